This design comes from an exercise in tuning for small area on the open sky130 flow, not from production work.
Where RTL was checked, it was by simulation tests only, not by an equivalence proof against the original.
Runs are listed by start time; runs that overlapped did not see each other's results, and the first one shown may already differ from the original design.
Some runs may be left out. An edit can pass the tests and still lose a function that they never use.
The RTL of runs 2 and 3 was laid out without a check of its function.
The flow treats the clock pin as an ideal source, which a real chip does not have.
Power figures rest on the tool's default switching activity, not on a simulated workload.

==> flow/design.v <==
`default_nettype none
`timescale 1ns/1ns
module generator #(
    parameter   [31:0]  BASE_ADDRESS    = 32'h3000_0000,         
    parameter   [15:0]  PERIOD          = 16'd8,                  
    parameter   [7:0]   RAM_END_ADDR  = 8'd0                   
)(
    input wire          caravel_wb_clk_i,        
    input wire          caravel_wb_rst_i,        
    input wire          caravel_wb_stb_i,        
    input wire          caravel_wb_cyc_i,        
    input wire          caravel_wb_we_i,         
    input wire  [3:0]   caravel_wb_sel_i,        
    input wire  [31:0]  caravel_wb_dat_i,        
    input wire  [31:0]  caravel_wb_adr_i,        
    output reg          caravel_wb_ack_o,        
    output reg  [31:0]  caravel_wb_dat_o,        
    output wire         rambus_wb_rst_o,         
    output reg          rambus_wb_stb_o,         
    output reg          rambus_wb_cyc_o,         
    output reg          rambus_wb_we_o,          
    output reg  [3:0]   rambus_wb_sel_o,         
    output reg  [31:0]  rambus_wb_dat_o,         
    output reg  [7:0]   rambus_wb_adr_o,         
    input wire          rambus_wb_ack_i,         
    input wire  [31:0]  rambus_wb_dat_i,         
    output reg [7:0]    dac,
    output wire         dbg_ram_addr_zero,
    output wire         dbg_state_run,
    output wire         dbg_dac_start,
    output wire         dbg_ram_wb_stb,
    output wire         dbg_caravel_wb_stb
);
    wire clk = caravel_wb_clk_i;
    wire reset = caravel_wb_rst_i;
    assign dbg_ram_addr_zero = ram_address == 0;
    assign dbg_state_run = run;
    assign dbg_dac_start = dbg_dac_start_q;
    assign dbg_ram_wb_stb = rambus_wb_stb_o;
    assign dbg_caravel_wb_stb = caravel_wb_stb_i;
    reg dbg_dac_start_q;
    always @(posedge clk)
        dbg_dac_start_q <= dac_state == DAC_STATE_UPDATE;
    reg [15:0] period;
    reg [7:0] ram_end_addr;
    reg run;
    always @(posedge clk) begin
        if(reset) begin
            period          <= PERIOD;
            ram_end_addr    <= RAM_END_ADDR;
            run             <= 1'b0;
        end
        else if(caravel_wb_stb_i && caravel_wb_cyc_i && caravel_wb_we_i && caravel_wb_adr_i == BASE_ADDRESS) begin
            period          <= caravel_wb_dat_i[15:0];
            ram_end_addr    <= caravel_wb_dat_i[23:16];
            run             <= caravel_wb_dat_i[24];
        end
    end
    always @(posedge clk) begin
        if(reset)
            caravel_wb_dat_o <= 0;
        else if(caravel_wb_stb_i && caravel_wb_cyc_i && !caravel_wb_we_i && caravel_wb_adr_i == BASE_ADDRESS) begin
            caravel_wb_dat_o <= { 7'b0, run, ram_end_addr, period };
        end
    end
    always @(posedge clk) begin
        if(reset)
            caravel_wb_ack_o <= 0;
        else
            caravel_wb_ack_o <= (caravel_wb_stb_i && caravel_wb_adr_i == BASE_ADDRESS);
    end
    localparam DAC_STATE_STOP           = 0;
    localparam DAC_STATE_UPDATE         = 1;
    localparam DAC_STATE_WAIT           = 2;
    localparam RAM_STATE_INIT           = 0;
    localparam RAM_STATE_WAIT           = 1;
    localparam RAM_STATE_ACK            = 2;
    reg [2:0]   dac_state;
    reg [31:0]  dac_data;
    reg [31:0]  dac_data_buf;
    reg [15:0]  wait_period;
    reg [2:0]   ram_state;
    reg [7:0]   ram_address;
    reg         fetch_next;
    reg         fetch_first;
    reg [1:0]   byte_count;
    always @(posedge clk) begin
        if(reset) begin
            dac                 <= 0;
            dac_state           <= DAC_STATE_STOP;
            dac_data            <= 0;
            dac_data_buf        <= 0;
            wait_period         <= period;
            fetch_next          <= 0;
            fetch_first         <= 1;
            byte_count          <= 0;
            ram_address         <= 0;
            ram_state           <= RAM_STATE_INIT;
            rambus_wb_adr_o     <= 0;
            rambus_wb_stb_o     <= 0;
            rambus_wb_cyc_o     <= 0;
            rambus_wb_dat_o     <= 0;
            rambus_wb_sel_o     <= 4'b1111;
            rambus_wb_we_o      <= 0;
        end else begin
            case(dac_state)
                DAC_STATE_STOP: begin
                    if(run)
                        dac_state       <= DAC_STATE_UPDATE;
                    end
                DAC_STATE_UPDATE: begin
                    dac             <= dac_data_buf[7:0];
                    byte_count      <= byte_count + 1;
                    dac_data_buf    <= (dac_data_buf >> 8);
                    dac_state       <= DAC_STATE_WAIT;
                    wait_period     <= period - 1;
                    if(byte_count == 1)  
                        fetch_next  <= 1;
                    end
                DAC_STATE_WAIT: begin
                    wait_period     <= wait_period - 1'b1;
                    fetch_next      <= 0;
                    if(wait_period == 1)
                        dac_state   <= DAC_STATE_UPDATE;
                    end
                default:
                    dac_state <= DAC_STATE_STOP;
            endcase
            case(ram_state)
		RAM_STATE_INIT: begin
		    if (ram_address & 8'h08) begin
		    	    ram_address <= 0;
		    	    ram_state <= RAM_STATE_WAIT;
		    	end else begin
		    	    ram_address <= ram_address + 1;
			end
		    end
                RAM_STATE_WAIT: begin
                    if(fetch_next || fetch_first) begin
                        ram_state           <= RAM_STATE_ACK;
                        rambus_wb_adr_o     <= ram_address;
                        ram_address         <= ram_address + 1;
                        rambus_wb_cyc_o     <= 1;
                        rambus_wb_stb_o     <= 1;
                        if(ram_address == ram_end_addr - 1)
                            ram_address     <= 0;
                        end
                        fetch_first <= 0;
                    end
                RAM_STATE_ACK: begin
                    if(rambus_wb_ack_i) begin
                        rambus_wb_cyc_o     <= 0;
                        rambus_wb_stb_o     <= 0;
                        dac_data            <= rambus_wb_dat_i;
                        dac_data_buf        <= dac_data;
                        ram_state           <= RAM_STATE_WAIT;
                        end
                    end
                default:
                    ram_state <= RAM_STATE_WAIT;
            endcase
        end
    end
    assign rambus_wb_rst_o = reset || (ram_state == RAM_STATE_INIT);
endmodule
==> flow/run.sh <==
#!/bin/bash
# synth_recipe.tcl (not shown) runs the flow's synth.tcl, then flattens the netlist and writes it again
# the make line also repeats each setting of config.mk as NAME=value (left out here)
make -C /OpenROAD-flow-scripts/flow DESIGN_CONFIG=/design/flow/config.mk WORK_HOME=/design/flow/orfs CLKGATE_MAP_FILE= SYNTH_SCRIPT=/design/flow/synth_recipe.tcl finish
==> flow/config.mk <==
export PLATFORM = sky130hd
export DESIGN_NAME = generator
export DESIGN_NICKNAME = generator
export VERILOG_FILES = /design/flow/design.v
export SDC_FILE = /design/flow/constraint.sdc
export NUM_CORES = 4
export LEC_CHECK = 0
export CAP_MARGIN = 20
export CORE_MARGIN = 2
export CORE_UTILIZATION = 40
export SLEW_MARGIN = 20
==> flow/constraint.sdc <==
create_clock -name core_clock -period 10.0 [get_ports {caravel_wb_clk_i}]
set_input_delay 2.0000 -clock core_clock [delete_from_list [all_inputs] [get_ports {caravel_wb_clk_i}]]
set_output_delay 2.0000 -clock core_clock [all_outputs]
set_load 0.01 [all_outputs]
==> flow_summary.json, run 1 <==
{
  "wirelength_um": 18600,
  "dpl_worst_slack_ns": 4.86,
  "fin_worst_skew_ns": 0.0129,
  "holdWs_ns": 0.445,
  "synth.distinct_cells": 56,
  "syn-cell-area_sq_um": 7620,
  "cp_data_arrival_time_ns": 3.14,
  "synth.largest_area_cell": "dfxtp_1",
  "rows": 50,
  "synth_top_family_by_area": "simple AND/OR/NAND/NOR gates",
  "status": "complete, no violations",
  "antenna_left": 0,
  "cts_buffer_depth": 2,
  "cts.clk_slew.worst_paths_ns": 0.07,
  "crit_fanout": 46,
  "gp_congestion": 0.801,
  "grt_max_degree": 90,
  "synth_top_area_frac": 0.391,
  "power.density_nw_per_um2": 155,
  "synthTopCellsByArea": "dfxtp_1 39%, nand2_1 13%, a21oi_1 8.7%, edfxtp_1 6.3%, buf_4 4.9%",
  "ys_async_sr_fraction": 0,
  "grt-ovfl-total": 0,
  "setup_slack_ns": 4.86,
  "post_cts_buffers": 0,
  "drt_iter0_drc": 413,
  "hold_viol": 0,
  "layout_commonest_cell": "nand2_1",
  "synth_compound_area_frac": 0.167,
  "grtUsageTotal": 0.186,
  "rsz0062_at_grt": "false",
  "syn_area_per_cell_sq_um": 7.85,
  "die_y_um": 142,
  "final_nets": 1184,
  "post_drt_via_cell_ratio": 5.06,
  "insertion_delay_ns": 0.43,
  "finalCritPeriodShare": 0.514,
  "core_area_sq_um": 18700,
  "drive_gt1_frac": 0.0452,
  "yosys_warnings": 1,
  "required_ns": 8.00,
  "hold_buffers": 0,
  "via_count": 6668,
  "start_kind": "input port",
  "hold_path.class": "flip-flop to flip-flop",
  "cts-resized-gates": 0,
  "cp-end-kind": "output port",
  "final-setup-viol-count": 0,
  "layout_common_cells": "268 x nand2_1, 149 x dfxtp_1, 143 x clkdlybuf4s50_1",
  "synthesis.instances": 971,
  "stdcell_area_sq_um": 9560,
  "fill_cells": 1872,
  "placed_cell_area_sq_um": 8940,
  "cts_num_sinks": 165,
  "grt_antenna_before_repair": 0,
  "root_buffer": "clkbuf_16",
  "synth_xor_area_frac": 0.0274,
  "synth-simple-area-share": 0.245,
  "fin_setup_tns_ns": 0,
  "p_leak_nw": 3.37,
  "ys_seq_area_frac": 0.454,
  "synthFlopType": "dfxtp_1",
  "period_needed_ns": 5.14,
  "fmax_mhz": 195,
  "ir_drop_mv": 0.124,
  "synth-edff-count": 16,
  "first_pass_iters": 4,
  "wl_per_cell_um": 14.1,
  "port_buffers": 144,
  "synthMuxAreaShare": 0,
  "fp.dieW_um": 142,
  "diodes": 0,
  "crit_type": "input port to output port",
  "initial_core_util": 0.408,
  "grt_first_pass_wirelength_um": 30200,
  "area.growth.synth_to_final_pct": 25.3,
  "cts_buffers": 17,
  "grt_pass1_vias": 6006,
  "maxSlewHeadroom": 0.344,
  "dieArea_sq_um": 20200,
  "io_pins": 200,
  "dp.cells": 1285,
  "drc": 0,
  "cts_tree": "done",
  "h-tree-depth": 4,
  "hpwl_um": 12400,
  "ys_ff_latch": 165,
  "finalNonFillerCells": 1317,
  "synth_fa_ha_area_frac": 0.0131,
  "worstMarginPinSlew_ns": 0.984,
  "maxCapViolations": 0,
  "drv_slew": 0
}
[report_power, final]
group | internal [W] | switching (W)
Clock | 0.000362 | 0.000312
Sequential | 0.000679 | 0.0000154
Combinational | 0.0000581 | 0.0000521
Total | 0.00110 | 0.000379
[cells by family (layout without fill, tap and decap cells)]
| kind of cell | Yosys count | after routing |
|---|---|---|
| xor+xnor | 23 | 23 |
| fa+ha+maj | 8 | 8 |
| buf+inv | 132 | 202 |
| other cells | 2 | 44 |
| simple gates | 430 | 430 |
| flops | 165 | 165 |
| compound gates | 211 | 211 |
[Yosys cell counts, types with 16 or more instances]
cell / count
a21oi_1: 132
nand2_1: 268
dfxtp_1: 149
clkbuf_1: 55
inv_1: 18
edfxtp_1: 16
nand3_1: 17
buf_4: 50
a311oi_1: 24
nor3_1: 18
nor2_1: 67
[per-layer routing]
layer | wire, um | share of wire | vias up | track usage
met5 | 0 | 0 | - | 0
met4 | 210 | 0.011 | 0 | 0.0553
met3 | 712 | 0.038 | 16 | 0.0370
met2 | 8800 | 0.47 | 127 | 0.302
met1 | 8890 | 0.48 | 3101 | 0.252
li1 | - | - | 3424 | -
[state kept, by name (all words and copies together), names as in the netlist, 2 cells and up]
signal and count:
dac_data 32, dac_data_buf 32, caravel_wb_dat_o 25, period 16, wait_period 16, dac 8, ram_address 8, ram_end_addr 8
rambus_wb_adr_o 8, byte_count 2, dac_state 2, ram_state 2
[cell type report]
cell class / count / area [sq um] / area share
Sequential cell: 165 / 3460 / 0.362
Tap cell: 234 / 293 / 0.0306
Clock buffer: 18 / 429 / 0.0449
Timing Repair Buffer: 152 / 1500 / 0.157
Inverter: 18 / 67.6 / 0.00707
Clock inverter: 14 / 183 / 0.0191
Multi-Input combinational cell: 716 / 3620 / 0.379
[worst max-delay path, cell delays in order]
cell and delay, ns:
buf_4 0.39, o21bai_1 0.18, clkdlybuf4s50_1 0.56
[path summary, 6_finish.rpt]
kind | start | slack (ns) | to | cells after the start
worst max register to register | ram_end_addr[0] | 7.34 | ram_address[6] | 8
worst min register to register | dac_data_buf[2] | 0.45 | dac[2] | 2
worst max-delay path | caravel_wb_rst_i | 4.86 | rambus_wb_rst_o | 3
worst min-delay path | dac_data_buf[2] | 0.45 | dac[2] | 2
[stage by stage]
| stage | utilization | total power, W |
|---|---|---|
| floorplan | - | 0.000777 |
| global placement | 0.478 | 0.000819 |
| detailed placement | 0.478 | 0.000820 |
| CTS | 0.511 | 0.00149 |
| global route | 0.511 | 0.00154 |
| finish | 0.511 | 0.00148 |
==> run 2: changes to the inputs <==
==> flow/design.v (replaced) <==
`default_nettype none
`timescale 1ns/1ns
module generator #(
    parameter   [31:0]  BASE_ADDRESS    = 32'h3000_0000,
    parameter   [15:0]  PERIOD          = 16'd8,
    parameter   [7:0]   RAM_END_ADDR    = 8'd0
)(
    input wire          caravel_wb_clk_i,        
    input wire          caravel_wb_rst_i,        
    input wire          caravel_wb_stb_i,        
    input wire          caravel_wb_cyc_i,        
    input wire          caravel_wb_we_i,         
    input wire  [3:0]   caravel_wb_sel_i,        
    input wire  [31:0]  caravel_wb_dat_i,        
    input wire  [31:0]  caravel_wb_adr_i,        
    output reg          caravel_wb_ack_o,        
    output wire [31:0]  caravel_wb_dat_o,        
    output wire         rambus_wb_rst_o,         
    output wire         rambus_wb_stb_o,         
    output wire         rambus_wb_cyc_o,         
    output wire         rambus_wb_we_o,          
    output wire [3:0]   rambus_wb_sel_o,         
    output wire [31:0]  rambus_wb_dat_o,         
    output reg  [7:0]   rambus_wb_adr_o,         
    input wire          rambus_wb_ack_i,         
    input wire  [31:0]  rambus_wb_dat_i,         
    output reg  [7:0]   dac,
    output wire         dbg_ram_addr_zero,
    output wire         dbg_state_run,
    output wire         dbg_dac_start,
    output wire         dbg_ram_wb_stb,
    output wire         dbg_caravel_wb_stb
);
    wire clk   = caravel_wb_clk_i;
    wire reset = caravel_wb_rst_i;
    wire adr_match = caravel_wb_adr_i == BASE_ADDRESS;
    wire bus_wr    = caravel_wb_stb_i & caravel_wb_cyc_i &  caravel_wb_we_i & adr_match;
    wire bus_rd    = caravel_wb_stb_i & caravel_wb_cyc_i & ~caravel_wb_we_i & adr_match;
    reg [15:0] period;
    reg [7:0]  ram_end_addr;
    reg        run;
    always @(posedge clk) begin
        if (reset) begin
            period       <= PERIOD;
            ram_end_addr <= RAM_END_ADDR;
            run          <= 1'b0;
        end else if (bus_wr) begin
            period       <= caravel_wb_dat_i[15:0];
            ram_end_addr <= caravel_wb_dat_i[23:16];
            run          <= caravel_wb_dat_i[24];
        end
    end
    reg [24:0] rd_data;
    always @(posedge clk) begin
        if (reset)
            rd_data <= 25'd0;
        else if (bus_rd)
            rd_data <= {run, ram_end_addr, period};
    end
    assign caravel_wb_dat_o = {7'd0, rd_data};
    always @(posedge clk)
        caravel_wb_ack_o <= ~reset & caravel_wb_stb_i & adr_match;
    reg        running;
    reg        upd;
    reg        dac_start_q;
    reg [1:0]  byte_count;
    reg [15:0] wait_cnt;             
    always @(posedge clk) begin
        dac_start_q <= upd;
        wait_cnt    <= upd ? period : wait_cnt - 16'd1;
        if (reset) begin
            running    <= 1'b0;
            upd        <= 1'b0;
            byte_count <= 2'd0;
        end else begin
            running <= running | run;
            upd     <= running ? (~upd & (wait_cnt == 16'd2)) : run;
            if (upd)
                byte_count <= byte_count + 2'd1;
        end
    end
    wire fetch_next = dac_start_q & (byte_count == 2'd2);
    reg        init;
    reg        req;
    reg [7:0]  ram_address;
    wire s_init  = init & ~req;
    wire s_first = init &  req;
    wire s_wait  = ~init & ~req;
    wire s_ack   = ~init &  req;
    wire fetch   = s_first | (s_wait & fetch_next);
    wire got     = s_ack & rambus_wb_ack_i;
    wire [7:0] ra_inc = ram_address + 8'd1;
    always @(posedge clk) begin
        if (reset) begin
            init            <= 1'b1;
            req             <= 1'b0;
            ram_address     <= 8'd0;
            rambus_wb_adr_o <= 8'd0;
        end else begin
            init <= s_init;
            if (s_init) begin
                req         <= ram_address[3];
                ram_address <= ram_address[3] ? 8'd0 : ra_inc;
            end else if (fetch) begin
                req             <= 1'b1;
                rambus_wb_adr_o <= ram_address;
                ram_address     <= (ra_inc == ram_end_addr) ? 8'd0 : ra_inc;
            end else if (got) begin
                req <= 1'b0;
            end
        end
    end
    reg [31:0] dac_data;
    reg [31:0] dac_data_buf;
    always @(posedge clk) begin
        if (reset) begin
            dac          <= 8'd0;
            dac_data     <= 32'd0;
            dac_data_buf <= 32'd0;
        end else begin
            if (upd)
                dac <= dac_data_buf[7:0];
            if (got) begin
                dac_data     <= rambus_wb_dat_i;
                dac_data_buf <= dac_data;
            end else if (upd)
                dac_data_buf <= dac_data_buf >> 8;
        end
    end
    assign rambus_wb_stb_o    = s_ack;
    assign rambus_wb_cyc_o    = s_ack;
    assign rambus_wb_rst_o    = reset | s_init;
    assign rambus_wb_we_o     = 1'b0;
    assign rambus_wb_sel_o    = 4'b1111;
    assign rambus_wb_dat_o    = 32'd0;
    assign dbg_ram_addr_zero  = ram_address == 8'd0;
    assign dbg_state_run      = run;
    assign dbg_dac_start      = dac_start_q;
    assign dbg_ram_wb_stb     = s_ack;
    assign dbg_caravel_wb_stb = caravel_wb_stb_i;
endmodule
==> flow/flow/run.sh (new file) <==
#!/bin/bash
# Own layout flow: the standard flow (standard synthesis unchanged), with
# minimum-size port buffers and a clock tree built from small buffers.
set -euo pipefail
export BUFFER_PORTS_ARGS="-buffer_cell sky130_fd_sc_hd__buf_1"
export CTS_ARGS="-sink_clustering_enable -repair_clock_nets -dont_use_dummy_load -buf_list sky130_fd_sc_hd__clkbuf_4 -root_buf sky130_fd_sc_hd__clkbuf_4"
bash standard.sh > standard.log 2>&1
==> flow/standard.sh (new file) <==
#!/bin/bash
# synth_recipe.tcl (not shown) runs the flow's synth.tcl, then flattens the netlist and writes it again
# the make line also repeats each setting of config.mk as NAME=value (left out here)
make -C /OpenROAD-flow-scripts/flow DESIGN_CONFIG=/design/flow/config.mk WORK_HOME=/design/flow/orfs CLKGATE_MAP_FILE= SYNTH_SCRIPT=/design/flow/synth_recipe.tcl "${@:-finish}"
--- a/flow/config.mk
+++ b/flow/config.mk
@@ -8,4 +8,4 @@
 export CAP_MARGIN = 20
 export CORE_MARGIN = 2
-export CORE_UTILIZATION = 40
+export CORE_UTILIZATION = 60
 export SLEW_MARGIN = 20
removed: flow/run.sh
==> flow_summary.json, run 2 <==
{
  "grt_pass1_vias": 5422,
  "hold_buffers": 0,
  "synth.distinct_cells": 54,
  "drt_iter0_drc": 310,
  "hpwl_um": 10300,
  "maxSlewHeadroom": 0.292,
  "wirelength_um": 14700,
  "cts-resized-gates": 0,
  "syn_area_per_cell_sq_um": 8.31,
  "layout_common_cells": "201 x nand2_1, 161 x dfxtp_1, 143 x buf_1",
  "ys_seq_area_frac": 0.464,
  "yosysMostFrequentCell": "nand2_1",
  "biggestRegsByFlops": "dac_data (32), dac_data_buf (32), rd_data (25)",
  "grtUsageTotal": 0.241,
  "dpl_worst_slack_ns": 5.18,
  "cp_cell_sequence": "clkbuf_4 > or2_2 > buf_1",
  "synth-edff-count": 0,
  "maxCapViolations": 0,
  "p_leak_nw": 2.57,
  "insertion_delay_ns": 0.54,
  "synth.largest_area_cell": "dfxtp_1",
  "finish.utilization": 0.656,
  "synthTopCellsByArea": "dfxtp_1 46%, nand2_1 11%, a21oi_1 7.1%, mux2i_1 5.9%, buf_4 5.1%",
  "cp-end-kind": "output port",
  "ys_ff_latch": 162,
  "die_y_um": 112,
  "post_drt_via_cell_ratio": 5.34,
  "drv_slew": 0,
  "dieArea_sq_um": 12500,
  "post_cts_buffers": 0,
  "core_area_sq_um": 11400,
  "power.density_nw_per_um2": 145,
  "cts_num_sinks": 162,
  "hold_viol": 0,
  "synth_top_area_frac": 0.464,
  "slowest_delay_ns": 0.37,
  "fin_setup_tns_ns": 0,
  "final-setup-viol-count": 0,
  "area.growth.synth_to_final_pct": 6.79,
  "setup_slack_ns": 5.19,
  "cts_buffers": 17,
  "required_ns": 8.00,
  "crit_fanout": 38,
  "via_count": 5807,
  "final_nets": 1059,
  "cts_buffer_depth": 2,
  "rsz0062_at_grt": "false",
  "wl_per_cell_um": 13.5,
  "diodes": 0,
  "syn-cell-area_sq_um": 6990,
  "fin_worst_skew_ns": 0.0285,
  "io_pins": 200,
  "finalCritPeriodShare": 0.481,
  "fmax_mhz": 208,
  "grt-ovfl-total": 0,
  "r2r_slack_ns": 7.61,
  "period_needed_ns": 4.81,
  "start_kind": "input port",
  "drc": 0,
  "layout_commonest_cell": "nand2_1",
  "synthesis.instances": 841,
  "worstMarginPinSlew_ns": 1.06,
  "fp.dieW_um": 112,
  "ys_async_sr_fraction": 0,
  "synthFlopType": "dfxtp_1",
  "grt_antenna_before_repair": 0,
  "initial_core_util": 0.614,
  "hold_path.class": "flip-flop to flip-flop",
  "first_pass_iters": 8,
  "ir_drop_mv": 0.0976,
  "cp_data_arrival_time_ns": 2.81,
  "port_buffers": 144,
  "gp_congestion": 0.851,
  "crit_type": "input port to output port",
  "h-tree-depth": 4,
  "cts_tree": "done",
  "status": "complete, no violations",
  "cts.clk_slew.worst_paths_ns": 0.11,
  "drive_gt1_frac": 0.0381,
  "rows": 39,
  "yosys_warnings": 1,
  "antenna_left": 0,
  "yosys-top-cells-count": "202 x nand2_1, 162 x dfxtp_1, 99 x a21oi_1",
  "root_buffer": "clkbuf_4",
  "worst_path_max_delay_cell": "or2_2",
  "grt_first_pass_wirelength_um": 24700,
  "grt_max_degree": 109
}
run 2: changes by cell type in the layout (fill, tap and decap cells not counted), sizes merged, moves of 12 or more:
cell / previous run / this run
a21oi: 132 / 100
mux2i: 0 / 41
clkdlybuf4s50: 143 / 0
a311oi: 24 / 0
nand2: 268 / 202
buf: 9 / 147
a211oi: 3 / 26
dfxtp: 149 / 162
nor2: 67 / 53
edfxtp: 16 / 0
inv: 26 / 11
nand3: 17 / 5
run 2: stage by stage:
| stage | hold slack, ns | std cells | power (W) | cell area (sq um) |
|---|---|---|---|---|
| after floorplan | 0.347 | 883 | 0.000813 | 7140 |
| after global placement | 0.422 | 1071 | 0.000829 | 7330 |
| after detailed placement | 0.427 | 1071 | 0.000835 | 7330 |
| after CTS | 0.439 | 1088 | 0.00110 | 7460 |
| after global routing | 0.471 | 1088 | 0.00114 | 7460 |
| final | 0.439 | 1088 | 0.00109 | 7460 |
run 2: power by group:
group / internal, W / switching, W / leakage [nW] / total (W)
Clock: 0.0000778 / 0.000186 / 0.0782 / 0.000264
Sequential: 0.000677 / 0.0000313 / 1.31 / 0.000708
Combinational: 0.0000529 / 0.0000604 / 1.18 / 0.000113
Total: 0.000807 / 0.000278 / 2.57 / 0.00109
run 2: cells by family after synthesis:
logic type / after synthesis / share of synthesized area
flops: 162 / 0.464
other cells: 2 / 0.00108
mux: 42 / 0.0604
buf+inv: 114 / 0.0881
xor+xnor: 20 / 0.0262
compound gates: 157 / 0.134
simple gates: 338 / 0.215
fa+ha+maj: 6 / 0.0107
run 2: critical path, delay by kind of cell:
family	cells	cell delay [ns]
buffers and inverters	2	0.42
AND/OR/NAND/NOR	1	0.37
run 2: final timing paths:
check	startpoint	end	cells past startpoint
worst max-delay path	caravel_wb_rst_i	rambus_wb_rst_o	3
worst min-delay path	dac_data[26]	dac_data_buf[26]	2
worst max register to register	ram_address[2]	ram_address[4]	8
worst min register to register	dac_data[26]	dac_data_buf[26]	2
run 2: area by class of cell:
type                       instances  area, sq um
fill                            1044         3910
multi-input combinational        607         3290
sequential                       162         3240
timing repair buffer             148          574
tap                              143          179
clock buffer                      17          128
inverter                          11         41.3
run 2: metal layers:
layer | GRT usage | vias to the layer above | wire length (um)
met3 | 0.0506 | 20 | 746
met4 | 0.0922 | 0 | 267
met5 | 0 | - | 0
met1 | 0.301 | 2670 | 6330
li1 | - | 2948 | -
met2 | 0.409 | 169 | 7390
==> run 3: changes to the inputs <==
==> flow/flow/run.sh (replaced) <==
#!/bin/bash
# Own layout flow: the standard flow (standard synthesis unchanged), with
# minimum-size port buffers and a clock tree built from small buffers.
set -euo pipefail
export BUFFER_PORTS_ARGS="-buffer_cell sky130_fd_sc_hd__buf_1"
export CTS_ARGS="-sink_clustering_enable -repair_clock_nets -dont_use_dummy_load -buf_list sky130_fd_sc_hd__clkbuf_4 -root_buf sky130_fd_sc_hd__clkbuf_8"
bash standard.sh > standard.log 2>&1
==> flow_summary.json, run 3 <==
{
  "status": "complete, no violations",
  "fin_setup_tns_ns": 0,
  "hold_path.class": "flip-flop to flip-flop",
  "hpwl_um": 10300,
  "ir_drop_mv": 0.0975,
  "cts-resized-gates": 0,
  "cts.clk_slew.worst_paths_ns": 0.11,
  "post_drt_via_cell_ratio": 5.35,
  "fin_worst_skew_ns": 0.0290,
  "worst_path_max_delay_cell": "or2_2",
  "yosysMostFrequentCell": "nand2_1",
  "power.internal_w": 0.000813,
  "synth.largest_area_cell": "dfxtp_1",
  "drv_slew": 0,
  "area.growth.synth_to_final_pct": 6.88,
  "setup_slack_ns": 5.18,
  "fp.dieW_um": 112,
  "yosys-top-cells-count": "202 x nand2_1, 162 x dfxtp_1, 99 x a21oi_1",
  "fill_cells": 1045,
  "syn-cell-area_sq_um": 6990,
  "grt-ovfl-total": 0,
  "cp_cell_sequence": "clkbuf_4 > or2_2 > buf_1",
  "maxSlewHeadroom": 0.290,
  "drive_gt1_frac": 0.0381,
  "start_kind": "input port",
  "port_buffers": 144,
  "p_leak_nw": 2.57,
  "worstMarginPinSlew_ns": 1.07,
  "drt_iter0_drc": 297,
  "via_count": 5821,
  "hold_buffers": 0,
  "pwr-share-seq": 0.650,
  "grt_pass1_vias": 5419,
  "synthFlopType": "dfxtp_1",
  "core_area_sq_um": 11400,
  "grt_first_pass_wirelength_um": 24700,
  "synth_top_area_frac": 0.464,
  "power.density_nw_per_um2": 146,
  "antenna_left": 0,
  "post_cts_buffers": 0,
  "synth.distinct_cells": 54,
  "crit_type": "input port to output port",
  "crit_fanout": 38,
  "grt_max_degree": 109,
  "maxCapViolations": 0,
  "io_pins": 200,
  "diodes": 0,
  "initial_core_util": 0.614,
  "syn_area_per_cell_sq_um": 8.31,
  "cts_num_sinks": 162,
  "insertion_delay_ns": 0.43,
  "wl_per_cell_um": 13.5,
  "combPwrFrac": 0.104,
  "multiInputGateArea_sq_um": 3290,
  "ff_latch_area_sq_um": 3240,
  "slowest_delay_ns": 0.37,
  "dpl_worst_slack_ns": 5.18,
  "cts_buffers": 17,
  "final-setup-viol-count": 0,
  "p_clk_frac": 0.247,
  "grtUsageTotal": 0.241,
  "cp-end-kind": "output port",
  "grt_antenna_before_repair": 0,
  "finalCritPeriodShare": 0.482,
  "synth-edff-count": 0,
  "root_buffer": "clkbuf_8",
  "h-tree-depth": 4,
  "cts_tree": "done",
  "finalPower_w": 0.00109,
  "first_pass_iters": 5,
  "fmax_mhz": 208,
  "synthesis.instances": 841,
  "cts_buffer_depth": 2,
  "layout_common_cells": "201 x nand2_1, 161 x dfxtp_1, 143 x buf_1",
  "hold_viol": 0,
  "rows": 39,
  "required_ns": 8.00,
  "ys_ff_latch": 162,
  "cp_data_arrival_time_ns": 2.82,
  "gp_congestion": 0.851,
  "rsz0062_at_grt": "false",
  "period_needed_ns": 4.82,
  "ys_async_sr_fraction": 0,
  "die_y_um": 112,
  "dieArea_sq_um": 12500,
  "synthTopCellsByArea": "dfxtp_1 46%, nand2_1 11%, a21oi_1 7.1%, mux2i_1 5.9%, buf_4 5.1%",
  "yosys_warnings": 1,
  "switching_share": 0.254,
  "layout_commonest_cell": "nand2_1",
  "p_switching_w": 0.000277,
  "wirelength_um": 14700,
  "drc": 0,
  "ys_seq_area_frac": 0.464,
  "biggestRegsByFlops": "dac_data (32), dac_data_buf (32), rd_data (25)",
  "final_nets": 1059
}
## run 3: cell counts after synthesis
Identical to the previous run, type by type.
## run 3: power groups by stage
stage / registers [W] / logic (W) / clock network [W]
6_report: 0.000708 / 0.000113 / 0.000269
5_1_grt: 0.000713 / 0.000130 / 0.000304
2_1_floorplan: 0.000715 / 0.0000978 / 0
3_5_place_dp: 0.000722 / 0.000113 / 0
4_1_cts: 0.000708 / 0.000114 / 0.000282
3_3_place_gp: 0.000719 / 0.000109 / 0
## run 3: cell type report
| type | count | area share |
|---|---|---|
| Inverter | 11 | 0.00553 |
| Sequential cell | 162 | 0.435 |
| Multi-Input combinational cell | 607 | 0.441 |
| Timing Repair Buffer | 148 | 0.0769 |
| Clock buffer | 17 | 0.0179 |
| Tap cell | 143 | 0.0240 |
## run 3: cells by family after synthesis
family / Yosys count / synth area share
fa+ha+maj: 6 / 0.0107
other cells: 2 / 0.00108
flops: 162 / 0.464
mux: 42 / 0.0604
buf+inv: 114 / 0.0881
compound gates: 157 / 0.134
xor+xnor: 20 / 0.0262
simple gates: 338 / 0.215
## run 3: worst paths after layout
check | startpoint | cells after the start | slack (ns) | end
worst max register to register | ram_address[2] | 8 | 7.61 | ram_address[4]
worst min-delay path | dac_data[26] | 2 | 0.44 | dac_data_buf[26]
worst max-delay path | caravel_wb_rst_i | 3 | 5.18 | rambus_wb_rst_o
worst min register to register | dac_data[26] | 2 | 0.44 | dac_data_buf[26]
## run 3: critical path, delay by kind of cell
kind / cells / cell delay [ns]
buffers and inverters: 2 / 0.42
and+or+nand+nor: 1 / 0.37
## run 3: stage by stage
step / cells / hold WS (ns) / area [sq um] / utilization
floorplan: 883 / 0.347 / 7140 / -
global placement: 1071 / 0.422 / 7330 / 0.645
detailed placement: 1071 / 0.427 / 7330 / 0.645
CTS: 1088 / 0.439 / 7460 / 0.656
global route: 1088 / 0.471 / 7470 / 0.657
finish: 1088 / 0.440 / 7470 / 0.657
## run 3: metal layers
layer	vias up	global-route usage	part of all wire
li1	2952	-	-
met1	2679	0.301	0.43
met5	-	0	0
met2	172	0.409	0.51
met4	0	0.0922	0.015
met3	18	0.0506	0.047
==> run 4: changes to the inputs <==
==> flow/design.v (replaced) <==
`default_nettype none
`timescale 1ns/1ns
module generator #(
    parameter   [31:0]  BASE_ADDRESS    = 32'h3000_0000,
    parameter   [15:0]  PERIOD          = 16'd8,
    parameter   [7:0]   RAM_END_ADDR    = 8'd0
)(
    input wire          caravel_wb_clk_i,        
    input wire          caravel_wb_rst_i,        
    input wire          caravel_wb_stb_i,        
    input wire          caravel_wb_cyc_i,        
    input wire          caravel_wb_we_i,         
    input wire  [3:0]   caravel_wb_sel_i,        
    input wire  [31:0]  caravel_wb_dat_i,        
    input wire  [31:0]  caravel_wb_adr_i,        
    output reg          caravel_wb_ack_o,        
    output wire [31:0]  caravel_wb_dat_o,        
    output wire         rambus_wb_rst_o,         
    output wire         rambus_wb_stb_o,         
    output wire         rambus_wb_cyc_o,         
    output wire         rambus_wb_we_o,          
    output wire [3:0]   rambus_wb_sel_o,         
    output wire [31:0]  rambus_wb_dat_o,         
    output reg  [7:0]   rambus_wb_adr_o,         
    input wire          rambus_wb_ack_i,         
    input wire  [31:0]  rambus_wb_dat_i,         
    output reg  [7:0]   dac,
    output wire         dbg_ram_addr_zero,
    output wire         dbg_state_run,
    output wire         dbg_dac_start,
    output wire         dbg_ram_wb_stb,
    output wire         dbg_caravel_wb_stb
);
    wire clk   = caravel_wb_clk_i;
    wire reset = caravel_wb_rst_i;
    wire nrst  = ~reset;
    wire adr_match = caravel_wb_adr_i == BASE_ADDRESS;
    wire bus_acc   = caravel_wb_stb_i & caravel_wb_cyc_i & adr_match;
    wire bus_wr    = bus_acc &  caravel_wb_we_i;
    wire bus_rd    = bus_acc & ~caravel_wb_we_i;
    reg [15:0] period;
    reg [7:0]  ram_end_addr;
    reg        run;
    wire [24:0] cfg     = {run, ram_end_addr, period};
    wire        wr_ld   = nrst & bus_wr;
    wire        wr_hd   = nrst & ~bus_wr;
    wire [24:0] cfg_ao;
    gen_ao22 #(25) u_cfg (.a(caravel_wb_dat_i[24:0]), .sa(wr_ld), .b(cfg), .sb(wr_hd), .y(cfg_ao));
    always @(posedge clk)
        {run, ram_end_addr, period} <= {cfg_ao[24:4], cfg_ao[3] | reset, cfg_ao[2:0]};
    reg [24:0] rd_data;
    wire rd_ld = nrst & bus_rd;
    wire rd_hd = nrst & ~bus_rd;
    wire [24:0] rd_nx;
    gen_ao22 #(25) u_rd (.a(cfg), .sa(rd_ld), .b(rd_data), .sb(rd_hd), .y(rd_nx));
    always @(posedge clk)
        rd_data <= rd_nx;
    assign caravel_wb_dat_o = {7'd0, rd_data};
    always @(posedge clk)
        caravel_wb_ack_o <= nrst & caravel_wb_stb_i & adr_match;
    reg        running;
    reg        upd;
    reg        dac_start_q;
    reg [1:0]  byte_count;
    reg [15:0] wait_cnt;             
    wire [15:0] wait_dec = wait_cnt - 16'd1;
    wire [15:0] wait_nx;
    gen_ao22 #(16) u_wait (.a(period), .sa(upd), .b(wait_dec), .sb(~upd), .y(wait_nx));
    always @(posedge clk) begin
        dac_start_q <= upd;
        wait_cnt    <= wait_nx;
        running     <= nrst & (running | run);
        upd         <= nrst & (running ? (~upd & (wait_cnt == 16'd2)) : run);
        byte_count  <= {2{nrst}} & (byte_count + {1'b0, upd});
    end
    wire fetch_next = dac_start_q & byte_count[1] & ~byte_count[0];
    reg        init;
    reg        req;
    reg [7:0]  ram_address;
    wire s_init  = init & ~req;
    wire s_first = init &  req;
    wire s_wait  = ~init & ~req;
    wire s_ack   = ~init &  req;
    wire fetch   = s_first | (s_wait & fetch_next);
    wire got     = s_ack & rambus_wb_ack_i;
    wire [7:0] ra_inc  = ram_address + 8'd1;
    wire       ra_wrap = ra_inc == ram_end_addr;
    wire       ra_ld   = nrst & ((s_init & ~ram_address[3]) | (fetch & ~ra_wrap));
    wire       ra_hd   = nrst & ~s_init & ~fetch;
    wire       ad_ld   = nrst & fetch;
    wire       ad_hd   = nrst & ~fetch;
    wire [7:0] ra_nx, ad_nx;
    gen_ao22 #(8) u_ra (.a(ra_inc), .sa(ra_ld), .b(ram_address), .sb(ra_hd), .y(ra_nx));
    gen_ao22 #(8) u_ad (.a(ram_address), .sa(ad_ld), .b(rambus_wb_adr_o), .sb(ad_hd), .y(ad_nx));
    always @(posedge clk) begin
        init            <= reset | s_init;
        req             <= nrst & ((s_init & ram_address[3]) | fetch | (s_ack & ~rambus_wb_ack_i));
        ram_address     <= ra_nx;
        rambus_wb_adr_o <= ad_nx;
    end
    reg [31:0] dac_data;
    reg [31:0] dac_data_buf;
    wire g_ld = nrst & got;                  
    wire g_hd = nrst & ~got;
    wire b_sh = nrst & ~got & upd;           
    wire b_hd = nrst & ~got & ~upd;
    wire d_ld = nrst & upd;
    wire d_hd = nrst & ~upd;
    wire [31:0] dd_nx, buf_nx;
    wire [7:0]  dac_nx;
    gen_ao22  #(32) u_dd   (.a(rambus_wb_dat_i), .sa(g_ld), .b(dac_data), .sb(g_hd), .y(dd_nx));
    gen_ao22  #(8)  u_bufh (.a(dac_data[31:24]), .sa(g_ld), .b(dac_data_buf[31:24]), .sb(b_hd),
                            .y(buf_nx[31:24]));
    gen_ao222 #(24) u_bufl (.a(dac_data[23:0]), .sa(g_ld), .b(dac_data_buf[31:8]), .sb(b_sh),
                            .c(dac_data_buf[23:0]), .sc(b_hd), .y(buf_nx[23:0]));
    gen_ao22  #(8)  u_dac  (.a(dac_data_buf[7:0]), .sa(d_ld), .b(dac), .sb(d_hd), .y(dac_nx));
    always @(posedge clk) begin
        dac_data     <= dd_nx;
        dac_data_buf <= buf_nx;
        dac          <= dac_nx;
    end
    assign rambus_wb_stb_o    = s_ack;
    assign rambus_wb_cyc_o    = s_ack;
    assign rambus_wb_rst_o    = reset | s_init;
    assign rambus_wb_we_o     = 1'b0;
    assign rambus_wb_sel_o    = 4'b1111;
    assign rambus_wb_dat_o    = 32'd0;
    assign dbg_ram_addr_zero  = ram_address == 8'd0;
    assign dbg_state_run      = run;
    assign dbg_dac_start      = dac_start_q;
    assign dbg_ram_wb_stb     = s_ack;
    assign dbg_caravel_wb_stb = caravel_wb_stb_i;
endmodule
module gen_ao22 #(
    parameter W = 1
)(
    input  wire [W-1:0] a,
    input  wire         sa,
    input  wire [W-1:0] b,
    input  wire         sb,
    output wire [W-1:0] y
);
    assign y = ({W{sa}} & a) | ({W{sb}} & b);
endmodule
module gen_ao222 #(
    parameter W = 1
)(
    input  wire [W-1:0] a,
    input  wire         sa,
    input  wire [W-1:0] b,
    input  wire         sb,
    input  wire [W-1:0] c,
    input  wire         sc,
    output wire [W-1:0] y
);
    assign y = ({W{sa}} & a) | ({W{sb}} & b) | ({W{sc}} & c);
endmodule
==> flow/flow/run.sh (replaced) <==
#!/bin/bash
# Own layout flow: the standard flow (standard synthesis unchanged), with
# minimum-size port buffers, one shared tie cell, combinational cells at their
# smallest size after floorplan, and a clock tree of small buffers.
set -euo pipefail
here=$(pwd)
export BUFFER_PORTS_ARGS="-buffer_cell sky130_fd_sc_hd__buf_1"
export CTS_ARGS="-sink_clustering_enable -repair_clock_nets -dont_use_dummy_load -buf_list sky130_fd_sc_hd__clkbuf_8 -root_buf sky130_fd_sc_hd__clkbuf_8 -sink_clustering_size 24"
export POST_FLOORPLAN_TCL=$here/flow/post_floorplan.tcl
bash standard.sh > standard.log 2>&1
==> flow/flow/post_floorplan.tcl (new file) <==
# Runs at the end of ORFS floorplan (POST_FLOORPLAN_TCL).
# 1. Drive every constant output from one tie cell (LO and HI pins of one conb_1).
# 2. Swap each combinational cell for the smallest-area cell of the same function.

set block [ord::get_db_block]

set ties {}
foreach inst [$block getInsts] {
  if {[[$inst getMaster] getName] eq "sky130_fd_sc_hd__conb_1"} {
    lappend ties $inst
  }
}
puts "bench-flow: [llength $ties] tie cells before merging"
if {[llength $ties] > 1} {
  set keep [lindex $ties 0]
  foreach pin {LO HI} {
    set kit [$keep findITerm $pin]
    set knet [$kit getNet]
    foreach tie [lrange $ties 1 end] {
      set it [$tie findITerm $pin]
      set net [$it getNet]
      if {$net eq "NULL" || $net eq ""} { continue }
      if {$knet eq "NULL" || $knet eq ""} {
        set knet [odb::dbNet_create $block "tie_${pin}_shared"]
        $kit connect $knet
      }
      foreach other [$net getITerms] {
        if {$other ne $it} {
          $other disconnect
          $other connect $knet
        }
      }
      foreach bt [$net getBTerms] {
        $bt disconnect
        $bt connect $knet
      }
      $it disconnect
    }
  }
  foreach tie [lrange $ties 1 end] {
    foreach pin {LO HI} {
      set net [[$tie findITerm $pin] getNet]
      if {$net ne "NULL" && $net ne ""} { [$tie findITerm $pin] disconnect }
    }
    odb::dbInst_destroy $tie
  }
  # drop nets left without pins
  foreach net [$block getNets] {
    if {[llength [$net getITerms]] == 0 && [llength [$net getBTerms]] == 0} {
      odb::dbNet_destroy $net
    }
  }
}

set area_of {}
foreach lc [get_lib_cells sky130_fd_sc_hd__*] {
  dict set area_of [get_name $lc] [get_property $lc area]
}
set dont_use $::env(DONT_USE_CELLS)
set swapped 0
foreach inst [$block getInsts] {
  set m [[$inst getMaster] getName]
  if {![regexp {^sky130_fd_sc_hd__(.+)_([0-9]+)$} $m -> base sz]} { continue }
  if {[regexp {^(df|edf|sdf|sedf|dl|conb|tap|fill|decap|clk|lpflow|diode|probe)} $base]} { continue }
  set best $m
  set best_area [dict get $area_of $m]
  dict for {name a} $area_of {
    if {[regexp "^sky130_fd_sc_hd__${base}_\[0-9\]+\$" $name] && [lsearch -exact $dont_use $name] < 0} {
      if {$a < $best_area} { set best $name; set best_area $a }
    }
  }
  if {$best ne $m} {
    replace_cell [get_cells [$inst getName]] [get_lib_cells $best]
    incr swapped
  }
}
puts "bench-flow: $swapped cells swapped for smaller ones"
--- a/flow/config.mk
+++ b/flow/config.mk
@@ -10,2 +10,4 @@
 export CORE_UTILIZATION = 60
 export SLEW_MARGIN = 20
+export SYNTH_HIERARCHICAL = 1
+export SYNTH_MINIMUM_KEEP_SIZE = 0
==> flow_summary.json, run 4 <==
{
  "synthFlopType": "dfxtp_1",
  "cp_data_arrival_time_ns": 2.68,
  "grt_first_pass_wirelength_um": 20900,
  "initial_core_util": 0.620,
  "insertion_delay_ns": 0.43,
  "period_needed_ns": 4.68,
  "diodes": 0,
  "placed_cell_area_sq_um": 6420,
  "h-tree-depth": 4,
  "layout_commonest_cell": "dfxtp_1",
  "switching_share": 0.241,
  "p_switching_w": 0.000281,
  "met3_usage": 0.0496,
  "synth-edff-count": 0,
  "area.growth.synth_to_final_pct": 3.62,
  "start_kind": "input port",
  "top_usage_layer": "met2",
  "fin_worst_skew_ns": 0.0293,
  "yosysMostFrequentCell": "dfxtp_1",
  "cts_buffer_depth": 2,
  "required_ns": 8.00,
  "grt_max_degree": 65,
  "fmax_mhz": 214,
  "wirelength_um": 13000,
  "syn_area_per_cell_sq_um": 11.2,
  "post_drt_via_cell_ratio": 5.73,
  "grt_antenna_before_repair": 0,
  "dieArea_sq_um": 11600,
  "synthesis.instances": 576,
  "synth_top_area_frac": 0.505,
  "hold_path.class": "flip-flop to flip-flop",
  "cts-resized-gates": 0,
  "via_count": 4528,
  "rsz0062_at_grt": "false",
  "hpwl_um": 9040,
  "holdPathStages": 1,
  "core_area_sq_um": 10400,
  "syn-cell-area_sq_um": 6430,
  "port_buffers": 144,
  "maxSlewHeadroom": 0.298,
  "power.internal_w": 0.000883,
  "rows": 37,
  "fin_setup_tns_ns": 0,
  "grt-ovfl-total": 0,
  "crit_type": "input port to output port",
  "status": "complete, no violations",
  "worstMarginPinSlew_ns": 1.05,
  "yosys_warnings": 7,
  "drive_gt1_frac": 0.0535,
  "power.density_nw_per_um2": 175,
  "final_nets": 768,
  "post_cts_buffers": 0,
  "biggestRegsByFlops": "dac_data (32), dac_data_buf (32), rd_data (25)",
  "first_pass_iters": 5,
  "grt_pass1_vias": 4334,
  "p_clk_frac": 0.293,
  "ys_seq_area_frac": 0.505,
  "setup_slack_ns": 5.32,
  "pwr-share-seq": 0.604,
  "finalCritPeriodShare": 0.468,
  "antenna_left": 0,
  "met1_usage": 0.307,
  "drt_iter0_drc": 234,
  "final-setup-viol-count": 0,
  "cts_buffers": 17,
  "wl_per_cell_um": 16.5,
  "combPwrFrac": 0.103,
  "drv_slew": 0,
  "cp-end-kind": "output port",
  "ys_async_sr_fraction": 0,
  "crit_fanout": 18,
  "synth.largest_area_cell": "dfxtp_1",
  "die_y_um": 107,
  "worstRegToRegCells": 8,
  "root_buffer": "clkbuf_8",
  "ir_drop_mv": 0.102,
  "layout_common_cells": "162 x dfxtp_1, 144 x buf_1, 130 x a22o_1",
  "io_pins": 200,
  "drc": 0,
  "maxCapViolations": 0,
  "hold_buffers": 0,
  "yosys-top-cells-count": "162 x dfxtp_1, 112 x a22o_1, 47 x buf_4",
  "fp.dieW_um": 107,
  "cts_num_sinks": 162,
  "hold_viol": 0,
  "ys_ff_latch": 162,
  "cts.clk_slew.worst_paths_ns": 0.07,
  "grtUsageMet2": 0.361,
  "synth.distinct_cells": 50,
  "dpl_worst_slack_ns": 5.30,
  "p_leak_nw": 2.70,
  "cts_tree": "done",
  "stdcell_area_sq_um": 6660,
  "grtUsageTotal": 0.229,
  "gp_congestion": 0.844,
  "synthTopCellsByArea": "dfxtp_1 50%, a22o_1 15%, buf_4 5.5%, buf_6 5.1%, a222oi_1 3.7%"
}
## run 4: path summary, 6_finish.rpt
check | start | slack [ns] | endpoint
max reg2reg | ram_address[0] | 7.41 | ram_address[6]
min | running | 0.45 | upd
max | caravel_wb_rst_i | 5.32 | rambus_wb_rst_o
min reg2reg | running | 0.45 | upd
## run 4: through the flow
step	total power, W	utilization	hold slack [ns]	instances
6_report	0.00116	0.642	0.453	790
5_1_grt	0.00122	0.642	0.486	790
4_1_cts	0.00117	0.641	0.454	790
3_5_place_dp	0.000837	0.619	0.442	773
3_3_place_gp	0.000831	0.619	0.436	773
2_1_floorplan	0.000821	-	0.410	618
## run 4: layout make-up
type | count | area, sq um
clock buffers | 17 | 234
fillers | 907 | 3710
inverters | 35 | 131
multi-input cells | 289 | 2290
flip-flops and latches | 162 | 3240
well taps | 136 | 170
repair buffers | 151 | 593
## run 4: kinds of logic (layout without fill, tap and decap cells)
logic type      after synthesis  after routing  synth area share
flops                       162            162             0.505
other cells                   2              1           0.00117
buf+inv                     124            203             0.137
fa+ha+maj                     5              5           0.00974
xor+xnor                     26             26            0.0354
simple gates                 79             79            0.0685
compound gates              178            178             0.243
## run 4: per-layer routing
layer  routed length, um  up-vias
met5                   0        -
met4                 151        0
met3                 820       13
met2                6050      163
met1                5990     2114
li1                    -     2238
## run 4: worst max-delay path: stages
cell and delay [ns]:
buf_1 0.08, buf_4 0.27, a21o_1 0.16, buf_1 0.17
## run 4: power by group through the flow
stage | clock network [W] | registers (W) | logic, W
after detailed placement | 0 | 0.000716 | 0.000121
after global placement | 0 | 0.000714 | 0.000116
after global routing | 0.000381 | 0.000707 | 0.000136
final | 0.000341 | 0.000703 | 0.000120
after floorplan | 0 | 0.000710 | 0.000111
after CTS | 0.000351 | 0.000702 | 0.000120
==> run 5: changes to the inputs <==
==> flow/flow/run.sh (replaced) <==
#!/bin/bash
# Own layout flow: the standard flow (standard synthesis unchanged), with
# minimum-size port buffers, one shared tie cell, combinational cells at their
# smallest size after floorplan, and a clock tree of small buffers, upsized
# where their slew is high.
set -euo pipefail
here=$(pwd)
export BUFFER_PORTS_ARGS="-buffer_cell sky130_fd_sc_hd__buf_1"
export CTS_ARGS="-sink_clustering_enable -repair_clock_nets -dont_use_dummy_load -buf_list sky130_fd_sc_hd__clkbuf_4 -root_buf sky130_fd_sc_hd__clkbuf_8"
export POST_FLOORPLAN_TCL=$here/flow/post_floorplan.tcl
export POST_CTS_TCL=$here/flow/post_cts.tcl
bash standard.sh > standard.log 2>&1
==> flow/flow/post_cts.tcl (new file) <==
# Runs at the end of ORFS CTS (POST_CTS_TCL): the tree is built from clkbuf_4;
# upsize to clkbuf_8 each clock buffer whose estimated output slew is above
# the target, then legalise the placement again.
set target 0.105
set_propagated_clock [all_clocks]
estimate_parasitics -placement
set changed 0
foreach inst [get_cells *] {
  if {[get_property $inst ref_name] eq "sky130_fd_sc_hd__clkbuf_4"} {
    if {[get_property [get_pins [get_name $inst]/X] slew_max] > $target} {
      replace_cell $inst [get_lib_cells sky130_fd_sc_hd__clkbuf_8]
      incr changed
    }
  }
}
puts "bench-flow: $changed clock buffers upsized"
if {$changed > 0} {
  detailed_placement
  check_placement -verbose
  estimate_parasitics -placement
}
--- a/flow/config.mk
+++ b/flow/config.mk
@@ -6,8 +6,8 @@
 export NUM_CORES = 4
 export LEC_CHECK = 0
-export CAP_MARGIN = 20
+export CAP_MARGIN = 0
 export CORE_MARGIN = 2
 export CORE_UTILIZATION = 60
-export SLEW_MARGIN = 20
+export SLEW_MARGIN = 0
 export SYNTH_HIERARCHICAL = 1
 export SYNTH_MINIMUM_KEEP_SIZE = 0
==> flow_summary.json, run 5 <==
{
  "status": "complete, no violations",
  "initial_core_util": 0.620,
  "finalPower_w": 0.00112,
  "grtUsageTotal": 0.226,
  "finalCritPeriodShare": 0.467,
  "ys_async_sr_fraction": 0,
  "synthTopCellsByArea": "dfxtp_1 50%, a22o_1 15%, buf_4 5.5%, buf_6 5.1%, a222oi_1 3.7%",
  "finish.utilization": 0.635,
  "rows": 37,
  "via_count": 4542,
  "cts_num_sinks": 162,
  "post_drt_via_cell_ratio": 5.75,
  "reg2reg_to": "ram_address[4]",
  "fin_worst_skew_ns": 0.0338,
  "first_pass_iters": 5,
  "p_switching_w": 0.000275,
  "yosysMostFrequentCell": "dfxtp_1",
  "required_ns": 8.00,
  "synthesis.instances": 576,
  "diodes": 0,
  "r2r_slack_ns": 7.45,
  "die_y_um": 107,
  "cts_tree": "done",
  "r2r-start": "ram_address[0]",
  "ys_ff_latch": 162,
  "ir_drop_mv": 0.101,
  "p_leak_nw": 2.67,
  "p_clk_frac": 0.263,
  "switching_share": 0.246,
  "fill_cells": 919,
  "core_area_sq_um": 10400,
  "min_from": "running",
  "syn-cell-area_sq_um": 6430,
  "drv_slew": 0,
  "worstRegToRegCells": 8,
  "period_needed_ns": 4.67,
  "maxCapViolations": 0,
  "pwr-share-seq": 0.629,
  "hold_path.class": "flip-flop to flip-flop",
  "hpwl_um": 9040,
  "grt-ovfl-total": 0,
  "ys_seq_area_frac": 0.505,
  "synth_top_area_frac": 0.505,
  "wirelength_um": 12900,
  "dieArea_sq_um": 11600,
  "insertion_delay_ns": 0.42,
  "crit_type": "input port to output port",
  "drive_gt1_frac": 0.0535,
  "power.internal_w": 0.000841,
  "final-setup-viol-count": 0,
  "synth.distinct_cells": 50,
  "cts.clk_slew.worst_paths_ns": 0.07,
  "worstMarginPinSlew_ns": 1.16,
  "port_buffers": 144,
  "biggestRegsByFlops": "dac_data (32), dac_data_buf (32), rd_data (25)",
  "synth-edff-count": 0,
  "wl_per_cell_um": 16.4,
  "final_nets": 768,
  "power.density_nw_per_um2": 169,
  "worstSetupEndpoint": "rambus_wb_rst_o",
  "maxSlewHeadroom": 0.227,
  "cp_data_arrival_time_ns": 2.67,
  "grt_antenna_before_repair": 0,
  "rsz0062_at_grt": "false",
  "yosys-top-cells-count": "162 x dfxtp_1, 112 x a22o_1, 47 x buf_4",
  "combPwrFrac": 0.108,
  "io_pins": 200,
  "grt_pass1_vias": 4303,
  "fin_setup_tns_ns": 0,
  "antenna_left": 0,
  "crit_fanout": 18,
  "start_kind": "input port",
  "area.growth.synth_to_final_pct": 2.53,
  "synthFlopType": "dfxtp_1",
  "gp_congestion": 0.844,
  "yosys_warnings": 7,
  "drc": 0,
  "grt_max_degree": 65,
  "startpoint": "caravel_wb_rst_i",
  "grt_first_pass_wirelength_um": 20800,
  "cp-end-kind": "output port",
  "syn_area_per_cell_sq_um": 11.2,
  "layout_common_cells": "162 x dfxtp_1, 144 x buf_1, 130 x a22o_1",
  "fmax_mhz": 214,
  "layout_commonest_cell": "dfxtp_1",
  "drt_iter0_drc": 265,
  "fp.dieW_um": 107,
  "hold_viol": 0,
  "synth.largest_area_cell": "dfxtp_1"
}
## run 5: cell count changes in the layout (fill, tap and decap cells not counted)
cell,delta
clkbuf_8,-10
a21oi_4,-1
clkbuf_4,+10
a21oi_2,+1
## run 5: worst min path at each step
stage / end / slack, ns / cells after the start
floorplan: dac_start_q / 0.41 / 0
global placement: upd / 0.44 / 1
detailed placement: upd / 0.44 / 1
global route: dac_data_buf[15] / 0.48 / 2
finish: upd / 0.45 / 1
## run 5: final cells by class
cell class | count | area (sq um) | area share
multi-input combinational | 289 | 2280 | 0.346
clock buffer | 17 | 171 | 0.0260
sequential | 162 | 3240 | 0.492
tap | 136 | 170 | 0.0258
timing repair buffer | 151 | 593 | 0.0900
inverter | 35 | 131 | 0.0199
## run 5: kinds of logic after synthesis
family | share of synthesized area
compound gates | 0.243
flops | 0.505
buf+inv | 0.137
simple gates | 0.0685
xor+xnor | 0.0354
fa+ha+maj | 0.00974
other cells | 0.00117
## run 5: metrics by stage
| step | hold WS (ns) | cells | area (sq um) | worst slack, ns |
|---|---|---|---|---|
| final | 0.452 | 790 | 6590 | 5.33 |
| after global routing | 0.484 | 790 | 6590 | 5.26 |
| after detailed placement | 0.442 | 773 | 6420 | 5.30 |
| after global placement | 0.436 | 773 | 6420 | 5.32 |
| after floorplan | 0.410 | 618 | 6580 | 5.67 |
## run 5: routing by layer
layer / track usage / wire length [um] / part of all wire
met3: 0.0502 / 827 / 0.064
met4: 0.0751 / 178 / 0.014
met1: 0.307 / 5990 / 0.46
met5: 0 / 0 / 0
met2: 0.358 / 5930 / 0.46
## run 5: critical path, cell delays in order
cell	delay, ns
buf_1	0.08
buf_4	0.26
a21o_1	0.16
buf_1	0.17
## run 5: power groups by stage
stage	Clock, W	Sequential, W	Combinational, W
3_3_place_gp	0	0.000714	0.000116
5_1_grt	0.000333	0.000707	0.000135
3_5_place_dp	0	0.000716	0.000121
6_report	0.000294	0.000702	0.000120
2_1_floorplan	0	0.000710	0.000111
==> run 6: changes to the inputs <==
--- a/flow/config.mk
+++ b/flow/config.mk
@@ -6,8 +6,8 @@
 export NUM_CORES = 4
 export LEC_CHECK = 0
-export CAP_MARGIN = 0
+export CAP_MARGIN = 20
 export CORE_MARGIN = 2
 export CORE_UTILIZATION = 60
-export SLEW_MARGIN = 0
+export SLEW_MARGIN = 20
 export SYNTH_HIERARCHICAL = 1
 export SYNTH_MINIMUM_KEEP_SIZE = 0
==> flow_summary.json, run 6 <==
{
  "yosys-top-cells-count": "162 x dfxtp_1, 112 x a22o_1, 47 x buf_4",
  "dieArea_sq_um": 11600,
  "synth_compound_area_frac": 0.243,
  "biggestRegsByFlops": "dac_data (32), dac_data_buf (32), rd_data (25)",
  "status": "complete, no violations",
  "synth_xor_area_frac": 0.0354,
  "fin_worst_skew_ns": 0.0325,
  "ys_seq_area_frac": 0.505,
  "grtUsageTotal": 0.226,
  "yosysMostFrequentCell": "dfxtp_1",
  "die_y_um": 107,
  "crit_type": "input port to output port",
  "synth.largest_area_cell": "dfxtp_1",
  "wl_per_cell_um": 16.4,
  "finalCritPeriodShare": 0.468,
  "multiInputGateArea_sq_um": 2290,
  "gp_congestion": 0.844,
  "yosys_warnings": 7,
  "first_pass_iters": 5,
  "period_needed_ns": 4.68,
  "layout_common_cells": "162 x dfxtp_1, 144 x buf_1, 130 x a22o_1",
  "syn_area_per_cell_sq_um": 11.2,
  "synthMuxAreaShare": 0,
  "stdcell_area_sq_um": 6600,
  "synthesis.instances": 576,
  "grt-ovfl-total": 0,
  "maxSlewHeadroom": 0.297,
  "wirelength_um": 13000,
  "diodes": 0,
  "drv_slew": 0,
  "via_count": 4529,
  "fin_setup_tns_ns": 0,
  "insertion_delay_ns": 0.42,
  "ys_async_sr_fraction": 0,
  "maxCapViolations": 0,
  "grt_antenna_before_repair": 0,
  "ir_drop_mv": 0.101,
  "synth_fa_ha_area_frac": 0.00974,
  "layout_commonest_cell": "dfxtp_1",
  "hold_viol": 0,
  "synth-simple-area-share": 0.0685,
  "fp.dieW_um": 107,
  "cp-end-kind": "output port",
  "fmax_mhz": 214,
  "synth_top_area_frac": 0.505,
  "p_leak_nw": 2.67,
  "placed_cell_area_sq_um": 6420,
  "final-setup-viol-count": 0,
  "final_nets": 768,
  "fill_cells": 918,
  "cts_num_sinks": 162,
  "synthFlopType": "dfxtp_1",
  "synthTopCellsByArea": "dfxtp_1 50%, a22o_1 15%, buf_4 5.5%, buf_6 5.1%, a222oi_1 3.7%",
  "worstRegToRegCells": 8,
  "power.density_nw_per_um2": 169,
  "drc": 0,
  "crit_fanout": 18,
  "hpwl_um": 9040,
  "grt_max_degree": 65,
  "top_usage_layer": "met2",
  "rows": 37,
  "met1_usage": 0.307,
  "holdWs_ns": 0.453,
  "cp_data_arrival_time_ns": 2.68,
  "holdPathStages": 1,
  "ff_latch_area_sq_um": 3240,
  "syn-cell-area_sq_um": 6430,
  "grtUsageMet2": 0.358,
  "post_drt_via_cell_ratio": 5.73,
  "cts.clk_slew.worst_paths_ns": 0.07,
  "drt_iter0_drc": 278,
  "ys_ff_latch": 162,
  "required_ns": 8.00,
  "synth.distinct_cells": 50,
  "rsz0062_at_grt": "false",
  "antenna_left": 0,
  "met3_usage": 0.0502,
  "area.growth.synth_to_final_pct": 2.65,
  "worstMarginPinSlew_ns": 1.05,
  "io_pins": 200,
  "grt_first_pass_wirelength_um": 20800,
  "synth-edff-count": 0,
  "initial_core_util": 0.620,
  "grt_pass1_vias": 4303,
  "start_kind": "input port",
  "core_area_sq_um": 10400,
  "cts_tree": "done",
  "synth_top_family_by_area": "compound AO/OA/AOI/OAI gates",
  "hold_path.class": "flip-flop to flip-flop",
  "port_buffers": 144,
  "drive_gt1_frac": 0.0535
}
==> run 6: worst paths after layout <==
path	from	end	slack [ns]
worst max-delay path	caravel_wb_rst_i	rambus_wb_rst_o	5.32
worst min-delay path	running	upd	0.45
worst max register to register	ram_address[0]	ram_address[4]	7.45
worst min register to register	running	upd	0.45
==> run 6: logic make-up after synthesis <==
group           after synthesis
compound gates              178
flops                       162
buf+inv                     124
other cells                   2
simple gates                 79
xor+xnor                     26
fa+ha+maj                     5
==> run 6: routing by layer <==
layer,share of wire,wire length [um],up-vias
met2,0.46,5970,149
met1,0.47,6070,2130
met4,0.014,178,0
met5,0,0,-
met3,0.058,746,13
li1,-,-,2237
==> run 6: layout make-up <==
cell class,count,area share
sequential,162,0.492
timing repair buffer,151,0.0899
multi-input combinational,289,0.347
tap,136,0.0258
inverter,35,0.0199
clock buffer,17,0.0260
==> run 6: power breakdown <==
part	switching [W]	total [W]	internal, W
sequential	0.0000297	0.000702	0.000672
combinational	0.0000605	0.000120	0.0000598
clock	0.000185	0.000294	0.000109
total	0.000276	0.00112	0.000841
==> run 6: stage by stage <==
step                utilization  power, W  setup slack (ns)  cells
floorplan                     -  0.000821              5.67    618
global placement          0.619  0.000831              5.32    773
detailed placement        0.619  0.000837              5.30    773
global route              0.636   0.00118              5.24    790
finish                    0.636   0.00112              5.32    790
==> run 6: critical path: stages <==
cell,delay [ns]
buf_1,0.08
buf_4,0.27
a21o_1,0.16
buf_1,0.17
==> run 7: changes to the inputs <==
--- a/flow/config.mk
+++ b/flow/config.mk
@@ -6,8 +6,8 @@
 export NUM_CORES = 4
 export LEC_CHECK = 0
-export CAP_MARGIN = 20
+export CAP_MARGIN = 0
 export CORE_MARGIN = 2
-export CORE_UTILIZATION = 60
-export SLEW_MARGIN = 20
+export CORE_UTILIZATION = 75
+export SLEW_MARGIN = 0
 export SYNTH_HIERARCHICAL = 1
 export SYNTH_MINIMUM_KEEP_SIZE = 0
==> flow_summary.json, run 7 <==
{
  "status": "complete, no violations",
  "cts_num_sinks": 162,
  "start_kind": "input port",
  "syn_area_per_cell_sq_um": 11.2,
  "worst_path_max_delay_cell": "buf_1",
  "synthFlopType": "dfxtp_1",
  "biggestRegsByFlops": "dac_data (32), dac_data_buf (32), rd_data (25)",
  "required_ns": 8.00,
  "critPathBufInv": 2,
  "diodes": 0,
  "cp-end-kind": "output port",
  "dieArea_sq_um": 9320,
  "drt_iter0_drc": 215,
  "hpwl_um": 8930,
  "core_area_sq_um": 8260,
  "initial_core_util": 0.778,
  "gp_congestion": 0.875,
  "ys_seq_area_frac": 0.505,
  "synth-edff-count": 0,
  "synthesis.instances": 576,
  "wirelength_um": 12900,
  "slowest_delay_ns": 0.73,
  "synth_top_area_frac": 0.505,
  "synthTopCellsByArea": "dfxtp_1 50%, a22o_1 15%, buf_4 5.5%, buf_6 5.1%, a222oi_1 3.7%",
  "placed_cell_area_sq_um": 6360,
  "yosys_warnings": 7,
  "cpLargestDelayFamily": "buffers and inverters",
  "grt_first_pass_wirelength_um": 20600,
  "post_drt_via_cell_ratio": 6.08,
  "grt_max_degree": 65,
  "period_needed_ns": 5.09,
  "io_pins": 200,
  "grtUsageTotal": 0.284,
  "syn-cell-area_sq_um": 6430,
  "fill_cells": 575,
  "fin_setup_tns_ns": 0,
  "crit_type": "input port to output port",
  "rsz0062_at_grt": "false",
  "wl_per_cell_um": 17.0,
  "cp_cell_sequence": "buf_1 > a21o_1 > buf_1",
  "drive_gt1_frac": 0.0492,
  "maxCapViolations": 0,
  "worstMarginPinSlew_ns": 1.18,
  "crit_fanout": 18,
  "cts_tree": "done",
  "insertion_delay_ns": 0.41,
  "ys_async_sr_fraction": 0,
  "yosysMostFrequentCell": "dfxtp_1",
  "port_buffers": 144,
  "rows": 33,
  "area.growth.synth_to_final_pct": 1.48,
  "maxSlewHeadroom": 0.213,
  "grt_antenna_before_repair": 0,
  "layout_common_cells": "162 x dfxtp_1, 144 x buf_1, 130 x a22o_1",
  "via_count": 4597,
  "antenna_left": 0,
  "drc": 0,
  "fin_worst_skew_ns": 0.0260,
  "synth.distinct_cells": 50,
  "final-setup-viol-count": 0,
  "cp_data_arrival_time_ns": 3.09,
  "fp.dieW_um": 96.6,
  "finalPower_w": 0.00111,
  "hold_viol": 0,
  "cts.clk_slew.worst_paths_ns": 0.08,
  "p_leak_nw": 2.65,
  "synth.largest_area_cell": "dfxtp_1",
  "cpMostUsedCell": "buf_1",
  "hold_path.class": "flip-flop to flip-flop",
  "stdcell_area_sq_um": 6520,
  "ys_ff_latch": 162,
  "fmax_mhz": 197,
  "ir_drop_mv": 0.0951,
  "layout_commonest_cell": "dfxtp_1",
  "finalCritPeriodShare": 0.509,
  "grt_pass1_vias": 4319,
  "grt-ovfl-total": 0,
  "die_y_um": 96.6,
  "power.density_nw_per_um2": 170,
  "drv_slew": 0,
  "yosys-top-cells-count": "162 x dfxtp_1, 112 x a22o_1, 47 x buf_4",
  "first_pass_iters": 6,
  "final_nets": 765
}
-- run 7: cell counts after synthesis --
Identical to the previous run, type by type.
-- run 7: cells by family (layout without fill, tap and decap cells) --
kind of cell	Yosys count	after routing	share of synthesized area
AOI/OAI and AO/OA	178	178	0.243
buffers and inverters	124	200	0.137
adders and majority gates	5	5	0.00974
DFF	162	162	0.505
and+or+nand+nor	79	79	0.0685
xor gates and xnor gates	26	26	0.0354
other	2	1	0.00117
-- run 7: report_power, final --
part / total, W / switching [W] / leakage [nW] / internal, W
Clock: 0.000287 / 0.000182 / 0.0937 / 0.000105
Combinational: 0.000121 / 0.0000620 / 1.25 / 0.0000590
Sequential: 0.000702 / 0.0000292 / 1.31 / 0.000672
-- run 7: worst paths after layout --
check / end / startpoint / depth (start not counted) / slack (ns)
max: rambus_wb_rst_o / caravel_wb_rst_i / 3 / 4.91
min: upd / running / 1 / 0.47
max reg2reg: ram_address[3] / ram_address[0] / 8 / 7.34
min reg2reg: upd / running / 1 / 0.47
-- run 7: per-stage QoR --
step | std cells | utilization | setup WS [ns] | hold WS (ns)
finish | 756 | 0.790 | 4.91 | 0.469
global route | 756 | 0.790 | 4.82 | 0.491
detailed placement | 739 | 0.770 | 4.91 | 0.432
global placement | 739 | 0.770 | 4.93 | 0.429
floorplan | 618 | - | 5.67 | 0.410
-- run 7: area by class of cell --
class / instances / area (sq um) / share of cell area
clock buffer: 17 / 165 / 0.0253
inverter: 35 / 131 / 0.0201
multi-input combinational: 289 / 2280 / 0.350
sequential: 162 / 3240 / 0.497
tap: 105 / 131 / 0.0201
timing repair buffer: 148 / 571 / 0.0875
-- run 7: per-layer routing --
layer,vias up,share of wire,wire (um),GRT usage
met5,-,0,0,0
met3,12,0.066,844,0.0667
li1,2235,-,-,-
met4,0,0.0071,91,0.0669
met2,173,0.49,6260,0.470
met1,2177,0.44,5660,0.379
==> run 8: changes to the inputs <==
--- a/flow/design.v
+++ b/flow/design.v
@@ -64,7 +64,12 @@
     reg [1:0]  byte_count;
     reg [15:0] wait_cnt;             
-    wire [15:0] wait_dec = wait_cnt - 16'd1;
+    wire [16:0] wait_z;
+    assign wait_z[0] = 1'b1;
+    genvar gi;
+    generate for (gi = 0; gi < 16; gi = gi + 1) begin : g_dec
+        assign wait_z[gi+1] = wait_z[gi] & ~wait_cnt[gi];
+    end endgenerate
     wire [15:0] wait_nx;
-    gen_ao22 #(16) u_wait (.a(period), .sa(upd), .b(wait_dec), .sb(~upd), .y(wait_nx));
+    gen_ldx #(16) u_wait (.a(period), .sa(upd), .b(wait_cnt), .t(wait_z[15:0]), .y(wait_nx));
     always @(posedge clk) begin
         dac_start_q <= upd;
@@ -72,5 +77,5 @@
         running     <= nrst & (running | run);
         upd         <= nrst & (running ? (~upd & (wait_cnt == 16'd2)) : run);
-        byte_count  <= {2{nrst}} & (byte_count + {1'b0, upd});
+        byte_count  <= {2{nrst}} & {byte_count[1] ^ (byte_count[0] & upd), byte_count[0] ^ upd};
     end
     wire fetch_next = dac_start_q & byte_count[1] & ~byte_count[0];
@@ -84,5 +89,10 @@
     wire fetch   = s_first | (s_wait & fetch_next);
     wire got     = s_ack & rambus_wb_ack_i;
-    wire [7:0] ra_inc  = ram_address + 8'd1;
+    wire [8:0] ra_c;
+    assign ra_c[0] = 1'b1;
+    generate for (gi = 0; gi < 8; gi = gi + 1) begin : g_inc
+        assign ra_c[gi+1] = ra_c[gi] & ram_address[gi];
+    end endgenerate
+    wire [7:0] ra_inc  = ram_address ^ ra_c[7:0];
     wire       ra_wrap = ra_inc == ram_end_addr;
     wire       ra_ld   = nrst & ((s_init & ~ram_address[3]) | (fetch & ~ra_wrap));
@@ -156,2 +166,13 @@
     assign y = ({W{sa}} & a) | ({W{sb}} & b) | ({W{sc}} & c);
 endmodule
+module gen_ldx #(
+    parameter W = 1
+)(
+    input  wire [W-1:0] a,
+    input  wire         sa,
+    input  wire [W-1:0] b,
+    input  wire [W-1:0] t,
+    output wire [W-1:0] y
+);
+    assign y = sa ? a : (b ^ t);
+endmodule
--- a/flow/config.mk
+++ b/flow/config.mk
@@ -8,5 +8,5 @@
 export CAP_MARGIN = 0
 export CORE_MARGIN = 2
-export CORE_UTILIZATION = 75
+export CORE_UTILIZATION = 60
 export SLEW_MARGIN = 0
 export SYNTH_HIERARCHICAL = 1
==> flow_summary.json, run 8 <==
{
  "status": "complete, no violations",
  "hold_path.class": "flip-flop to flip-flop",
  "core_area_sq_um": 10200,
  "final-setup-viol-count": 0,
  "crit_type": "input port to output port",
  "cts_tree": "done",
  "cp-end-kind": "output port",
  "synth-edff-count": 0,
  "period_needed_ns": 4.67,
  "fin_setup_tns_ns": 0,
  "synthesis.instances": 554,
  "ir_drop_mv": 0.146,
  "initial_core_util": 0.611,
  "slowest_delay_ns": 0.25,
  "layout_common_cells": "162 x dfxtp_1, 144 x buf_1, 114 x a22o_1",
  "maxSlewHeadroom": 0.195,
  "p_leak_nw": 2.58,
  "grt_pass1_vias": 4171,
  "whs_endpoint": "dac_start_q",
  "area.growth.synth_to_final_pct": 3.64,
  "required_ns": 8.00,
  "r2r-start": "init",
  "maxCapViolations": 0,
  "cts_num_sinks": 162,
  "post_drt_via_cell_ratio": 5.63,
  "insertion_delay_ns": 0.43,
  "yosys-top-cells-count": "162 x dfxtp_1, 102 x a22o_1, 47 x buf_4",
  "met1_usage": 0.289,
  "min_from": "upd",
  "cts.clk_slew.worst_paths_ns": 0.10,
  "rows": 37,
  "wl_per_cell_um": 16.1,
  "antenna_left": 0,
  "drt_iter0_drc": 266,
  "grt-ovfl-total": 0,
  "yosys_warnings": 7,
  "via_count": 4355,
  "grt_max_degree": 65,
  "ys_ff_latch": 162,
  "port_buffers": 144,
  "syn-cell-area_sq_um": 6250,
  "placed_cell_area_sq_um": 6310,
  "wirelength_um": 12500,
  "biggestRegsByFlops": "dac_data (32), dac_data_buf (32), rd_data (25)",
  "grtUsageMet2": 0.372,
  "diodes": 0,
  "cp_cell_sequence": "buf_1 > buf_4 > nand2b_1 > buf_1",
  "cp_data_arrival_time_ns": 2.67,
  "fill_cells": 889,
  "grtUsageTotal": 0.227,
  "io_pins": 200,
  "reg2reg_to": "dac_data_buf[19]",
  "finalCritPeriodShare": 0.467,
  "stdcell_area_sq_um": 6480,
  "ys_seq_area_frac": 0.519,
  "top_usage_layer": "met2",
  "hold_viol": 0,
  "holdPathStages": 0,
  "grt_antenna_before_repair": 0,
  "fp.dieW_um": 106,
  "worstRegToRegCells": 7,
  "ys_async_sr_fraction": 0,
  "drv_slew": 0,
  "synthFlopType": "dfxtp_1",
  "synthTopCellsByArea": "dfxtp_1 52%, a22o_1 14%, buf_4 5.6%, buf_6 5.2%, a222oi_1 3.8%",
  "layout_commonest_cell": "dfxtp_1",
  "fmax_mhz": 214,
  "yosysMostFrequentCell": "dfxtp_1",
  "worst_path_max_delay_cell": "buf_4",
  "fin_worst_skew_ns": 0.0327,
  "grt_first_pass_wirelength_um": 20200,
  "dieArea_sq_um": 11300,
  "synth_top_area_frac": 0.519,
  "first_pass_iters": 9,
  "synth.largest_area_cell": "dfxtp_1",
  "synth.distinct_cells": 39,
  "critPathBufInv": 3,
  "rsz0062_at_grt": "false",
  "cpMostUsedCell": "buf_1",
  "drive_gt1_frac": 0.0517,
  "cpLargestDelayFamily": "buffers and inverters",
  "gp_congestion": 0.758,
  "syn_area_per_cell_sq_um": 11.3,
  "met3_usage": 0.0619,
  "die_y_um": 106,
  "final_nets": 755,
  "drc": 0,
  "crit_fanout": 19,
  "hpwl_um": 8620,
  "r2r_slack_ns": 7.12,
  "worstMarginPinSlew_ns": 1.21,
  "start_kind": "input port",
  "power.density_nw_per_um2": 172
}
[run 8: cell types whose count changed in the layout (fill, tap and decap cells not counted), sizes merged, moves of 4 or more]
| cell | before | now |
|---|---|---|
| a22o | 130 | 114 |
| o21ai | 2 | 16 |
| xnor2 | 11 | 23 |
| xor2 | 15 | 3 |
| nand2 | 9 | 19 |
| nor2 | 22 | 13 |
| a21oi | 8 | 2 |
| nor3 | 11 | 6 |
| buf | 148 | 152 |
[run 8: power breakdown]
group / internal (W) / total [W] / switching [W] / leakage [nW]
logic: 0.0000533 / 0.000109 / 0.0000560 / 1.17
registers: 0.000679 / 0.000715 / 0.0000356 / 1.31
clock network: 0.000109 / 0.000293 / 0.000184 / 0.0963
total: 0.000841 / 0.00112 / 0.000276 / 2.58
[run 8: area by class of cell]
cell class,instances,area (sq um),share of cell area
clock buffers,17,171,0.0264
inverters,32,120,0.0185
multi-input cells,275,2180,0.336
flip-flops and latches,162,3240,0.500
well taps,136,170,0.0262
repair buffers,152,601,0.0926
[run 8: per-stage QoR]
stage / setup slack, ns / total power, W / utilization / hold slack, ns / std cells
floorplan: 5.59 / 0.000826 / - / 0.407 / 597
global placement: 5.33 / 0.000832 / 0.617 / 0.419 / 757
detailed placement: 5.31 / 0.000838 / 0.617 / 0.418 / 757
global route: 5.26 / 0.00117 / 0.634 / 0.430 / 774
finish: 5.33 / 0.00112 / 0.634 / 0.411 / 774
[run 8: worst reg2reg max path, delay by kind of cell (launching register included)]
family	cells	cell delay [ns]
buffers and inverters	2	0.90
flip-flops	1	0.44
AND/OR/NAND/NOR	4	1.26
AO/OA/AOI/OAI	1	0.21
[run 8: routing by layer]
layer / wire [um] / vias to the layer above
li1: - / 2160
met1: 5590 / 2044
met2: 6030 / 140
met3: 721 / 11
met4: 124 / 0
met5: 0 / -
[run 8: cell families after synthesis]
| group | after synthesis | synth area share |
|---|---|---|
| AOI/OAI and AO/OA | 163 | 0.226 |
| xor gates and xnor gates | 26 | 0.0364 |
| adders and majority gates | 8 | 0.0160 |
| buffers and inverters | 116 | 0.134 |
| DFF | 162 | 0.519 |
| other | 2 | 0.00120 |
| and+or+nand+nor | 77 | 0.0680 |
[run 8: worst max path at each step]
stage	start	endpoint	slack [ns]	cells past startpoint
3_5_place_dp	caravel_wb_rst_i	rambus_wb_rst_o	5.31	4
5_1_grt	caravel_wb_rst_i	rambus_wb_rst_o	5.26	4
6_report	caravel_wb_rst_i	rambus_wb_rst_o	5.33	4
3_3_place_gp	caravel_wb_rst_i	rambus_wb_rst_o	5.33	4
2_1_floorplan	caravel_wb_rst_i	rambus_wb_rst_o	5.59	2
==> run 9: changes to the inputs <==
--- a/flow/config.mk
+++ b/flow/config.mk
@@ -8,5 +8,5 @@
 export CAP_MARGIN = 0
 export CORE_MARGIN = 2
-export CORE_UTILIZATION = 60
+export CORE_UTILIZATION = 75
 export SLEW_MARGIN = 0
 export SYNTH_HIERARCHICAL = 1
==> flow_summary.json, run 9 <==
{
  "wl_per_cell_um": 15.9,
  "fmax_mhz": 215,
  "cts.clk_slew.worst_paths_ns": 0.09,
  "power.internal_w": 0.000841,
  "worst_path_max_delay_cell": "buf_4",
  "wirelength_um": 11800,
  "drt_iter0_drc": 246,
  "cp_data_arrival_time_ns": 2.65,
  "maxSlewHeadroom": 0.222,
  "holdWs_ns": 0.437,
  "finalCritPeriodShare": 0.465,
  "placed_cell_area_sq_um": 6260,
  "insertion_delay_ns": 0.42,
  "grt-ovfl-total": 0,
  "fin_worst_skew_ns": 0.0329,
  "synth_top_area_frac": 0.519,
  "cp_cell_sequence": "buf_1 > buf_4 > nand2b_1 > buf_1",
  "synth.largest_area_cell": "dfxtp_1",
  "drv_slew": 0,
  "hold_path.class": "flip-flop to flip-flop",
  "grt_max_degree": 65,
  "rows": 33,
  "cp-end-kind": "output port",
  "ys_async_sr_fraction": 0,
  "drive_gt1_frac": 0.0487,
  "ir_drop_mv": 0.101,
  "maxCapViolations": 0,
  "crit_type": "input port to output port",
  "start_kind": "input port",
  "drc": 0,
  "area.growth.synth_to_final_pct": 2.78,
  "status": "complete, no violations",
  "yosys_warnings": 7,
  "dpl_worst_slack_ns": 5.35,
  "grt_antenna_before_repair": 0,
  "p_switching_w": 0.000272,
  "final-setup-viol-count": 0,
  "synthTopCellsByArea": "dfxtp_1 52%, a22o_1 14%, buf_4 5.6%, buf_6 5.2%, a222oi_1 3.8%",
  "final_nets": 753,
  "cts_num_sinks": 162,
  "critPathBufInv": 3,
  "port_buffers": 144,
  "rsz0062_at_grt": "false",
  "p_leak_nw": 2.57,
  "dieArea_sq_um": 9090,
  "ys_seq_area_frac": 0.519,
  "pwr-share-seq": 0.641,
  "initial_core_util": 0.769,
  "period_needed_ns": 4.65,
  "cts_tree": "done",
  "power.density_nw_per_um2": 173,
  "io_pins": 200,
  "synthesis.instances": 554,
  "core_area_sq_um": 8130,
  "grt_pass1_vias": 4127,
  "stdcell_area_sq_um": 6430,
  "switching_share": 0.244,
  "diodes": 0,
  "first_pass_iters": 9,
  "post_drt_via_cell_ratio": 5.94,
  "layout_common_cells": "162 x dfxtp_1, 144 x buf_1, 114 x a22o_1",
  "syn-cell-area_sq_um": 6250,
  "setup_slack_ns": 5.35,
  "combPwrFrac": 0.099,
  "synth.distinct_cells": 39,
  "worstMarginPinSlew_ns": 1.17,
  "finalPower_w": 0.00111,
  "biggestRegsByFlops": "dac_data (32), dac_data_buf (32), rd_data (25)",
  "syn_area_per_cell_sq_um": 11.3,
  "cpLargestDelayFamily": "buffers and inverters",
  "required_ns": 8.00,
  "hold_viol": 0,
  "via_count": 4398,
  "gp_congestion": 0.838,
  "antenna_left": 0,
  "crit_fanout": 19,
  "yosys-top-cells-count": "162 x dfxtp_1, 102 x a22o_1, 47 x buf_4",
  "yosysMostFrequentCell": "dfxtp_1",
  "die_y_um": 95.3,
  "grtUsageTotal": 0.267,
  "hpwl_um": 8350,
  "slowest_delay_ns": 0.26,
  "ys_ff_latch": 162,
  "synth-edff-count": 0,
  "fp.dieW_um": 95.3,
  "layout_commonest_cell": "dfxtp_1",
  "synthFlopType": "dfxtp_1",
  "fin_setup_tns_ns": 0,
  "p_clk_frac": 0.260,
  "cpMostUsedCell": "buf_1",
  "grt_first_pass_wirelength_um": 18700
}
run 9: changes by cell type in the layout (fill, tap and decap cells not counted), sizes merged:
cell,before,now
buf,152,150
run 9: area by class of cell:
| type | count | area, sq um |
|---|---|---|
| multi-input cells | 275 | 2180 |
| clock buffers | 17 | 171 |
| well taps | 105 | 131 |
| repair buffers | 150 | 586 |
| inverters | 32 | 120 |
| flip-flops and latches | 162 | 3240 |
| fillers | 552 | 1710 |
run 9: cell families after synthesis:
family	Yosys count	share of synthesized area
AOI/OAI and AO/OA	163	0.226
xor gates and xnor gates	26	0.0364
adders and majority gates	8	0.0160
buffers and inverters	116	0.134
DFF	162	0.519
other	2	0.00120
and+or+nand+nor	77	0.0680
run 9: worst register-to-register path: cells and delay by family (launching register included):
family / cells / cell delay [ns]
simple gates: 4 / 1.34
flops: 1 / 0.43
buf+inv: 2 / 0.53
compound gates: 1 / 0.44
run 9: layer usage:
metal | global-route usage | up-vias | share of wire
met2 | 0.436 | 142 | 0.49
met4 | 0.112 | 0 | 0.015
met1 | 0.334 | 2090 | 0.43
met3 | 0.0743 | 15 | 0.061
met5 | 0 | - | 0
li1 | - | 2151 | -
run 9: power by group through the flow:
stage | sequential [W] | combinational [W] | clock, W
after global placement | 0.000726 | 0.000105 | 0
after detailed placement | 0.000728 | 0.000110 | 0
after floorplan | 0.000722 | 0.000104 | 0
final | 0.000713 | 0.000110 | 0.000289
after global routing | 0.000719 | 0.000124 | 0.000321
run 9: worst paths after layout:
| kind | from | end | slack, ns | depth (start not counted) |
|---|---|---|---|---|
| worst min register to register | running | upd | 0.44 | 1 |
| worst max register to register | req | dac_data_buf[17] | 7.15 | 7 |
| worst max-delay path | caravel_wb_rst_i | rambus_wb_rst_o | 5.35 | 4 |
| worst min-delay path | running | upd | 0.44 | 1 |
run 9: through the flow:
step / util / cells
after detailed placement: 0.769 / 724
after floorplan: - / 597
after global routing: 0.790 / 741
after global placement: 0.769 / 724
final: 0.790 / 741
==> run 10: changes to the inputs <==
--- a/flow/config.mk
+++ b/flow/config.mk
@@ -8,5 +8,6 @@
 export CAP_MARGIN = 0
 export CORE_MARGIN = 2
-export CORE_UTILIZATION = 75
+export CORE_UTILIZATION = 85
+export PLACE_DENSITY = 0.9
 export SLEW_MARGIN = 0
 export SYNTH_HIERARCHICAL = 1
==> flow_summary.json, run 10 <==
{
  "port_buffers": 144,
  "cpMostUsedCell": "buf_1",
  "fp.dieW_um": 89.8,
  "p_leak_nw": 2.55,
  "start_kind": "input port",
  "met3_usage": 0.0763,
  "synth.largest_area_cell": "dfxtp_1",
  "synth-edff-count": 0,
  "cts.clk_slew.worst_paths_ns": 0.07,
  "diodes": 0,
  "status": "complete, no violations",
  "rsz0062_at_grt": "false",
  "worst_path_max_delay_cell": "buf_4",
  "synthTopCellsByArea": "dfxtp_1 52%, a22o_1 14%, buf_4 5.6%, buf_6 5.2%, a222oi_1 3.8%",
  "ir_drop_mv": 0.154,
  "syn_area_per_cell_sq_um": 11.3,
  "critPathBufInv": 3,
  "hold_path.class": "flip-flop to flip-flop",
  "setup_slack_ns": 5.33,
  "synth_top_area_frac": 0.519,
  "ys_async_sr_fraction": 0,
  "drv_slew": 0,
  "dp.cells": 716,
  "drive_gt1_frac": 0.0457,
  "grt_max_degree": 65,
  "required_ns": 8.00,
  "finalNonFillerCells": 733,
  "cpLargestDelayFamily": "buffers and inverters",
  "via_count": 4501,
  "insertion_delay_ns": 0.42,
  "initial_core_util": 0.872,
  "dpl_worst_slack_ns": 5.34,
  "yosysMostFrequentCell": "dfxtp_1",
  "cp_cell_sequence": "buf_1 > buf_4 > nand2b_1 > buf_1",
  "rows": 31,
  "final_nets": 751,
  "finalCritPeriodShare": 0.467,
  "drc": 0,
  "yosys_warnings": 7,
  "grt_first_pass_wirelength_um": 20600,
  "worstMarginPinSlew_ns": 1.28,
  "synthMuxAreaShare": 0,
  "synth_fa_ha_area_frac": 0.0160,
  "grtUsageMet2": 0.556,
  "gp_congestion": 0.862,
  "period_needed_ns": 4.67,
  "crit_fanout": 19,
  "layout_common_cells": "162 x dfxtp_1, 144 x buf_1, 114 x a22o_1",
  "fin_worst_skew_ns": 0.0348,
  "maxSlewHeadroom": 0.143,
  "cp_data_arrival_time_ns": 2.67,
  "cts_tree": "done",
  "yosys-top-cells-count": "162 x dfxtp_1, 102 x a22o_1, 47 x buf_4",
  "synthFlopType": "dfxtp_1",
  "top_usage_layer": "met2",
  "finalPower_w": 0.00112,
  "grt_antenna_before_repair": 0,
  "wirelength_um": 12700,
  "cp-end-kind": "output port",
  "crit_type": "input port to output port",
  "area.growth.synth_to_final_pct": 2.32,
  "synthesis.instances": 554,
  "grt-ovfl-total": 0,
  "grtUsageTotal": 0.317,
  "holdWs_ns": 0.446,
  "biggestRegsByFlops": "dac_data (32), dac_data_buf (32), rd_data (25)",
  "maxCapViolations": 0,
  "hold_viol": 0,
  "met1_usage": 0.383,
  "fin_setup_tns_ns": 0,
  "core_area_sq_um": 7180,
  "synth_top_family_by_area": "compound AO/OA/AOI/OAI gates",
  "grt_pass1_vias": 4384,
  "drt_iter0_drc": 456,
  "synth-simple-area-share": 0.0680,
  "dieArea_sq_um": 8060,
  "synth_compound_area_frac": 0.226,
  "fmax_mhz": 214,
  "final-setup-viol-count": 0,
  "io_pins": 200,
  "power.density_nw_per_um2": 174,
  "ys_seq_area_frac": 0.519,
  "wl_per_cell_um": 17.3,
  "first_pass_iters": 7,
  "syn-cell-area_sq_um": 6250,
  "synth_xor_area_frac": 0.0364,
  "ys_ff_latch": 162,
  "layout_commonest_cell": "dfxtp_1",
  "post_drt_via_cell_ratio": 6.14,
  "antenna_left": 0,
  "slowest_delay_ns": 0.26,
  "synth.distinct_cells": 39,
  "die_y_um": 89.8,
  "hpwl_um": 8590,
  "cts_num_sinks": 162
}
## run 10: cells by family after synthesis
| group | Yosys count |
|---|---|
| other | 2 |
| buffers and inverters | 116 |
| XOR/XNOR | 26 |
| flip-flops | 162 |
| AND/OR/NAND/NOR | 77 |
| AO/OA/AOI/OAI | 163 |
| adder cells (fa/ha/maj) | 8 |
## run 10: stage by stage
stage / cell area [sq um] / utilization
final: 6400 / 0.892
after global routing: 6400 / 0.892
after detailed placement: 6230 / 0.869
after global placement: 6230 / 0.869
after floorplan: 6420 / -
## run 10: layout make-up
| type | instances | area, sq um |
|---|---|---|
| sequential | 162 | 3240 |
| multi-input combinational | 275 | 2180 |
| fill | 366 | 776 |
| timing repair buffer | 148 | 571 |
| clock buffer | 17 | 165 |
| tap | 99 | 124 |
| inverter | 32 | 120 |
## run 10: path summary, 6_finish.rpt
check                                      start          endpoint  slack, ns  depth (start not counted)
worst max-delay path            caravel_wb_rst_i   rambus_wb_rst_o       5.33                          4
worst min-delay path                     running               upd       0.45                          1
worst max register to register              init  dac_data_buf[19]       7.10                          7
worst min register to register           running               upd       0.45                          1
## run 10: power by group
part	switching (W)	internal, W	leakage (nW)
logic	0.0000581	0.0000530	1.15
registers	0.0000366	0.000679	1.31
clock network	0.000185	0.000105	0.0937
total	0.000279	0.000837	2.55
## run 10: metal layers
layer / routed length (um) / share of wire
met2: 6400 / 0.51
met1: 5200 / 0.41
met5: 0 / 0
met3: 792 / 0.063
met4: 261 / 0.021
==> run 11: changes to the inputs <==
--- a/flow/design.v
+++ b/flow/design.v
@@ -71,5 +71,7 @@
     end endgenerate
     wire [15:0] wait_nx;
-    gen_ldx #(16) u_wait (.a(period), .sa(upd), .b(wait_cnt), .t(wait_z[15:0]), .y(wait_nx));
+    gen_ldx #(15) u_wait (.a(period[15:1]), .sa(upd), .b(wait_cnt[15:1]), .t(wait_z[15:1]),
+                          .y(wait_nx[15:1]));
+    assign wait_nx[0] = upd ? period[0] : ~wait_cnt[0];
     always @(posedge clk) begin
         dac_start_q <= upd;
==> flow_summary.json, run 11 <==
{
  "die_y_um": 89.5,
  "cp_data_arrival_time_ns": 2.73,
  "cp-end-kind": "output port",
  "grt_first_pass_wirelength_um": 20000,
  "grt_antenna_before_repair": 0,
  "finalCritPeriodShare": 0.473,
  "grtUsageTotal": 0.329,
  "switching_share": 0.259,
  "period_needed_ns": 4.73,
  "antenna_left": 0,
  "cts_tree": "done",
  "fin_setup_tns_ns": 0,
  "fp.dieW_um": 89.5,
  "layout_commonest_cell": "dfxtp_1",
  "insertion_delay_ns": 0.43,
  "drc": 0,
  "worstMarginPinSlew_ns": 1.19,
  "pwr-share-seq": 0.627,
  "drv_slew": 0,
  "area.growth.synth_to_final_pct": 3.28,
  "grt_max_degree": 65,
  "ys_ff_latch": 162,
  "post_drt_via_cell_ratio": 6.31,
  "hpwl_um": 9040,
  "hold_viol": 0,
  "via_count": 4638,
  "diodes": 0,
  "wl_per_cell_um": 18.4,
  "required_ns": 8.00,
  "io_pins": 200,
  "gp_congestion": 0.814,
  "status": "complete, no violations",
  "syn_area_per_cell_sq_um": 11.2,
  "dieArea_sq_um": 8020,
  "p_clk_frac": 0.253,
  "grt_pass1_vias": 4237,
  "wirelength_um": 13500,
  "ir_drop_mv": 0.144,
  "port_buffers": 144,
  "final_nets": 753,
  "power.internal_w": 0.000857,
  "holdWs_ns": 0.458,
  "power.density_nw_per_um2": 180,
  "maxCapViolations": 0,
  "fmax_mhz": 212,
  "initial_core_util": 0.867,
  "crit_fanout": 20,
  "synth.largest_area_cell": "dfxtp_1",
  "ys_async_sr_fraction": 0,
  "synthesis.instances": 554,
  "syn-cell-area_sq_um": 6220,
  "cts.clk_slew.worst_paths_ns": 0.09,
  "synth_top_area_frac": 0.521,
  "cts_num_sinks": 162,
  "finish.utilization": 0.895,
  "final-setup-viol-count": 0,
  "maxSlewHeadroom": 0.205,
  "p_switching_w": 0.000300,
  "biggestRegsByFlops": "dac_data (32), dac_data_buf (32), rd_data (25)",
  "synthFlopType": "dfxtp_1",
  "start_kind": "input port",
  "crit_type": "input port to output port",
  "layout_common_cells": "162 x dfxtp_1, 144 x buf_1, 114 x a22o_1",
  "synthTopCellsByArea": "dfxtp_1 52%, a22o_1 14%, buf_4 5.7%, buf_6 4.7%, a222oi_1 3.9%",
  "hold_path.class": "flip-flop to flip-flop",
  "p_leak_nw": 2.56,
  "drive_gt1_frac": 0.0503,
  "rows": 31,
  "synth.distinct_cells": 39,
  "combPwrFrac": 0.120,
  "core_area_sq_um": 7180,
  "yosys-top-cells-count": "162 x dfxtp_1, 102 x a22o_1, 47 x buf_4",
  "rsz0062_at_grt": "false",
  "drt_iter0_drc": 352,
  "synth-edff-count": 0,
  "first_pass_iters": 7,
  "fin_worst_skew_ns": 0.0317,
  "yosys_warnings": 7,
  "ys_seq_area_frac": 0.521,
  "yosysMostFrequentCell": "dfxtp_1",
  "grt-ovfl-total": 0
}
## run 11: cell families after synthesis
logic type	count (synthesis)	synth area share
adder cells (fa/ha/maj)	8	0.0161
flip-flops	162	0.521
buffers and inverters	115	0.131
XOR/XNOR	25	0.0352
AO/OA/AOI/OAI	162	0.224
other	2	0.00121
AND/OR/NAND/NOR	80	0.0710
## run 11: area by class of cell
cell class / instances / area, sq um
fill: 331 / 752
timing repair buffer: 150 / 586
clock buffer: 17 / 171
inverter: 31 / 116
sequential: 162 / 3240
multi-input combinational: 276 / 2180
tap: 99 / 124
## run 11: stage by stage
| stage | instances | worst slack, ns | power, W | cell area [sq um] |
|---|---|---|---|---|
| 2_1_floorplan | 596 | 5.58 | 0.000850 | 6380 |
| 3_3_place_gp | 718 | 5.34 | 0.000864 | 6250 |
| 3_5_place_dp | 718 | 5.29 | 0.000874 | 6250 |
| 5_1_grt | 735 | 5.24 | 0.00120 | 6420 |
| 6_report | 735 | 5.27 | 0.00116 | 6420 |
## run 11: power groups by stage
stage / registers [W] / logic, W / clock network, W
after floorplan: 0.000729 / 0.000121 / 0
after global placement: 0.000735 / 0.000129 / 0
after detailed placement: 0.000739 / 0.000136 / 0
after global routing: 0.000731 / 0.000154 / 0.000318
final: 0.000725 / 0.000139 / 0.000293
## run 11: final timing paths
path                                       start  slack [ns]         endpoint  depth (start not counted)
worst min-delay path                     running        0.46              upd                          1
worst min register to register           running        0.46              upd                          1
worst max register to register    ram_address[0]        7.12   ram_address[6]                         11
worst max-delay path            caravel_wb_rst_i        5.27  rambus_wb_rst_o                          4
## run 11: metal layers
| metal | track usage | vias to the layer above | routed length, um |
|---|---|---|---|
| li1 | - | 2159 | - |
| met1 | 0.393 | 2207 | 5300 |
| met2 | 0.568 | 234 | 6980 |
| met3 | 0.0886 | 38 | 903 |
| met4 | 0.118 | 0 | 301 |
| met5 | 0 | - | 0 |
## run 11: critical path, cell delays in order
cell      delay [ns]
buf_1           0.08
buf_4           0.28
nand2b_1        0.19
buf_1           0.17
==> run 12: changes to the inputs <==
--- a/flow/flow/post_cts.tcl
+++ b/flow/flow/post_cts.tcl
@@ -2,5 +2,5 @@
 # upsize to clkbuf_8 each clock buffer whose estimated output slew is above
 # the target, then legalise the placement again.
-set target 0.105
+set target 0.115
 set_propagated_clock [all_clocks]
 estimate_parasitics -placement
==> flow_summary.json, run 12 <==
{
  "status": "complete, no violations",
  "wirelength_um": 13300,
  "synth-edff-count": 0,
  "r2r-start": "ram_address[0]",
  "post_drt_via_cell_ratio": 6.24,
  "hpwl_um": 9040,
  "fin_worst_skew_ns": 0.0301,
  "synth.distinct_cells": 39,
  "core_area_sq_um": 7180,
  "wl_per_cell_um": 18.1,
  "startpoint": "caravel_wb_rst_i",
  "cpMostUsedCell": "buf_1",
  "syn-cell-area_sq_um": 6220,
  "pwr-share-seq": 0.632,
  "worst_path_max_delay_cell": "buf_4",
  "slowest_delay_ns": 0.27,
  "ir_drop_mv": 0.154,
  "power.internal_w": 0.000849,
  "drive_gt1_frac": 0.0503,
  "layout_common_cells": "162 x dfxtp_1, 144 x buf_1, 114 x a22o_1",
  "final_nets": 753,
  "synth.largest_area_cell": "dfxtp_1",
  "port_buffers": 144,
  "layout_commonest_cell": "dfxtp_1",
  "holdPathStages": 1,
  "biggestRegsByFlops": "dac_data (32), dac_data_buf (32), rd_data (25)",
  "r2r_slack_ns": 7.17,
  "maxCapViolations": 0,
  "grt-ovfl-total": 0,
  "cp-end-kind": "output port",
  "p_clk_frac": 0.247,
  "synthTopCellsByArea": "dfxtp_1 52%, a22o_1 14%, buf_4 5.7%, buf_6 4.7%, a222oi_1 3.9%",
  "gp_congestion": 0.814,
  "period_needed_ns": 4.72,
  "reg2reg_to": "ram_address[6]",
  "area.growth.synth_to_final_pct": 3.08,
  "syn_area_per_cell_sq_um": 11.2,
  "switching_share": 0.260,
  "drt_iter0_drc": 344,
  "hold_path.class": "flip-flop to flip-flop",
  "rows": 31,
  "grtUsageTotal": 0.328,
  "start_kind": "input port",
  "insertion_delay_ns": 0.42,
  "antenna_left": 0,
  "maxSlewHeadroom": 0.218,
  "cp_data_arrival_time_ns": 2.72,
  "worstRegToRegCells": 11,
  "hold_viol": 0,
  "via_count": 4588,
  "io_pins": 200,
  "drc": 0,
  "ys_async_sr_fraction": 0,
  "crit_type": "input port to output port",
  "synthFlopType": "dfxtp_1",
  "diodes": 0,
  "required_ns": 8.00,
  "dieArea_sq_um": 8020,
  "rsz0062_at_grt": "false",
  "synth_top_area_frac": 0.521,
  "final-setup-viol-count": 0,
  "finalCritPeriodShare": 0.472,
  "cp_cell_sequence": "buf_1 > buf_4 > nand2b_1 > buf_1",
  "fin_setup_tns_ns": 0,
  "die_y_um": 89.5,
  "grt_antenna_before_repair": 0,
  "yosysMostFrequentCell": "dfxtp_1",
  "yosys_warnings": 7,
  "p_switching_w": 0.000299,
  "power.density_nw_per_um2": 179,
  "p_leak_nw": 2.55,
  "fmax_mhz": 212,
  "yosys-top-cells-count": "162 x dfxtp_1, 102 x a22o_1, 47 x buf_4",
  "drv_slew": 0,
  "crit_fanout": 20,
  "cts_num_sinks": 162,
  "combPwrFrac": 0.121,
  "initial_core_util": 0.867,
  "grt_first_pass_wirelength_um": 19900,
  "worstSetupEndpoint": "rambus_wb_rst_o",
  "cts_tree": "done",
  "grt_max_degree": 65,
  "grt_pass1_vias": 4227,
  "synthesis.instances": 554,
  "fp.dieW_um": 89.5,
  "ys_ff_latch": 162,
  "worstMarginPinSlew_ns": 1.17,
  "holdWs_ns": 0.458,
  "cts.clk_slew.worst_paths_ns": 0.09,
  "ys_seq_area_frac": 0.521,
  "first_pass_iters": 9
}
## run 12: cell families after synthesis
logic type,count (synthesis),share of synthesized area
adders and majority gates,8,0.0161
other,2,0.00121
buffers and inverters,115,0.131
and+or+nand+nor,80,0.0710
AOI/OAI and AO/OA,162,0.224
xor gates and xnor gates,25,0.0352
DFF,162,0.521
## run 12: how the worst min path moves through the flow
stage	start	to
after floorplan	running	upd
after global placement	running	upd
after detailed placement	running	upd
after global routing	running	upd
final	running	upd
## run 12: power groups by stage
stage / Clock [W] / Sequential, W / Combinational, W
floorplan: 0 / 0.000729 / 0.000121
global placement: 0 / 0.000735 / 0.000129
detailed placement: 0 / 0.000739 / 0.000136
global route: 0.000308 / 0.000731 / 0.000154
finish: 0.000283 / 0.000725 / 0.000139
## run 12: worst max-delay path, delay by kind of cell
| family | cells | cell delay, ns |
|---|---|---|
| and+or+nand+nor | 1 | 0.19 |
| buffers and inverters | 3 | 0.52 |
## run 12: cell type report
class,count,area (sq um)
timing repair buffer,150,586
tap,99,124
clock buffer,17,159
multi-input combinational,276,2180
inverter,31,116
sequential,162,3240
fill,336,764
## run 12: metrics by stage
step                      std cells  area, sq um  power (W)  utilization  setup slack, ns
final                           735         6410    0.00115        0.893             5.28
after global routing            735         6410    0.00119        0.893             5.24
after detailed placement        718         6250   0.000874        0.871             5.29
after global placement          718         6250   0.000864        0.871             5.34
after floorplan                 596         6380   0.000850            -             5.58
## run 12: per-layer routing
layer / vias to the layer above / wire length [um] / global-route usage / part of all wire
li1: 2159 / - / - / -
met1: 2162 / 5220 / 0.393 / 0.39
met2: 233 / 6860 / 0.561 / 0.51
met3: 34 / 949 / 0.0886 / 0.071
met4: 0 / 291 / 0.125 / 0.022
met5: - / 0 / 0 / 0
==> run 13: changes to the inputs <==
--- a/flow/flow/post_cts.tcl
+++ b/flow/flow/post_cts.tcl
@@ -2,5 +2,5 @@
 # upsize to clkbuf_8 each clock buffer whose estimated output slew is above
 # the target, then legalise the placement again.
-set target 0.115
+set target 0.105
 set_propagated_clock [all_clocks]
 estimate_parasitics -placement
--- a/flow/config.mk
+++ b/flow/config.mk
@@ -8,6 +8,6 @@
 export CAP_MARGIN = 0
 export CORE_MARGIN = 2
-export CORE_UTILIZATION = 85
-export PLACE_DENSITY = 0.9
+export CORE_UTILIZATION = 80
+export PLACE_DENSITY = 0.85
 export SLEW_MARGIN = 0
 export SYNTH_HIERARCHICAL = 1
==> flow_summary.json, run 13 <==
{
  "cp_data_arrival_time_ns": 2.73,
  "crit_type": "input port to output port",
  "power.internal_w": 0.000858,
  "antenna_left": 0,
  "ir_drop_mv": 0.108,
  "die_y_um": 92.2,
  "yosysMostFrequentCell": "dfxtp_1",
  "first_pass_iters": 7,
  "p_leak_nw": 2.56,
  "yosys-top-cells-count": "162 x dfxtp_1, 102 x a22o_1, 47 x buf_4",
  "rsz0062_at_grt": "false",
  "grt_pass1_vias": 4210,
  "start_kind": "input port",
  "io_pins": 200,
  "post_drt_via_cell_ratio": 6.03,
  "status": "complete, no violations",
  "slowest_delay_ns": 0.27,
  "fin_worst_skew_ns": 0.0273,
  "fp.dieW_um": 92.2,
  "period_needed_ns": 4.73,
  "cp-end-kind": "output port",
  "power.density_nw_per_um2": 180,
  "p_clk_frac": 0.252,
  "dp.cells": 722,
  "drive_gt1_frac": 0.0518,
  "maxSlewHeadroom": 0.229,
  "yosys_warnings": 7,
  "core_area_sq_um": 7650,
  "multiInputGateArea_sq_um": 2180,
  "ys_async_sr_fraction": 0,
  "synth.distinct_cells": 39,
  "diodes": 0,
  "cts_num_sinks": 162,
  "grtUsageTotal": 0.301,
  "ff_latch_area_sq_um": 3240,
  "biggestRegsByFlops": "dac_data (32), dac_data_buf (32), rd_data (25)",
  "synthFlopType": "dfxtp_1",
  "combPwrFrac": 0.121,
  "wirelength_um": 12800,
  "drc": 0,
  "cts_tree": "done",
  "worstMarginPinSlew_ns": 1.16,
  "grt-ovfl-total": 0,
  "finalCritPeriodShare": 0.473,
  "synth-edff-count": 0,
  "port_buffers": 144,
  "cp_cell_sequence": "buf_1 > buf_4 > nand2b_1 > buf_1",
  "syn-cell-area_sq_um": 6220,
  "fin_setup_tns_ns": 0,
  "gp_congestion": 0.800,
  "rows": 32,
  "layout_common_cells": "162 x dfxtp_1, 144 x buf_1, 114 x a22o_1",
  "switching_share": 0.259,
  "synth_top_area_frac": 0.521,
  "hold_path.class": "flip-flop to flip-flop",
  "drt_iter0_drc": 296,
  "maxCapViolations": 0,
  "cts.clk_slew.worst_paths_ns": 0.07,
  "synthesis.instances": 554,
  "wl_per_cell_um": 17.3,
  "synth.largest_area_cell": "dfxtp_1",
  "ys_ff_latch": 162,
  "finalNonFillerCells": 739,
  "initial_core_util": 0.813,
  "dieArea_sq_um": 8500,
  "layout_commonest_cell": "dfxtp_1",
  "pwr-share-seq": 0.626,
  "drv_slew": 0,
  "final-setup-viol-count": 0,
  "cpMostUsedCell": "buf_1",
  "fmax_mhz": 211,
  "hold_viol": 0,
  "grt_antenna_before_repair": 0,
  "area.growth.synth_to_final_pct": 3.46,
  "syn_area_per_cell_sq_um": 11.2,
  "synthTopCellsByArea": "dfxtp_1 52%, a22o_1 14%, buf_4 5.7%, buf_6 4.7%, a222oi_1 3.9%",
  "hpwl_um": 8780,
  "insertion_delay_ns": 0.41,
  "grt_first_pass_wirelength_um": 20000,
  "fill_cells": 456,
  "grt_max_degree": 65,
  "p_switching_w": 0.000299,
  "via_count": 4453,
  "worst_path_max_delay_cell": "buf_4",
  "final_nets": 754,
  "crit_fanout": 20,
  "ys_seq_area_frac": 0.521,
  "required_ns": 8.00
}
-- run 13: cell counts after synthesis --
Identical to the previous run, type by type.
-- run 13: cell type report --
type	instances	share of cell area
sequential	162	0.504
multi-input combinational	276	0.339
timing repair buffer	151	0.0922
clock buffer	17	0.0266
tap	102	0.0198
inverter	31	0.0181
-- run 13: cell families (layout without fill, tap and decap cells) --
logic type,after synthesis,count (layout),share of synthesized area
AOI/OAI and AO/OA,162,162,0.224
xor gates and xnor gates,25,25,0.0352
adders and majority gates,8,8,0.0161
buffers and inverters,115,199,0.131
DFF,162,162,0.521
other,2,1,0.00121
and+or+nand+nor,80,80,0.0710
-- run 13: power by group through the flow --
stage	clock, W	combinational [W]	sequential (W)
2_1_floorplan	0	0.000121	0.000729
3_3_place_gp	0	0.000130	0.000735
3_5_place_dp	0	0.000137	0.000737
5_1_grt	0.000320	0.000157	0.000730
6_report	0.000292	0.000140	0.000724
-- run 13: layer usage --
metal  up-vias  share of wire  track usage
met2       162           0.50        0.512
met3        17          0.053       0.0682
met1      2112           0.43        0.379
li1       2162              -            -
met4         0          0.013        0.103
met5         -              0            0
-- run 13: worst paths after layout --
kind	from	endpoint	slack [ns]	cells after the start
min	running	upd	0.45	1
max	caravel_wb_rst_i	rambus_wb_rst_o	5.27	4
min reg2reg	running	upd	0.45	1
max reg2reg	ram_address[0]	ram_address[2]	7.21	11
-- run 13: worst max-delay path, delay by kind of cell --
family        cells  cell delay, ns
simple gates      1            0.20
buf+inv           3            0.53
-- run 13: metrics by stage --
step	area (sq um)	setup slack, ns	total power (W)	utilization	hold slack [ns]
3_5_place_dp	6260	5.25	0.000874	0.819	0.431
2_1_floorplan	6380	5.58	0.000850	-	0.407
3_3_place_gp	6260	5.30	0.000865	0.819	0.421
5_1_grt	6430	5.20	0.00121	0.841	0.490
6_report	6430	5.27	0.00116	0.841	0.454
==> run 14: changes to the inputs <==
--- a/flow/flow/run.sh
+++ b/flow/flow/run.sh
@@ -7,5 +7,5 @@
 here=$(pwd)
 export BUFFER_PORTS_ARGS="-buffer_cell sky130_fd_sc_hd__buf_1"
-export CTS_ARGS="-sink_clustering_enable -repair_clock_nets -dont_use_dummy_load -buf_list sky130_fd_sc_hd__clkbuf_4 -root_buf sky130_fd_sc_hd__clkbuf_8"
+export CTS_ARGS="-sink_clustering_enable -repair_clock_nets -dont_use_dummy_load -buf_list sky130_fd_sc_hd__clkbuf_4 -root_buf sky130_fd_sc_hd__clkbuf_8 -clustering_exponent 2 -clustering_unbalance_ratio 0.5"
 export POST_FLOORPLAN_TCL=$here/flow/post_floorplan.tcl
 export POST_CTS_TCL=$here/flow/post_cts.tcl
--- a/flow/config.mk
+++ b/flow/config.mk
@@ -8,6 +8,6 @@
 export CAP_MARGIN = 0
 export CORE_MARGIN = 2
-export CORE_UTILIZATION = 80
-export PLACE_DENSITY = 0.85
+export CORE_UTILIZATION = 85
+export PLACE_DENSITY = 0.9
 export SLEW_MARGIN = 0
 export SYNTH_HIERARCHICAL = 1
==> flow_summary.json, run 14 <==
{
  "status": "complete, no violations",
  "hold_path.class": "flip-flop to flip-flop",
  "crit_fanout": 20,
  "rsz0062_at_grt": "false",
  "grt_first_pass_wirelength_um": 20300,
  "required_ns": 8.00,
  "io_pins": 200,
  "ys_seq_area_frac": 0.521,
  "worstMarginPinSlew_ns": 1.19,
  "maxCapViolations": 0,
  "ys_ff_latch": 162,
  "synth.distinct_cells": 39,
  "drv_slew": 0,
  "worstRegToRegCells": 11,
  "period_needed_ns": 4.71,
  "core_area_sq_um": 7180,
  "post_drt_via_cell_ratio": 6.38,
  "drc": 0,
  "hold_viol": 0,
  "start_kind": "input port",
  "p_leak_nw": 2.56,
  "insertion_delay_ns": 0.42,
  "drt_iter0_drc": 451,
  "fin_setup_tns_ns": 0,
  "synth_top_area_frac": 0.521,
  "cts_tree": "done",
  "placed_cell_area_sq_um": 6250,
  "syn_area_per_cell_sq_um": 11.2,
  "grt_antenna_before_repair": 0,
  "critPathBufInv": 3,
  "via_count": 4689,
  "drive_gt1_frac": 0.0503,
  "fmax_mhz": 212,
  "reg2reg_to": "ram_address[3]",
  "whs_endpoint": "upd",
  "finish.utilization": 0.895,
  "grt-ovfl-total": 0,
  "dieArea_sq_um": 8020,
  "gp_congestion": 0.814,
  "grtUsageTotal": 0.334,
  "fill_cells": 331,
  "finalCritPeriodShare": 0.471,
  "wirelength_um": 13700,
  "yosys-top-cells-count": "162 x dfxtp_1, 102 x a22o_1, 47 x buf_4",
  "synthFlopType": "dfxtp_1",
  "cp_cell_sequence": "buf_1 > buf_4 > nand2b_1 > buf_1",
  "antenna_left": 0,
  "hpwl_um": 9040,
  "cts.clk_slew.worst_paths_ns": 0.10,
  "fin_worst_skew_ns": 0.0350,
  "r2r_slack_ns": 7.14,
  "cp_data_arrival_time_ns": 2.71,
  "synthesis.instances": 554,
  "area.growth.synth_to_final_pct": 3.28,
  "yosysMostFrequentCell": "dfxtp_1",
  "crit_type": "input port to output port",
  "rows": 31,
  "cpLargestDelayFamily": "buffers and inverters",
  "layout_common_cells": "162 x dfxtp_1, 144 x buf_1, 114 x a22o_1",
  "worst_path_max_delay_cell": "buf_4",
  "wl_per_cell_um": 18.6,
  "cts_num_sinks": 162,
  "yosys_warnings": 7,
  "synthTopCellsByArea": "dfxtp_1 52%, a22o_1 14%, buf_4 5.7%, buf_6 4.7%, a222oi_1 3.9%",
  "holdPathStages": 1,
  "ys_async_sr_fraction": 0,
  "ir_drop_mv": 0.136,
  "syn-cell-area_sq_um": 6220,
  "r2r-start": "ram_address[0]",
  "grt_max_degree": 65,
  "stdcell_area_sq_um": 6420,
  "first_pass_iters": 6,
  "synth.largest_area_cell": "dfxtp_1",
  "cpMostUsedCell": "buf_1",
  "synth-edff-count": 0,
  "dpl_worst_slack_ns": 5.29,
  "final_nets": 753,
  "biggestRegsByFlops": "dac_data (32), dac_data_buf (32), rd_data (25)",
  "diodes": 0,
  "slowest_delay_ns": 0.27,
  "initial_core_util": 0.867,
  "setup_slack_ns": 5.29,
  "maxSlewHeadroom": 0.207,
  "cp-end-kind": "output port",
  "power.density_nw_per_um2": 181,
  "fp.dieW_um": 89.5,
  "die_y_um": 89.5,
  "final-setup-viol-count": 0,
  "min_from": "running",
  "layout_commonest_cell": "dfxtp_1",
  "finalPower_w": 0.00116,
  "port_buffers": 144,
  "grt_pass1_vias": 4284
}
-- run 14: cell type report --
class / instances / area [sq um] / area share
clock buffer: 17 / 171 / 0.0267
inverter: 31 / 116 / 0.0181
tap: 99 / 124 / 0.0193
timing repair buffer: 150 / 586 / 0.0912
sequential: 162 / 3240 / 0.505
multi-input combinational: 276 / 2180 / 0.340
-- run 14: how the worst max path moves through the flow --
| stage | from | end | slack [ns] | cells after the start |
|---|---|---|---|---|
| final | caravel_wb_rst_i | rambus_wb_rst_o | 5.29 | 4 |
| after global routing | caravel_wb_rst_i | rambus_wb_rst_o | 5.24 | 4 |
| after floorplan | caravel_wb_rst_i | rambus_wb_rst_o | 5.58 | 2 |
| after detailed placement | caravel_wb_rst_i | rambus_wb_rst_o | 5.29 | 4 |
| after global placement | caravel_wb_rst_i | rambus_wb_rst_o | 5.34 | 4 |
-- run 14: logic make-up after synthesis --
kind of cell / share of synthesized area
AOI/OAI and AO/OA: 0.224
xor gates and xnor gates: 0.0352
adders and majority gates: 0.0161
buffers and inverters: 0.131
DFF: 0.521
other: 0.00121
and+or+nand+nor: 0.0710
-- run 14: per-layer routing --
| metal | wire length [um] | up-vias | track usage |
|---|---|---|---|
| met1 | 5260 | 2197 | 0.397 |
| met2 | 6960 | 293 | 0.570 |
| met4 | 393 | 0 | 0.145 |
| met5 | 0 | - | 0 |
| met3 | 1070 | 43 | 0.0840 |
| li1 | - | 2156 | - |
-- run 14: where the power goes --
| group | switching [W] | total [W] | internal (W) |
|---|---|---|---|
| sequential | 0.0000421 | 0.000725 | 0.000683 |
| clock | 0.000190 | 0.000299 | 0.000109 |
| combinational | 0.0000733 | 0.000138 | 0.0000652 |
-- run 14: per-stage QoR --
step	hold slack, ns	instances
2_1_floorplan	0.407	596
3_3_place_gp	0.418	718
3_5_place_dp	0.448	718
5_1_grt	0.473	735
6_report	0.461	735
==> run 15: changes to the inputs <==
--- a/flow/config.mk
+++ b/flow/config.mk
@@ -8,6 +8,6 @@
 export CAP_MARGIN = 0
 export CORE_MARGIN = 2
-export CORE_UTILIZATION = 85
-export PLACE_DENSITY = 0.9
+export CORE_UTILIZATION = 80
+export PLACE_DENSITY = 0.85
 export SLEW_MARGIN = 0
 export SYNTH_HIERARCHICAL = 1
==> flow_summary.json, run 15 <==
{
  "status": "complete, no violations",
  "fin_setup_tns_ns": 0,
  "power.internal_w": 0.000853,
  "grt-ovfl-total": 0,
  "maxCapViolations": 0,
  "fin_worst_skew_ns": 0.0393,
  "final_nets": 754,
  "area.growth.synth_to_final_pct": 3.36,
  "hold_path.class": "flip-flop to flip-flop",
  "ff_latch_area_sq_um": 3240,
  "worstMarginPinSlew_ns": 1.14,
  "rsz0062_at_grt": "false",
  "synth_top_area_frac": 0.521,
  "period_needed_ns": 4.73,
  "ys_ff_latch": 162,
  "p_clk_frac": 0.254,
  "finish.utilization": 0.841,
  "finalCritPeriodShare": 0.473,
  "fill_cells": 468,
  "yosys-top-cells-count": "162 x dfxtp_1, 102 x a22o_1, 47 x buf_4",
  "drt_iter0_drc": 346,
  "cp_data_arrival_time_ns": 2.73,
  "io_pins": 200,
  "drc": 0,
  "initial_core_util": 0.813,
  "stdcell_area_sq_um": 6430,
  "ys_async_sr_fraction": 0,
  "slowest_delay_ns": 0.27,
  "synthTopCellsByArea": "dfxtp_1 52%, a22o_1 14%, buf_4 5.7%, buf_6 4.7%, a222oi_1 3.9%",
  "syn_area_per_cell_sq_um": 11.2,
  "hold_viol": 0,
  "drive_gt1_frac": 0.0518,
  "crit_fanout": 20,
  "biggestRegsByFlops": "dac_data (32), dac_data_buf (32), rd_data (25)",
  "port_buffers": 144,
  "post_drt_via_cell_ratio": 6.10,
  "p_leak_nw": 2.56,
  "yosysMostFrequentCell": "dfxtp_1",
  "drv_slew": 0,
  "antenna_left": 0,
  "cp-end-kind": "output port",
  "insertion_delay_ns": 0.43,
  "synth.distinct_cells": 39,
  "placed_cell_area_sq_um": 6260,
  "layout_common_cells": "162 x dfxtp_1, 144 x buf_1, 114 x a22o_1",
  "first_pass_iters": 5,
  "die_y_um": 92.2,
  "core_area_sq_um": 7650,
  "start_kind": "input port",
  "fmax_mhz": 211,
  "cp_cell_sequence": "buf_1 > buf_4 > nand2b_1 > buf_1",
  "grt_antenna_before_repair": 0,
  "rows": 32,
  "pwr-share-seq": 0.626,
  "synthFlopType": "dfxtp_1",
  "layout_commonest_cell": "dfxtp_1",
  "synthesis.instances": 554,
  "grt_max_degree": 65,
  "hpwl_um": 8780,
  "dieArea_sq_um": 8500,
  "fp.dieW_um": 92.2,
  "wirelength_um": 12900,
  "cts_num_sinks": 162,
  "cpMostUsedCell": "buf_1",
  "wl_per_cell_um": 17.5,
  "grt_pass1_vias": 4206,
  "power.density_nw_per_um2": 180,
  "ys_seq_area_frac": 0.521,
  "final-setup-viol-count": 0,
  "cts_tree": "done",
  "diodes": 0,
  "ir_drop_mv": 0.111,
  "gp_congestion": 0.800,
  "cts.clk_slew.worst_paths_ns": 0.10,
  "required_ns": 8.00,
  "syn-cell-area_sq_um": 6220,
  "worst_path_max_delay_cell": "buf_4",
  "via_count": 4510,
  "switching_share": 0.263,
  "grtUsageTotal": 0.308,
  "maxSlewHeadroom": 0.240,
  "grt_first_pass_wirelength_um": 20400,
  "p_switching_w": 0.000305,
  "yosys_warnings": 7,
  "synth-edff-count": 0,
  "combPwrFrac": 0.120,
  "crit_type": "input port to output port",
  "synth.largest_area_cell": "dfxtp_1",
  "multiInputGateArea_sq_um": 2180
}
==> run 15: routing by layer <==
layer	global-route usage	share of wire	up-vias
met4	0.0995	0.014	0
met5	0	0	-
met3	0.0698	0.063	23
met1	0.395	0.42	2121
met2	0.518	0.50	197
li1	-	-	2169
==> run 15: cell type report <==
type / count / area share
repair buffers: 151 / 0.0923
multi-input cells: 276 / 0.340
flip-flops and latches: 162 / 0.504
well taps: 102 / 0.0199
inverters: 31 / 0.0181
clock buffers: 17 / 0.0257
==> run 15: final timing paths <==
check,start,slack (ns),end,cells past startpoint
worst max-delay path,caravel_wb_rst_i,5.27,rambus_wb_rst_o,4
worst min-delay path,running,0.45,upd,1
worst max register to register,ram_address[0],7.24,ram_address[4],11
worst min register to register,running,0.45,upd,1
==> run 15: cells by family after synthesis <==
group           after synthesis  synth area share
compound gates              162             0.224
flops                       162             0.521
buf+inv                     115             0.131
simple gates                 80            0.0710
xor+xnor                     25            0.0352
fa+ha+maj                     8            0.0161
other cells                   2           0.00121
==> run 15: per-stage QoR <==
stage | hold WS [ns] | worst slack [ns] | instances | power [W]
6_report | 0.445 | 5.27 | 739 | 0.00116
5_1_grt | 0.490 | 5.21 | 739 | 0.00121
3_5_place_dp | 0.431 | 5.25 | 722 | 0.000874
3_3_place_gp | 0.421 | 5.30 | 722 | 0.000865
2_1_floorplan | 0.407 | 5.58 | 596 | 0.000850
==> run 15: power by group through the flow <==
stage,Sequential (W),Clock (W),Combinational (W)
after global routing,0.000730,0.000325,0.000157
after detailed placement,0.000737,0,0.000137
after global placement,0.000735,0,0.000130
after floorplan,0.000729,0,0.000121
final,0.000725,0.000294,0.000139
==> run 15: worst max-delay path, delay by kind of cell <==
| family | cells | cell delay, ns |
|---|---|---|
| buf+inv | 3 | 0.52 |
| simple gates | 1 | 0.20 |

port drivers added, routing unchanged:
No port has a modelled driver above. Below, the same layouts with a new extraction and two added sets of constraints.
Step 1 (the two cells are an assumption about what drives the block):
set clk [get_ports {caravel_wb_clk_i}]
set_driving_cell -lib_cell sky130_fd_sc_hd__clkbuf_16 $clk
set_driving_cell -lib_cell sky130_fd_sc_hd__buf_2 [delete_from_list [all_inputs] $clk]
Step 2, shift: input delay + t, output delay - t, t = (earliest + latest rising clock arrival at the registers) / 2. This alone moves slack from input paths to output paths.
a / b / c = ideal ports / drivers / drivers and shift; a / b = the first two.
run | t, ns | setup WS [ns] | slew at the worst register clock pin (ns)
run 1 | 0.475 | 4.864 / 4.839 / 4.839 | 0.08 / 0.08
run 2 | 0.564 | 5.187 / 5.164 / 5.164 | 0.12 / 0.12
run 3 | 0.449 | 5.184 / 5.161 / 5.161 | 0.12 / 0.12
run 4 | 0.448 | 5.318 / 5.296 / 5.296 | 0.08 / 0.08
run 5 | 0.434 | 5.328 / 5.306 / 5.306 | 0.11 / 0.11
run 6 | 0.433 | 5.319 / 5.297 / 5.297 | 0.10 / 0.10
run 7 | 0.428 | 4.913 / 4.877 / 4.877 | 0.10 / 0.10
run 8 | 0.448 | 5.334 / 5.312 / 5.312 | 0.10 / 0.10
run 9 | 0.438 | 5.352 / 5.324 / 5.324 | 0.10 / 0.10
run 10 | 0.435 | 5.332 / 5.302 / 5.302 | 0.11 / 0.11
run 11 | 0.440 | 5.274 / 5.242 / 5.242 | 0.12 / 0.12
run 12 | 0.438 | 5.280 / 5.248 / 5.248 | 0.11 / 0.11
run 13 | 0.434 | 5.269 / 5.246 / 5.246 | 0.10 / 0.10
run 14 | 0.434 | 5.288 / 5.256 / 5.256 | 0.11 / 0.11
run 15 | 0.438 | 5.266 / 5.243 / 5.243 | 0.11 / 0.11
After both steps setup and hold are still met in every run listed. The setup slack of run 7, which loses most, moves by -0.036 ns with the drivers and by -0.036 ns with both steps.
